Background: an optimization exercise with open tools, aiming at small area. Do not read the settings as production practice. At most, simulation tests tie the RTL to the original design; equivalence was not proved. Runs are listed by start time; runs that overlapped did not see each other's results, and the first one shown may already differ from the original design. Not every run is shown, and edits may drop behaviour that the tests do not exercise. Function not checked in runs 3 and 15: the RTL went through the layout flow alone. In runs 6, 8, 9 and 11 to 16 the design's own scripts or RTL, not TritonCTS, make the clock network. The clock input has no modelled driver; a real chip could not lean on it and would need a root buffer or a full tree. No activity file was given, so power comes from the tool's default toggle rates.

### flow/constraint.sdc
create_clock -name core_clock -period 10.0 [get_ports {clk}]
set_input_delay 2.0000 -clock core_clock [delete_from_list [all_inputs] [get_ports {clk}]]
set_output_delay 2.0000 -clock core_clock [all_outputs]
set_load 0.01 [all_outputs]
### flow/design.v
`timescale 1ns / 1ps
module pro_v_2_0(a,clk,rst,colomn,r,l,u,d
 );
localparam integer DISP_DIV = 30;        
localparam integer TICK_DIV = 5000;      
integer i;
integer j;
input clk;
input rst;
input l,r,u,d;
output reg [6:0] a;
output reg [4:0] colomn;
reg [6:0] b;
reg [6:0]  m [4:0];
reg [6:0]  m_next [4:0];
reg [3:0] motion;
reg [6:0] sample_var;
integer i_block2;
integer light;
integer curr_coordinate;
reg [2:0] x_cor [2:0];
reg [2:0] y_cor [2:0];
reg [2:0] rand_x;
reg [2:0] rand_y;
integer i_block3;
integer k;
integer l1;
integer l2;
integer l3;
integer food_xcor;
integer food_ycor;
integer food_index;
integer ate_food;
always @(*) begin
	case (food_index)
	0:  begin rand_x = 3'b001; rand_y = 3'b010; end
	1:  begin rand_x = 3'b001; rand_y = 3'b001; end
	2:  begin rand_x = 3'b100; rand_y = 3'b000; end
	3:  begin rand_x = 3'b011; rand_y = 3'b100; end
	4:  begin rand_x = 3'b110; rand_y = 3'b000; end
	5:  begin rand_x = 3'b001; rand_y = 3'b011; end
	6:  begin rand_x = 3'b011; rand_y = 3'b001; end
	7:  begin rand_x = 3'b100; rand_y = 3'b000; end
	8:  begin rand_x = 3'b010; rand_y = 3'b011; end
	9:  begin rand_x = 3'b011; rand_y = 3'b000; end
	10: begin rand_x = 3'b001; rand_y = 3'b010; end
	11: begin rand_x = 3'b100; rand_y = 3'b011; end
	12: begin rand_x = 3'b001; rand_y = 3'b100; end
	13: begin rand_x = 3'b001; rand_y = 3'b011; end
	14: begin rand_x = 3'b010; rand_y = 3'b011; end
	15: begin rand_x = 3'b101; rand_y = 3'b010; end
	16: begin rand_x = 3'b110; rand_y = 3'b010; end
	17: begin rand_x = 3'b101; rand_y = 3'b100; end
	18: begin rand_x = 3'b110; rand_y = 3'b100; end
	19: begin rand_x = 3'b010; rand_y = 3'b010; end
	20: begin rand_x = 3'b000; rand_y = 3'b001; end
	21: begin rand_x = 3'b010; rand_y = 3'b000; end
	22: begin rand_x = 3'b000; rand_y = 3'b001; end
	23: begin rand_x = 3'b010; rand_y = 3'b010; end
	24: begin rand_x = 3'b100; rand_y = 3'b000; end
	25: begin rand_x = 3'b101; rand_y = 3'b001; end
	26: begin rand_x = 3'b011; rand_y = 3'b100; end
	27: begin rand_x = 3'b110; rand_y = 3'b001; end
	28: begin rand_x = 3'b011; rand_y = 3'b010; end
	29: begin rand_x = 3'b101; rand_y = 3'b001; end
	30: begin rand_x = 3'b100; rand_y = 3'b011; end
	31: begin rand_x = 3'b110; rand_y = 3'b010; end
	32: begin rand_x = 3'b000; rand_y = 3'b100; end
	33: begin rand_x = 3'b000; rand_y = 3'b000; end
	34: begin rand_x = 3'b000; rand_y = 3'b011; end
	default: begin rand_x = 3'b000; rand_y = 3'b000; end
	endcase
end
always @(posedge clk)
	begin
	if (rst)
		begin
			i = 0;
			k = 0;
			a = 7'b0000000;
			colomn = 5'b11111;
		end
	else
		begin
		i=i+1;
		if (i==DISP_DIV)
			begin
				a=7'b0000000;
				colomn = 5'b11111;
				i=0;
				colomn[k] = 0;
				b = m[k];
				a = b;
				k = k+1;
				if (k==5)
					begin
						k=0;
					end
			end
		end
end
always@(posedge clk) begin
	if (rst)
		motion <= 4'b1000;
	else if(l==1)
		motion <= 4'b1000;
	else if(r==1)
		motion <= 4'b0100;
	else if(u==1)
		motion <= 4'b0010;
	else if(d==1)
		motion <= 4'b0001;
end
always@(posedge clk)
		begin
		if (rst)
			begin
				i_block2 = 0;
				ate_food = 1;
				food_xcor = 0;
				food_ycor = 0;
				for (l1=0;l1<5;l1=l1+1)
					m[l1] <= 7'b0000000;
				x_cor[0] <= 3'b001;
				x_cor[1] <= 3'b010;
				x_cor[2] <= 3'b011;
				y_cor[0] <= 3'b100;
				y_cor[1] <= 3'b100;
				y_cor[2] <= 3'b100;
			end
		else
		begin
		i_block2=i_block2+1;
			if(i_block2==TICK_DIV)
				begin
					i_block2=0;
					if(ate_food==1)
					begin
					ate_food=0;
					food_xcor = rand_x;
					food_ycor = rand_y;
					end
								for(curr_coordinate = 0;curr_coordinate < 2;curr_coordinate = curr_coordinate+1)
									begin
										x_cor[curr_coordinate] <= x_cor[curr_coordinate+1] ;
										y_cor[curr_coordinate] <= y_cor[curr_coordinate+1] ;
									end
								if(motion==4'b0100)
									begin
									x_cor[curr_coordinate] <= x_cor[curr_coordinate] + 1;
									if (x_cor[curr_coordinate]==6)
									begin
										x_cor[curr_coordinate] <= 0 ;
									end
									end
								if(motion==4'b1000)
									begin
									x_cor[curr_coordinate] <= x_cor[curr_coordinate] - 1;
										if (x_cor[curr_coordinate]==0)
										begin
											x_cor[curr_coordinate] <= 6 ;
										end
									end
								if(motion==4'b0010)
									begin
									y_cor[curr_coordinate] <= y_cor[curr_coordinate]-1 ;
										if (y_cor[curr_coordinate]==0)
										begin
											y_cor[curr_coordinate] <= 4 ;
										end
									end
								if(motion==4'b0001)
									begin
									y_cor[curr_coordinate] <= y_cor[curr_coordinate]+1 ;
										if (y_cor[curr_coordinate]==4)
										begin
											y_cor[curr_coordinate] <= 0 ;
										end
									end
								if(x_cor[curr_coordinate]==food_xcor && y_cor[curr_coordinate]==food_ycor)
								begin
									food_xcor = rand_x;
									food_ycor = rand_y;
								end
								for(l1=0;l1<5;l1=l1+1)
									begin
										sample_var = 7'b0000000;
										for(l2=0;l2<3;l2 = l2+1)
											begin
												l3 = y_cor[l2];
												if(l3==l1)
													begin
														light = x_cor[l2];
														sample_var[light] = 1;
													end
											end
									m_next[l1] = sample_var;
									end
									sample_var = m_next[food_ycor];
									sample_var[food_xcor] = 1;
									m_next[food_ycor] = sample_var;
									for (l1=0;l1<5;l1=l1+1)
										m[l1] <= m_next[l1];
						end
					end
		end
always@(posedge clk) begin
	if (rst)
		begin
		i_block3 = 0;
		food_index <= 0;
		end
	else
	begin
	i_block3=i_block3+1;
	if(i_block3==TICK_DIV)
	begin
	i_block3=0;
	if(food_index+1==34)
		food_index <= 0;
	else
		food_index <= food_index+1;
	end
	end
	end
endmodule
### flow/run.sh
#!/bin/bash
# synth_recipe.tcl (not shown) runs the flow's synth.tcl, then flattens the netlist and writes it again
# the make line also repeats each setting of config.mk as NAME=value (left out here)
make -C /OpenROAD-flow-scripts/flow DESIGN_CONFIG=/design/flow/config.mk WORK_HOME=/design/flow/orfs CLKGATE_MAP_FILE= SYNTH_SCRIPT=/design/flow/synth_recipe.tcl finish
### flow/config.mk
export PLATFORM = sky130hd
export DESIGN_NAME = pro_v_2_0
export DESIGN_NICKNAME = pro_v_2_0
export VERILOG_FILES = /design/flow/design.v
export SDC_FILE = /design/flow/constraint.sdc
export NUM_CORES = 4
export LEC_CHECK = 0
export CAP_MARGIN = 20
export CORE_MARGIN = 2
export CORE_UTILIZATION = 40
export SLEW_MARGIN = 20
==> notes.md, run 1 <==
status - no timing/DRC/antenna violations
dpl cell area - 19300 um2
CTS max path bufs - 3
cell family with most CP delay - simple AND/OR/NAND/NOR gates
crit path DAT - 7.95 ns
post-synthesis async set-or-reset flop share - 0
diode count - 0
# DRC - 0
Worst-Margin Slew - 1.14 ns
DRT Pass-1 Iters - 8
WL final - 50.5 mm
number of port buffers - 17
placer congestion estimate - 0.948
fin crit share - 0.749
largest net degree at the start of global routing - 60
Pleak - 7.19 nW
worst hold path class - reg2reg
die area - 48600 um2
Crit Reg-Reg Endpoint - m[0][5]
Max-cap violations - 0
Iter 0 DRT Violations - 1694
post-CTS sizing - 0
GRT Total Usage - 0.207
Setup Fix Bufs, Post-CTS - 0
Final HPWL DP - 35.3 mm
CTS Buf Count - 36
Synth Area in Compound Gates - 0.188
Filler cells - 4654
R2R depth - 21
Die H - 221 um
critical path fanouts, max - 17
XOR/XNOR Fraction of Synth Area - 0.0738
Vias - 17700
area of the core - 46500 um2
row count - 79
Seq cells post-synth - 300
layout cells sized above 1 - 0.0565
GRT Residual Overflow - 0
largest family of logic cells by synthesized area - simple AND/OR/NAND/NOR gates
CTS Root Buffer Type - clkbuf_16
Largest stage delay, worst path - 0.80 ns
simple-gate share of the synthesized area - 0.318
synthesized area - 18800 um2
Area Growth Syn to Fin - 9.72%
Sequential cell area - 6190 um2
initial core utilization - 0.404
worst endpoint required time - 10.46 ns
RSZ-0062 raised after global routing - no
Buf/Inv on CP - 1
setup violators final - 0
worst path cell trace - nor4_4 -> nand4b_1 -> nor4b_2 -> a31oi_1 -> nor4_4 -> a21oi_2 -> nand2_1 -> o21ai_0 -> inv_1 -> ha_1 -> or3b_2 -> a32oi_1 -> o21ai_1 -> o21ai_1 -> mux2i_1 -> a221o_1 -> o32ai_1 -> or4b_1 -> nor4_4 -> a31oi_1 -> a211oi_1
final core occ - 0.443
startpoint types - register
fmax - 134 MHz
Final Non-Filler Cells - 3014
synth warn - 3
hold_ws - 0.447 ns
Top cell by count, worst path - nor4_4
Area contributors post-synth - dfxtp_1, nor2_1, nand2_1
flop2flop setup slack - 2.51 ns
Crit-path slowest cell - nor4_4
Final Instance Area - 20600 um2
Slew Limit Fails - 0
initial antenna violation count - 0
Setup WS post-layout - 2.51 ns
Setup Total Neg Slack - 0 ns
post-synth top area cell - dfxtp_1
number of global-route vias before repair - 16100
CP startpoint - food_xcor[9]
Avg Cell Area, Syn - 7.68 um2
Routed WL per cell - 16.8 um
total power per unit cell area - 131 nW/um2
Crit path depth - 21
Critical Path Sink - m[0][5]
# clock sinks - 300
Final min period - 7.49 ns
CTS H-tree lvls - 2
Place WS - 2.66 ns
cts hold-fix bufs - 0
remaining antenna violation count - 0
post-synthesis mux area share - 0.0219
Total Power - 2.70 mW
R2R Path Start - food_xcor[9]
Worst slew margin - 0.234
Synth Instances - 2442
top-area cell type share of the netlist area - 0.301
Final Hold Fails - 0
post-synth cell types - 88
Post-Synth Adder-Cell Area - 0.0253
CTS tree - built
first-pass GRT wire length - 83.3 mm
clk_skew - 0.0197 ns
Via density - 5.87
Inst Count DP - 2947
Primary FF master, synth - dfxtp_1
crit path kind - reg2reg
Reg clk slew, reported paths - 0.06 ns
Clk Latency, worst-skew pair - 0.56 ns
die width - 221 um
IO Count - 18
fin nets - 2423
post-synth net total - 2486
Multi-input gate area - 11800 um2
Worst setup EP type - register
Max IR drop VDD - 0.000120 V
EDFF count, synth - 18
register area share after synthesis - 0.330
## worst min-delay path by stage
stage	cells past startpoint	slack (ns)	from	endpoint
3_5_place_dp	1	0.44	food_ycor[14]	food_ycor[14]
5_1_grt	1	0.47	food_ycor[28]	food_ycor[28]
2_1_floorplan	1	0.42	food_ycor[18]	food_ycor[18]
6_report	2	0.45	m[2][1]	m[2][1]
4_1_cts	2	0.45	m[2][1]	m[2][1]
3_3_place_gp	1	0.43	food_ycor[18]	food_ycor[18]
## worst register-to-register path: stages, from the launching register on
cell      delay, ns
dfxtp_1        0.38
nor4_4         0.39
nand4b_1       0.34
nor4b_2        0.59
a31oi_1        0.24
nor4_4         0.44
a21oi_2        0.28
nand2_1        0.13
o21ai_0        0.16
inv_1          0.18
ha_1           0.31
or3b_2         0.47
a32oi_1        0.23
o21ai_1        0.11
o21ai_1        0.61
mux2i_1        0.27
a221o_1        0.16
o32ai_1        0.09
or4b_1         0.69
nor4_4         0.80
a31oi_1        0.21
a211oi_1       0.28
## where the power goes
group	total, mW	switching (mW)	internal, mW
registers	1.22	0.00776	1.21
clock network	1.42	0.533	0.891
logic	0.0578	0.0418	0.0160
## cell usage after synthesis (33+ instances only)
| library cell | number |
|---|---|
| xnor2_1 | 88 |
| o21ai_0 | 124 |
| nor2_1 | 278 |
| dfxtp_1 | 282 |
| nor3_1 | 103 |
| a31oi_1 | 48 |
| xor2_1 | 70 |
| inv_1 | 67 |
| nand3_1 | 98 |
| ha_1 | 38 |
| clkbuf_1 | 114 |
| and2_1 | 88 |
| a21oi_1 | 113 |
| or3_1 | 35 |
| and3_1 | 57 |
| nor4_1 | 68 |
| nand2_1 | 237 |
| o31ai_1 | 33 |
| nand4_1 | 54 |
## logic make-up after synthesis
group / count (synthesis)
and+or+nand+nor: 1160
AOI/OAI and AO/OA: 540
DFF: 300
buffers and inverters: 206
xor gates and xnor gates: 158
muxes: 40
adders and majority gates: 38
## final cells by class
| cell class | instances | area share |
|---|---|---|
| clock buffer | 48 | 0.0489 |
| clock inverter | 18 | 0.0134 |
| inverter | 69 | 0.0126 |
| multi-input combinational | 1936 | 0.572 |
| sequential | 300 | 0.301 |
| tap | 607 | 0.0369 |
| timing repair buffer | 36 | 0.0151 |
## state kept, by name (all words and copies together), names as in the netlist, named ones only
signal,cells
i_block3,32
food_index,32
x_cor,9
i_block2,32
k,32
colomn,5
i,32
a,7
food_ycor,32
m,35
food_xcor,32
ate_food,1
y_cor,9
motion,4
## layer usage
metal,wire (um),up-vias,global-route usage
li1,-,8771,-
met4,1140,0,0.0631
met3,2720,87,0.0318
met1,24100,8339,0.289
met5,0,-,0
met2,22600,491,0.329
## layout by cell type, fill, tap and decap left out, types with 23 or more instances in the layout
cell,n
a21oi_1,113
nand2_1,237
xnor2_1,88
a22oi_1,23
nor4_1,68
o21ai_0,124
and3_1,57
mux2i_1,32
clkbuf_16,37
ha_1,38
nor2_1,277
o31ai_1,32
nor2b_1,26
nand4_1,54
nor3_1,102
xor2_1,70
or3_1,35
nand3_1,98
inv_1,67
a31oi_1,48
and2_1,88
dfxtp_1,281
==> run 2: changes to the inputs <==
==> flow/design.v (replaced) <==
`timescale 1ns / 1ps
module pro_v_2_0(a,clk,rst,colomn,r,l,u,d);
input clk;
input rst;
input l,r,u,d;
output [6:0] a;
output [4:0] colomn;
localparam [1:0] DL = 2'b00, DR = 2'b01, DU = 2'b10, DD = 2'b11;
reg [4:0] i;
reg [2:0] lr;
reg [6:0] q;
reg [1:0] motion, sd;
reg [5:0] mp;           
reg [1:0] d0, d1, d2;
reg [5:0] food;         
reg [5:0] fi;
function [5:0] mv;
	input [5:0] p;
	input [1:0] dd;
	input neg;
	reg [2:0] x, y;
	reg plus;
	begin
		x = p[5:3]; y = p[2:0];
		plus = dd[0] ^ neg;
		if (!dd[1])
			x = plus ? ((x == 3'd6) ? 3'd0 : x + 3'd1) : ((x == 3'd0) ? 3'd6 : x - 3'd1);
		else
			y = plus ? ((y == 3'd4) ? 3'd0 : y + 3'd1) : ((y == 3'd0) ? 3'd4 : y - 3'd1);
		mv = {x, y};
	end
endfunction
reg [5:0] tab;
always @(*) begin
	case (fi)
	0:  tab = {3'd1, 3'd2};
	1:  tab = {3'd1, 3'd1};
	2:  tab = {3'd4, 3'd0};
	3:  tab = {3'd3, 3'd4};
	4:  tab = {3'd6, 3'd0};
	5:  tab = {3'd1, 3'd3};
	6:  tab = {3'd3, 3'd1};
	7:  tab = {3'd4, 3'd0};
	8:  tab = {3'd2, 3'd3};
	9:  tab = {3'd3, 3'd0};
	10: tab = {3'd1, 3'd2};
	11: tab = {3'd4, 3'd3};
	12: tab = {3'd1, 3'd4};
	13: tab = {3'd1, 3'd3};
	14: tab = {3'd2, 3'd3};
	15: tab = {3'd5, 3'd2};
	16: tab = {3'd6, 3'd2};
	17: tab = {3'd5, 3'd4};
	18: tab = {3'd6, 3'd4};
	19: tab = {3'd2, 3'd2};
	20: tab = {3'd0, 3'd1};
	21: tab = {3'd2, 3'd0};
	22: tab = {3'd0, 3'd1};
	23: tab = {3'd2, 3'd2};
	24: tab = {3'd4, 3'd0};
	25: tab = {3'd5, 3'd1};
	26: tab = {3'd3, 3'd4};
	27: tab = {3'd6, 3'd1};
	28: tab = {3'd3, 3'd2};
	29: tab = {3'd5, 3'd1};
	30: tab = {3'd4, 3'd3};
	31: tab = {3'd6, 3'd2};
	32: tab = {3'd0, 3'd4};
	33: tab = {3'd0, 3'd0};
	default: tab = 6'bxxxxxx;
	endcase
end
wire first = food[2] & food[1];
wire refresh = (i == 5'd29);
wire q33 = (q == 7'd33), q66 = (q == 7'd66), q0 = (q == 7'd0);
wire w1 = (lr == 3'd0) & q33;
wire w2 = (lr == 3'd2) & q66;
wire w3 = (lr == 3'd4) & q0;
wire apply = refresh & (w1 | w2 | w3);
wire hold = (w1 & (i >= 5'd20)) | (w2 & (i >= 5'd10)) | w3;
wire [5:0] head = mv(mp, d0, 1'b0);
wire [5:0] tail = mv(mp, d1, 1'b1);
wire [5:0] ptail = mv(tail, d2, 1'b1);
wire eat = first | (head == food);
always @(posedge clk) begin
	if (rst) begin
		i <= 5'd0;
		lr <= 3'd7;
		q <= 7'd0;
		motion <= DL;
		mp <= {3'd2, 3'd4};
		d0 <= DR;
		d1 <= DR;
		food[2:1] <= 2'b11;
		fi <= 6'd0;
	end else begin
		i <= refresh ? 5'd0 : i + 5'd1;
		if (refresh) begin
			lr <= (lr == 3'd4 || lr == 3'd7) ? 3'd0 : lr + 3'd1;
			if (lr == 3'd3)
				q <= (q == 7'd99) ? 7'd0 : q + 7'd1;
		end
		if (l) motion <= DL;
		else if (r) motion <= DR;
		else if (u) motion <= DU;
		else if (d) motion <= DD;
		if (apply) begin
			mp <= head;
			d0 <= sd;
			d1 <= d0;
			if (eat) food[2:1] <= tab[2:1];
			fi <= (fi == 6'd33) ? 6'd0 : fi + 6'd1;
		end
	end
end
always @(posedge clk) begin
	if (!hold)
		sd <= motion;
	if (apply) begin
		d2 <= d1;
		if (eat) begin
			food[5:3] <= tab[5:3];
			food[0] <= tab[0];
		end
	end
end
wire show = ~lr[2] | ~(lr[1] | lr[0]);    
wire on = show & ~first;
reg [6:0] row;
always @(*) begin
	row = 7'd0;
	if (ptail[2:0] == lr) row[ptail[5:3]] = 1'b1;
	if (tail[2:0] == lr) row[tail[5:3]] = 1'b1;
	if (mp[2:0] == lr) row[mp[5:3]] = 1'b1;
	if (food[2:0] == lr) row[food[5:3]] = 1'b1;
end
assign a = on ? row : 7'd0;
assign colomn = ~({4'd0, show} << lr);
endmodule
--- a/flow/config.mk
+++ b/flow/config.mk
@@ -5,7 +5,8 @@
 export SDC_FILE = /design/flow/constraint.sdc
 export NUM_CORES = 4
 export LEC_CHECK = 0
+export ABC_AREA = 1
 export CAP_MARGIN = 20
 export CORE_MARGIN = 2
-export CORE_UTILIZATION = 40
+export CORE_UTILIZATION = 60
 export SLEW_MARGIN = 20
==> run 2 against run 1 <==
Net effect: clock skew fell by 0.012 ns; first-iteration DRC count is 85% lower; register-to-register slack better by 4.0 ns; via count is 77% lower; cell area is 77% lower; global-route usage grew 4.7 points; sequential share of layout area is 7.5 points lower; synthesized area shrank 77%; die area fell by 84%; count of clock-buffer cells in the layout down 42; sequential cell count is 251 lower.
==> notes.md, run 2 <==
row count - 31
Avg Cell Area, Syn - 6.65 um2
number of global-route vias before repair - 3594
placer congestion estimate - 0.895
commonest non-fill, non-tap cell in the layout - nand2_1
Area Growth Syn to Fin - 7.17%
CTS Root Buffer Type - clkbuf_8
startpoint types - register
CTS Buf Count - 5
cell family with most CP delay - buffers and inverters
Via density - 5.32
worst hold path class - reg2reg
Place WS - 4.23 ns
Filler cells - 647
Buf/Inv on CP - 5
Final Hold Fails - 0
# DRC - 0
Setup Fix Bufs, Post-CTS - 0
EDFF count, synth - 8
GRT Residual Overflow - 0
post-synth cell types - 42
top-area cell type share of the netlist area - 0.187
Vias - 4093
post-synth net total - 711
max reg flops - 7
Setup WS post-layout - 3.86 ns
area of the core - 7180 um2
Biggest register - q
Area contributors post-synth - dfxtp_1, nand2_1, ha_1
diode count - 0
Iter 0 DRT Violations - 260
Setup Total Neg Slack - 0 ns
register area share after synthesis - 0.242
Reg clk slew, reported paths - 0.09 ns
Sequential cell area - 1060 um2
WL final - 9.86 mm
dpl cell area - 4580 um2
most frequent cells in the layout - nand2_1, inv_1, nand3_1, nor2_1, ha_1
Worst-Margin Slew - 0.658 ns
list of most frequent post-synthesis cells - nand2_1, inv_1, nand3_1
Final HPWL DP - 7.68 mm
post-synthesis async set-or-reset flop share - 0
layout cells sized above 1 - 0.106
status - no timing/DRC/antenna violations
critical path fanouts, max - 8
CTS tree - built
# clock sinks - 49
post-synth top area cell - dfxtp_1
Largest stage delay, worst path - 0.55 ns
DRT Pass-1 Iters - 5
first-pass GRT wire length - 16.1 mm
initial antenna violation count - 0
Final min period - 6.14 ns
die area - 8000 um2
hold_ws - 0.411 ns
worst endpoint required time - 8.00 ns
Worst setup EP type - output port
Seq cells post-synth - 49
Routed WL per cell - 12.8 um
initial core utilization - 0.610
die width - 89.4 um
most common cell in the netlist - nand2_1
Synth Instances - 659
Top cell by count, worst path - inv_1
Clk Latency, worst-skew pair - 0.31 ns
clk_skew - 0.00730 ns
remaining antenna violation count - 0
fin nets - 722
largest net degree at the start of global routing - 22
Final Instance Area - 4690 um2
Multi-input gate area - 2850 um2
IO Count - 18
GRT Total Usage - 0.254
synthesized area - 4380 um2
Max-cap violations - 0
Primary FF master, synth - dfxtp_1
setup violators final - 0
fin crit share - 0.614
crit path DAT - 4.14 ns
fmax - 163 MHz
worst path cell trace - inv_1 -> ha_1 -> nand3_1 -> o211ai_1 -> o21ai_1 -> inv_1 -> ha_1 -> inv_1 -> o21ai_0 -> a21oi_1 -> a21oi_2 -> ha_1 -> inv_1 -> nand2_1 -> nand2_1 -> nor2_1 -> nand2_1 -> a21oi_1 -> clkdlybuf4s50_1
Slew Limit Fails - 0
RSZ-0062 raised after global routing - no
Worst slew margin - 0.561
Die H - 89.4 um
cts hold-fix bufs - 0
number of port buffers - 17
post-CTS sizing - 0
Crit-path slowest cell - clkdlybuf4s50_1
crit path kind - reg2out
synth warn - 1
CTS max path bufs - 2
CTS H-tree lvls - 2
## run 2: cell count changes after synthesis, moves of 86 or more
| cell | before | now |
|---|---|---|
| and2_1 | 88 | 1 |
| dfxtp_1 | 282 | 41 |
| nor2_1 | 278 | 49 |
| o21ai_0 | 124 | 31 |
| nor3_1 | 103 | 13 |
| xnor2_1 | 88 | 2 |
| clkbuf_1 | 114 | 3 |
## run 2: per-stage QoR
step           instances   util
2_1_floorplan        659      -
3_3_place_gp         762  0.639
3_5_place_dp         762  0.639
4_1_cts              770  0.654
5_1_grt              770  0.654
6_report             770  0.654
## run 2: final timing paths
path                             start       to  slack [ns]  cells after the start
worst max-delay path             mp[3]     a[2]        3.86                     19
worst min-delay path            tab[4]  food[4]        0.41                      0
worst max register to register   lr[1]   tab[1]        6.56                     16
worst min register to register  tab[4]  food[4]        0.41                      0
## run 2: metal layers
metal,track usage,vias to the layer above,share of wire
li1,-,2161,-
met1,0.324,1857,0.47
met2,0.456,61,0.49
met3,0.0259,14,0.025
met4,0.0692,0,0.015
met5,0,-,0
## run 2: final cells by class
cell class | instances | area share
well taps | 99 | 0.0264
multi-input cells | 500 | 0.607
clock inverters | 2 | 0.00826
inverters | 97 | 0.0802
flip-flops and latches | 49 | 0.226
repair buffers | 17 | 0.0363
clock buffers | 6 | 0.0155
## run 2: kinds of logic (layout without fill, tap and decap cells)
group                    count (synthesis)  after routing  share of synthesized area
flip-flops                              49             49                      0.242
buffers and inverters                  110            122                      0.107
adder cells (fa/ha/maj)                 46             46                      0.131
XOR/XNOR                                15             15                     0.0300
AND/OR/NAND/NOR                        338            338                      0.355
AO/OA/AOI/OAI                          101            101                      0.134
Power of run 2 is not shown: the default activity estimate is doubtful for this run.
==> run 3: changes to the inputs <==
==> flow/design.v (replaced) <==
`timescale 1ns / 1ps
module pro_v_2_0(a,clk,rst,colomn,r,l,u,d);
input clk;
input rst;
input l,r,u,d;
output [6:0] a;
output [4:0] colomn;
reg [4:0] i;
reg [2:0] lr;
reg [6:0] q;
reg [1:0] motion, sd;
reg [2:0] mx, my;
reg [1:0] d0, d1, d2;
reg [2:0] fx, fy;
reg [5:0] fi;
function [2:0] mvx;
	input [2:0] x;
	input [1:0] dd;
	input neg;
	begin
		if (!dd[1]) mvx = x;
		else if (dd[0] ^ neg) mvx = {x[1], x[0], x[2] ^ x[1]};
		else mvx = {x[0] ^ x[2], x[2], x[1]};
	end
endfunction
function [2:0] mvy;
	input [2:0] y;
	input [1:0] dd;
	input neg;
	begin
		if (dd[1]) mvy = y;
		else if (dd[0] ^ neg) mvy = {y[1], y[0], ~(y[2] | y[1])};
		else mvy = {~(y[1] | y[0]), y[2], y[1]};
	end
endfunction
reg [5:0] tab;
always @(*) begin
	case (fi)
	6'd0: tab = {3'b010, 3'b000};
	6'd1: tab = {3'b010, 3'b100};
	6'd2: tab = {3'b111, 3'b110};
	6'd3: tab = {3'b011, 3'b011};
	6'd4: tab = {3'b100, 3'b110};
	6'd5: tab = {3'b010, 3'b001};
	6'd6: tab = {3'b011, 3'b100};
	6'd7: tab = {3'b111, 3'b110};
	6'd8: tab = {3'b101, 3'b001};
	6'd9: tab = {3'b011, 3'b110};
	6'd10: tab = {3'b010, 3'b000};
	6'd11: tab = {3'b111, 3'b001};
	6'd12: tab = {3'b010, 3'b011};
	6'd13: tab = {3'b010, 3'b001};
	6'd14: tab = {3'b101, 3'b001};
	6'd15: tab = {3'b110, 3'b000};
	6'd16: tab = {3'b100, 3'b000};
	6'd17: tab = {3'b110, 3'b011};
	6'd18: tab = {3'b100, 3'b011};
	6'd19: tab = {3'b101, 3'b000};
	6'd20: tab = {3'b001, 3'b100};
	6'd21: tab = {3'b101, 3'b110};
	6'd22: tab = {3'b001, 3'b100};
	6'd23: tab = {3'b101, 3'b000};
	6'd24: tab = {3'b111, 3'b110};
	6'd25: tab = {3'b110, 3'b100};
	6'd26: tab = {3'b011, 3'b011};
	6'd27: tab = {3'b100, 3'b100};
	6'd28: tab = {3'b011, 3'b000};
	6'd29: tab = {3'b110, 3'b100};
	6'd30: tab = {3'b111, 3'b001};
	6'd31: tab = {3'b100, 3'b000};
	6'd32: tab = {3'b001, 3'b011};
	6'd33: tab = {3'b001, 3'b110};
	default: tab = 6'bxxxxxx;
	endcase
end
wire first = fy[2] & fy[0];
wire refresh = (i == 5'd29);
wire w1 = (lr == 3'b110) & (q == 7'd33);
wire w2 = (lr == 3'b000) & (q == 7'd66);
wire w3 = (lr == 3'b011) & (q == 7'd0);
wire apply = refresh & (w1 | w2 | w3);
wire hold = (w1 & (i >= 5'd20)) | (w2 & (i >= 5'd10)) | w3;
wire [2:0] hx = mvx(mx, d0, 1'b0);
wire [2:0] hy = mvy(my, d0, 1'b0);
wire [2:0] tx = mvx(mx, d1, 1'b1);
wire [2:0] ty = mvy(my, d1, 1'b1);
wire [2:0] px = mvx(tx, d2, 1'b1);
wire [2:0] py = mvy(ty, d2, 1'b1);
wire eat = first | ({hx, hy} == {fx, fy});
always @(posedge clk) begin
	if (rst) begin
		i <= 5'd0;
		lr <= 3'b111;
		q <= 7'd0;
		motion <= 2'b10;
		mx <= 3'b101;
		my <= 3'b011;
		d0 <= 2'b11;
		d1 <= 2'b11;
		d2 <= 2'b11;
		fy <= 3'b101;
		fi <= 6'd0;
	end else begin
		i <= refresh ? 5'd0 : i + 5'd1;
		if (refresh) begin
			lr <= {lr[1], lr[0], ~(lr[2] | lr[1])};
			if (lr == 3'b001)
				q <= (q == 7'd99) ? 7'd0 : q + 7'd1;
		end
		if (l) motion <= 2'b10;
		else if (r) motion <= 2'b11;
		else if (u) motion <= 2'b00;
		else if (d) motion <= 2'b01;
		if (apply) begin
			mx <= hx;
			my <= hy;
			d0 <= sd;
			d1 <= d0;
			d2 <= d1;
			if (eat) fy <= tab[2:0];
			fi <= (fi == 6'd33) ? 6'd0 : fi + 6'd1;
		end
	end
end
always @(posedge clk) begin
	if (!hold)
		sd <= motion;
	if (apply & eat)
		fx <= tab[5:3];
end
wire [2:0] lre = lr | {3{first}};
wire mt = (ty == lre), mp_ = (py == lre), mm = (my == lre), mf = (fy == lre);
assign a = {
		(tx == 3'b100) & mt | (px == 3'b100) & mp_ | (mx == 3'b100) & mm | (fx == 3'b100) & mf,
		(tx == 3'b110) & mt | (px == 3'b110) & mp_ | (mx == 3'b110) & mm | (fx == 3'b110) & mf,
		(tx == 3'b111) & mt | (px == 3'b111) & mp_ | (mx == 3'b111) & mm | (fx == 3'b111) & mf,
		(tx == 3'b011) & mt | (px == 3'b011) & mp_ | (mx == 3'b011) & mm | (fx == 3'b011) & mf,
		(tx == 3'b101) & mt | (px == 3'b101) & mp_ | (mx == 3'b101) & mm | (fx == 3'b101) & mf,
		(tx == 3'b010) & mt | (px == 3'b010) & mp_ | (mx == 3'b010) & mm | (fx == 3'b010) & mf,
		(tx == 3'b001) & mt | (px == 3'b001) & mp_ | (mx == 3'b001) & mm | (fx == 3'b001) & mf
	};
assign colomn = {lr != 3'b011, lr != 3'b001, lr != 3'b000, lr != 3'b100, lr != 3'b110};
endmodule
==> flow/flow/run.sh (new file) <==
#!/bin/bash
# Own layout flow: ORFS through standard.sh, with
#  - synthesis mapped for area (synth.tcl: ABC script area.abc, no adder extraction);
#    registers come from the same passes as the standard synthesis;
#  - port buffers of the smallest buffer cell;
#  - a clock tree without dummy loads.
set -euo pipefail
W=$(pwd)
F=$W/flow
export MY_ABC_SCRIPT=$F/area.abc
bash standard.sh SYNTH_SCRIPT=$F/synth.tcl synth > $W/synth.log 2>&1
bash standard.sh SYNTH_SCRIPT=$F/synth.tcl \
  "BUFFER_PORTS_ARGS=-buffer_cell sky130_fd_sc_hd__buf_1" \
  "CTS_ARGS=-sink_clustering_enable -repair_clock_nets -dont_use_dummy_load -buf_list sky130_fd_sc_hd__clkbuf_8" \
  finish > $W/layout.log 2>&1
==> flow/flow/area.abc (new file) <==
strash
dch -f
map -a
strash
dch -f
amap
==> flow/flow/synth.tcl (new file) <==
proc synth {args} { yosys synth -nofsm -noshare {*}$args }
# Technology mapping for area: replace the ABC script ORFS passes.
proc abc {args} {
  set i [lsearch -exact $args -script]
  if { $i >= 0 } { set args [lreplace $args $i [expr {$i + 1}] -script $::env(MY_ABC_SCRIPT)] }
  set i [lsearch -exact $args -constr]
  if { $i >= 0 } { set args [lreplace $args $i [expr {$i + 1}]] }
  set i [lsearch -exact $args -D]
  if { $i >= 0 } { set args [lreplace $args $i [expr {$i + 1}]] }
  yosys abc {*}$args
}
# No full-adder extraction: ABC maps that logic smaller.
set ::env(ADDER_MAP_FILE) ""
source $::env(SCRIPTS_DIR)/synth.tcl
# left out here: clear keep_hierarchy, flatten, clean up, hide names made inside functions, write 1_2_yosys.v
==> flow/standard.sh (new file) <==
#!/bin/bash
# synth_recipe.tcl (not shown) runs the flow's synth.tcl, then flattens the netlist and writes it again
# the make line also repeats each setting of config.mk as NAME=value (left out here)
make -C /OpenROAD-flow-scripts/flow DESIGN_CONFIG=/design/flow/config.mk WORK_HOME=/design/flow/orfs CLKGATE_MAP_FILE= SYNTH_SCRIPT=/design/flow/synth_recipe.tcl "${@:-finish}"
--- a/flow/config.mk
+++ b/flow/config.mk
@@ -5,7 +5,6 @@
 export SDC_FILE = /design/flow/constraint.sdc
 export NUM_CORES = 4
 export LEC_CHECK = 0
-export ABC_AREA = 1
 export CAP_MARGIN = 20
 export CORE_MARGIN = 2
 export CORE_UTILIZATION = 60
removed: flow/run.sh
==> run 3 against run 2 <==
Net effect: still clean on timing, DRC and antenna; setup slack better by 0.65 ns; synthesized area down 37%; sequential share of layout area up 12 points; register-to-register slack worse by 1.1 ns; cell area down 36%; global-route usage up 0.45 points; non-clock buffer count up 1.
==> notes.md, run 3 <==
Largest stage delay, worst path - 0.55 ns
fin nets - 405
Seq cells post-synth - 49
worst endpoint required time - 8.00 ns
DRT Pass-1 Iters - 5
CTS H-tree lvls - 2
Max-cap violations - 0
R2R Path Start - q[0]
GRT Max-Usage Layer - met2
Crit path depth - 12
GRT Total Usage - 0.259
startpoint types - register
WL final - 6.51 mm
R2R depth - 13
Worst setup EP type - output port
number of global-route vias before repair - 2545
RSZ-0062 raised after global routing - no
Final Hold Fails - 0
top-area cell type share of the netlist area - 0.317
number of port buffers - 17
Final min period - 5.49 ns
CTS Buf Count - 5
# clock sinks - 49
initial core utilization - 0.629
area of the core - 4410 um2
register area share after synthesis - 0.372
list of most frequent post-synthesis cells - nor2_1, clkinv_1, dfxtp_1
layout cells sized above 1 - 0.0151
most frequent cells in the layout - nor2_1, clkinv_1, dfxtp_1, a21oi_1, o221ai_1
EDFF count, synth - 5
Final HPWL DP - 4.85 mm
CTS tree - built
initial antenna violation count - 0
diode count - 0
commonest non-fill, non-tap cell in the layout - nor2_1
post-synth cell types - 37
GRT Residual Overflow - 0
Routed WL per cell - 14.5 um
placer congestion estimate - 0.916
Biggest register - q
first-pass GRT wire length - 10.9 mm
Inst Count DP - 444
Iter 0 DRT Violations - 326
Synth Instances - 374
remaining antenna violation count - 0
Hold Path Origin - tab[3]
Reg clk slew, reported paths - 0.08 ns
Final Non-Filler Cells - 449
clk_skew - 0.0249 ns
Clk Latency, worst-skew pair - 0.30 ns
most common cell in the netlist - nor2_1
CTS max path bufs - 2
crit path DAT - 3.49 ns
row count - 24
Area Growth Syn to Fin - 7.39%
max reg flops - 7
Die H - 72.0 um
CP startpoint - mx[2]
critical path fanouts, max - 9
Crit-path slowest cell - o32ai_1
Buf/Inv on CP - 4
largest net degree at the start of global routing - 20
IO Count - 18
die area - 5190 um2
Setup Fix Bufs, Post-CTS - 0
# DRC - 0
post-CTS sizing - 0
status - no timing/DRC/antenna violations
Worst-Margin Slew - 0.784 ns
Cells on Worst Hold Path - 0
cts hold-fix bufs - 0
Setup Total Neg Slack - 0 ns
met3 Use GR - 0.0361
synth warn - 1
Worst slew margin - 0.472
worst path cell trace - clkinv_1 -> a22oi_1 -> nor2_1 -> o32ai_1 -> clkinv_1 -> o22ai_1 -> o221ai_1 -> o21ai_0 -> clkinv_1 -> o32a_1 -> o221ai_1 -> buf_1
Area contributors post-synth - dfxtp_1, nor2_1, clkinv_1
CTS Root Buffer Type - clkbuf_8
Avg Cell Area, Syn - 7.42 um2
Slew Limit Fails - 0
fin crit share - 0.549
die width - 72.0 um
post-synth top area cell - dfxtp_1
Via density - 6.45
crit path kind - reg2out
synthesized area - 2780 um2
Primary FF master, synth - dfxtp_1
met2 usage - 0.429
fmax - 182 MHz
Vias - 2897
post-synth net total - 380
cell family with most CP delay - compound AO/OA/AOI/OAI gates
grt met1 use - 0.345
worst hold path class - reg2reg
Top cell by count, worst path - clkinv_1
post-synthesis async set-or-reset flop share - 0
setup violators final - 0
run 3: cell count changes in the layout (fill, tap and decap cells not counted), sizes merged, moves of 23 or more:
| cell | previous run | this run |
|---|---|---|
| o21ai | 45 | 21 |
| inv | 96 | 0 |
| clkinv | 2 | 57 |
| ha | 46 | 0 |
| nand3 | 64 | 8 |
| o221ai | 0 | 23 |
| nand2 | 189 | 21 |
run 3: logic make-up after synthesis:
| family | Yosys count | synth area share |
|---|---|---|
| AND/OR/NAND/NOR | 136 | 0.220 |
| AO/OA/AOI/OAI | 132 | 0.331 |
| buffers and inverters | 57 | 0.0771 |
| flip-flops | 49 | 0.372 |
run 3: stage by stage:
stage          cell area, um2  hold slack (ns)  setup slack, ns   util
6_report                 2980            0.407             4.51  0.675
5_1_grt                  2980            0.430             4.23  0.675
4_1_cts                  2980            0.409             4.55  0.675
3_5_place_dp             2910            0.390             4.87  0.660
3_3_place_gp             2910            0.387             4.85  0.660
2_1_floorplan            2780            0.386             5.50      -
run 3: path summary, 6_finish.rpt:
check             endpoint  slack, ns
setup reg to reg    tab[1]       5.46
setup / recovery      a[0]       4.51
hold / removal       fx[0]       0.41
hold reg to reg      fx[0]       0.41
run 3: cell type report:
| type | count | area (um2) |
|---|---|---|
| multi-input combinational | 268 | 1530 |
| clock buffer | 5 | 68.8 |
| tap | 52 | 65.1 |
| inverter | 57 | 214 |
| fill | 389 | 1430 |
| sequential | 49 | 1030 |
| timing repair buffer | 18 | 71.3 |
run 3: routing by layer:
metal / part of all wire / wire length (um)
met5: 0 / 0
met4: 0.019 / 121
met3: 0.042 / 276
met2: 0.46 / 3010
met1: 0.48 / 3100
Power of run 3 is not shown: the default activity estimate is doubtful for this run.
==> run 4: changes to the inputs <==
--- a/flow/design.v
+++ b/flow/design.v
@@ -33,46 +33,8 @@
 		else mvy = {~(y[1] | y[0]), y[2], y[1]};
 	end
 endfunction
-reg [5:0] tab;
-always @(*) begin
-	case (fi)
-	6'd0: tab = {3'b010, 3'b000};
-	6'd1: tab = {3'b010, 3'b100};
-	6'd2: tab = {3'b111, 3'b110};
-	6'd3: tab = {3'b011, 3'b011};
-	6'd4: tab = {3'b100, 3'b110};
-	6'd5: tab = {3'b010, 3'b001};
-	6'd6: tab = {3'b011, 3'b100};
-	6'd7: tab = {3'b111, 3'b110};
-	6'd8: tab = {3'b101, 3'b001};
-	6'd9: tab = {3'b011, 3'b110};
-	6'd10: tab = {3'b010, 3'b000};
-	6'd11: tab = {3'b111, 3'b001};
-	6'd12: tab = {3'b010, 3'b011};
-	6'd13: tab = {3'b010, 3'b001};
-	6'd14: tab = {3'b101, 3'b001};
-	6'd15: tab = {3'b110, 3'b000};
-	6'd16: tab = {3'b100, 3'b000};
-	6'd17: tab = {3'b110, 3'b011};
-	6'd18: tab = {3'b100, 3'b011};
-	6'd19: tab = {3'b101, 3'b000};
-	6'd20: tab = {3'b001, 3'b100};
-	6'd21: tab = {3'b101, 3'b110};
-	6'd22: tab = {3'b001, 3'b100};
-	6'd23: tab = {3'b101, 3'b000};
-	6'd24: tab = {3'b111, 3'b110};
-	6'd25: tab = {3'b110, 3'b100};
-	6'd26: tab = {3'b011, 3'b011};
-	6'd27: tab = {3'b100, 3'b100};
-	6'd28: tab = {3'b011, 3'b000};
-	6'd29: tab = {3'b110, 3'b100};
-	6'd30: tab = {3'b111, 3'b001};
-	6'd31: tab = {3'b100, 3'b000};
-	6'd32: tab = {3'b001, 3'b011};
-	6'd33: tab = {3'b001, 3'b110};
-	default: tab = 6'bxxxxxx;
-	endcase
-end
+localparam [383:0] TABLE = 384'b000000000000000000000000000000000000000000000000000000000000000000000000000000000000000000000000000000000000000000000000000000000000000000000000000000000000000000000000000000000000001110001011100000111001110100011000100100011011110100111110101000001100101110001100101000100011110011100000110000101001010001010011111001010000011110101001111110011100010001100110011011111110010100010000;
+wire [5:0] tab = TABLE[fi * 6 +: 6];
 wire first = fy[2] & fy[0];
 wire refresh = (i == 5'd29);
 wire w1 = (lr == 3'b110) & (q == 7'd33);
==> run 4 against run 3 <==
Net effect: critical endpoint is now a[3]; wire length increased by 4.7%; die area down 4.0%; non-clock buffer count did not move; still clean; critical path type unchanged; synthesized cell count fell by 2.7%; largest cell class unchanged.
==> notes.md, run 4 <==
WL final - 6.81 mm
clk_skew - 0.0245 ns
Synth Instances - 364
RSZ-0062 raised after global routing - no
crit path DAT - 3.49 ns
IO Count - 18
synth warn - 1
post-synthesis async set-or-reset flop share - 0
most frequent cells in the layout - nor2_1, clkinv_1, dfxtp_1, a21oi_1, o221ai_1
Area contributors post-synth - dfxtp_1, nor2_1, clkinv_1
CTS max path bufs - 2
row count - 24
number of port buffers - 17
post-synth cell types - 32
Setup WS post-layout - 4.51 ns
largest net degree at the start of global routing - 18
Crit-path slowest cell - o32ai_1
first-pass GRT wire length - 11.6 mm
post-CTS sizing - 0
max reg flops - 7
initial antenna violation count - 0
Seq cells post-synth - 43
top-area cell type share of the netlist area - 0.286
layout cells sized above 1 - 0.0155
Buf/Inv on CP - 3
crit path kind - reg2out
GRT Residual Overflow - 0
list of most frequent post-synthesis cells - nor2_1, clkinv_1, dfxtp_1
fin crit share - 0.549
Final Hold Fails - 0
GRT Total Usage - 0.283
Primary FF master, synth - dfxtp_1
flop2flop setup slack - 7.08 ns
post-synth net total - 370
post-synth top area cell - dfxtp_1
worst path cell trace - clkinv_1 -> a22oi_1 -> nor2_1 -> o32ai_1 -> clkinv_1 -> a21oi_1 -> o32ai_1 -> or2_0 -> or2_0 -> o221ai_1 -> buf_1
cell family with most CP delay - compound AO/OA/AOI/OAI gates
Final min period - 5.49 ns
CTS Buf Count - 5
synthesized area - 2660 um2
hold_ws - 0.444 ns
Worst setup EP type - output port
Clk Latency, worst-skew pair - 0.29 ns
Worst-Margin Slew - 0.881 ns
Routed WL per cell - 15.5 um
CTS Root Buffer Type - clkbuf_8
most common cell in the netlist - nor2_1
die area - 4980 um2
Final HPWL DP - 5.08 mm
Setup Total Neg Slack - 0 ns
fmax - 182 MHz
DRT Pass-1 Iters - 5
register area share after synthesis - 0.343
cts hold-fix bufs - 0
Via density - 6.56
setup violators final - 0
Area Growth Syn to Fin - 7.72%
critical path fanouts, max - 10
Reg clk slew, reported paths - 0.08 ns
# DRC - 0
Largest stage delay, worst path - 0.60 ns
# clock sinks - 43
commonest non-fill, non-tap cell in the layout - nor2_1
worst hold path class - reg2reg
Setup Fix Bufs, Post-CTS - 0
Place WS - 4.89 ns
startpoint types - register
die width - 70.6 um
status - no timing/DRC/antenna violations
Worst slew margin - 0.411
CTS tree - built
placer congestion estimate - 0.942
Iter 0 DRT Violations - 262
initial core utilization - 0.615
diode count - 0
Avg Cell Area, Syn - 7.30 um2
CTS H-tree lvls - 2
fin nets - 395
EDFF count, synth - 5
area of the core - 4320 um2
number of global-route vias before repair - 2547
remaining antenna violation count - 0
Max-cap violations - 0
Vias - 2879
Slew Limit Fails - 0
Die H - 70.6 um
Biggest register - q
worst endpoint required time - 8.00 ns
==> run 4: path summary, 6_finish.rpt <==
check | startpoint | to | cells after the start
setup / recovery | mx[2] | a[3] | 11
hold / removal | motion[1] | sd[1] | 0
setup reg to reg | lr[2] | fy[1] | 11
hold reg to reg | motion[1] | sd[1] | 0
==> run 4: final cells by class <==
cell class / instances / area, um2
Inverter: 62 / 233
Timing Repair Buffer: 18 / 71.3
Tap cell: 52 / 65.1
Multi-Input combinational cell: 259 / 1510
Fill cell: 390 / 1460
Sequential cell: 43 / 911
Clock buffer: 5 / 68.8
==> run 4: stage by stage <==
stage | utilization | cell area (um2) | std cells
2_1_floorplan | - | 2660 | 364
3_3_place_gp | 0.646 | 2790 | 434
3_5_place_dp | 0.646 | 2790 | 434
4_1_cts | 0.662 | 2860 | 439
5_1_grt | 0.662 | 2860 | 439
6_report | 0.662 | 2860 | 439
==> run 4: layer usage <==
metal  share of wire  global-route usage
met3           0.044              0.0442
met4           0.024              0.0943
met1            0.45               0.394
met5               0                   0
met2            0.48               0.454
==> run 4: kinds of logic after synthesis <==
logic type      synth area share
simple gates               0.214
flops                      0.343
buf+inv                   0.0876
compound gates             0.355
Power of run 4 is not shown: the default activity estimate is doubtful for this run.
==> run 5: changes to the inputs <==
==> flow/design.v (replaced) <==
`timescale 1ns / 1ps
module pro_v_2_0(a,clk,rst,colomn,r,l,u,d);
input clk;
input rst;
input l,r,u,d;
output [6:0] a;
output [4:0] colomn;
reg [4:0] i;
reg [2:0] lr;
reg [6:0] q;
reg [1:0] motion, sd;
reg [2:0] mx, my;
reg [1:0] d0, d1, d2;
reg [2:0] fx, fy;
reg [5:0] fi;
function [2:0] mvx;
	input [2:0] x;
	input [1:0] dd;
	input neg;
	begin
		if (!dd[1]) mvx = x;
		else if (dd[0] ^ neg) mvx = {x[1], x[0], x[2] ^ x[1]};
		else mvx = {x[0] ^ x[2], x[2], x[1]};
	end
endfunction
function [2:0] mvy;
	input [2:0] y;
	input [1:0] dd;
	input neg;
	begin
		if (dd[1]) mvy = y;
		else if (dd[0] ^ neg) mvy = {y[1], y[0], ~(y[2] | y[1])};
		else mvy = {~(y[1] | y[0]), y[2], y[1]};
	end
endfunction
localparam [203:0] TABLE = 204'b101110101011010000100001001100110000010100110011001100100110111000101100111110101100111000010011001011010000001000111001011001011011100001011000110110111001100110110100011001010110110011100110011100011000;
wire [5:0] tab = (fi < 6'd34) ? TABLE[fi * 6 +: 6] : 6'd0;
wire first = fy[2] & fy[0];
wire refresh = (i[4] & i[3] & ~i[2] & ~i[1] & i[0]);
wire apply = refresh & (
	(lr == 3'b110) & (~q[5] & ~q[4] & ~q[3] & ~q[2] & ~q[0]) |
	(lr == 3'b000) & (~q[5] & ~q[4] & ~q[3] & ~q[2] & ~q[1]) |
	(lr == 3'b011) & (~q[6] & ~q[4] & q[3] & ~q[2] & q[1] & ~q[0]));
wire hold = lr[0] ? lr[1] : (lr[1] ? (~i[0] | ~i[2]) : (i[0] | ~i[1] | ~i[4]));
wire [2:0] hx = mvx(mx, d0, 1'b0);
wire [2:0] hy = mvy(my, d0, 1'b0);
wire [2:0] tx = mvx(mx, d1, 1'b1);
wire [2:0] ty = mvy(my, d1, 1'b1);
wire [2:0] px = mvx(tx, d2, 1'b1);
wire [2:0] py = mvy(ty, d2, 1'b1);
wire eat = first | ({hx, hy} == {fx, fy});
always @(posedge clk) begin
	if (rst | refresh)
		i <= 5'b00101;
	else
		i <= {i[3:0], ~^{i[4], i[1]}};
	if (rst) begin
		lr <= 3'b111;
		q <= 7'b0101010;
		motion <= 2'b10;
		mx <= 3'b111;
		my <= 3'b011;
		d0 <= 2'b11;
		d1 <= 2'b11;
		d2 <= 2'b11;
		fy <= 3'b101;
		fi <= 6'd0;
	end else begin
		if (refresh) begin
			lr <= {lr[1], lr[0], ~(lr[2] | lr[1])};
			if (lr == 3'b001)
				q <= (q[6] & q[4] & q[2] & q[1] & q[0]) ? 7'b0101010 : {q[5:0], ~^{q[6], q[0]}};
		end
		if (l) motion <= 2'b10;
		else if (r) motion <= 2'b11;
		else if (u) motion <= 2'b00;
		else if (d) motion <= 2'b01;
		if (apply) begin
			mx <= hx;
			my <= hy;
			d0 <= sd;
			d1 <= d0;
			d2 <= d1;
			if (eat) fy <= tab[2:0];
			fi <= (fi == 6'd33) ? 6'd0 : fi + 6'd1;
		end
	end
end
always @(posedge clk) begin
	if (!hold)
		sd <= motion;
	if (apply & eat)
		fx <= tab[5:3];
end
wire [2:0] lre = lr | {3{first}};
wire mt = (ty == lre), mp = (py == lre), mm = (my == lre), mf = (fy == lre);
assign a = {
		(tx == 3'b010) & mt | (px == 3'b010) & mp | (mx == 3'b010) & mm | (fx == 3'b010) & mf,
		(tx == 3'b001) & mt | (px == 3'b001) & mp | (mx == 3'b001) & mm | (fx == 3'b001) & mf,
		(tx == 3'b100) & mt | (px == 3'b100) & mp | (mx == 3'b100) & mm | (fx == 3'b100) & mf,
		(tx == 3'b110) & mt | (px == 3'b110) & mp | (mx == 3'b110) & mm | (fx == 3'b110) & mf,
		(tx == 3'b111) & mt | (px == 3'b111) & mp | (mx == 3'b111) & mm | (fx == 3'b111) & mf,
		(tx == 3'b011) & mt | (px == 3'b011) & mp | (mx == 3'b011) & mm | (fx == 3'b011) & mf,
		(tx == 3'b101) & mt | (px == 3'b101) & mp | (mx == 3'b101) & mm | (fx == 3'b101) & mf
	};
assign colomn = {lr != 3'b011, lr != 3'b001, lr != 3'b000, lr != 3'b100, lr != 3'b110};
endmodule
--- a/flow/flow/run.sh
+++ b/flow/flow/run.sh
@@ -11,5 +11,5 @@
 bash standard.sh SYNTH_SCRIPT=$F/synth.tcl synth > $W/synth.log 2>&1
 bash standard.sh SYNTH_SCRIPT=$F/synth.tcl \
   "BUFFER_PORTS_ARGS=-buffer_cell sky130_fd_sc_hd__buf_1" \
-  "CTS_ARGS=-sink_clustering_enable -repair_clock_nets -dont_use_dummy_load -buf_list sky130_fd_sc_hd__clkbuf_8" \
+  "CTS_ARGS=-sink_clustering_enable -sink_clustering_size 64 -sink_clustering_max_diameter 1000 -repair_clock_nets -dont_use_dummy_load -buf_list sky130_fd_sc_hd__clkbuf_8 -root_buf sky130_fd_sc_hd__clkbuf_8" \
   finish > $W/layout.log 2>&1
==> run 5 against run 4 <==
Net effect: global-route usage shrank 1.5 points; synthesized area down 2.6%; synthesized cell count fell by 3.8%; utilization up 2.3 points; critical path type unchanged; critical endpoint unchanged; largest cell class unchanged.
==> notes.md, run 5 <==
list of most frequent post-synthesis cells - nor2_1, clkinv_1, dfxtp_1
DRT Pass-1 Iters - 8
CTS H-tree lvls - 2
first-pass GRT wire length - 10.9 mm
Area Growth Syn to Fin - 8.07%
row count - 23
max reg flops - 7
die width - 69.7 um
Biggest register - q
Final Hold Fails - 0
fin nets - 381
die area - 4860 um2
Clk Latency, worst-skew pair - 0.30 ns
total power per unit cell area - 101 nW/um2
initial core utilization - 0.633
Primary FF master, synth - dfxtp_1
post-synth top area cell - dfxtp_1
Crit Reg-Reg Endpoint - fy[1]
post-synthesis async set-or-reset flop share - 0
# clock sinks - 43
status - no timing/DRC/antenna violations
Worst setup EP type - output port
Pleak - 0.843 nW
Final min period - 5.55 ns
final core occ - 0.685
Final HPWL DP - 4.83 mm
area of the core - 4090 um2
Reg clk slew, reported paths - 0.09 ns
register area share after synthesis - 0.352
synthesized area - 2590 um2
most common cell in the netlist - nor2_1
# DRC - 0
flop2flop setup slack - 6.49 ns
fin crit share - 0.555
Cells on Worst Hold Path - 2
setup violators final - 0
CTS Buf Count - 5
Setup Total Neg Slack - 0 ns
crit path DAT - 3.55 ns
placer congestion estimate - 0.965
worst hold path class - reg2reg
Die H - 69.7 um
startpoint types - register
commonest non-fill, non-tap cell in the layout - nor2_1
fmax - 180 MHz
CTS Root Buffer Type - clkbuf_8
top-area cell type share of the netlist area - 0.294
Seq cells post-synth - 43
hold_ws - 0.444 ns
R2R Path Start - i[4]
Via density - 6.56
Hold Path Origin - i[2]
Area contributors post-synth - dfxtp_1, nor2_1, o221ai_1
critical path fanouts, max - 11
number of global-route vias before repair - 2450
Hold Crit Endpoint - i[3]
EDFF count, synth - 5
Max-cap violations - 0
CTS tree - built
Setup Fix Bufs, Post-CTS - 0
CTS max path bufs - 2
crit path kind - reg2out
RSZ-0062 raised after global routing - no
Iter 0 DRT Violations - 323
initial antenna violation count - 0
most frequent cells in the layout - nor2_1, clkinv_1, dfxtp_1, o221ai_1, a21oi_1
layout cells sized above 1 - 0.0188
Filler cells - 359
IO Count - 18
GRT Total Usage - 0.268
R2R depth - 10
WL final - 6.43 mm
Avg Cell Area, Syn - 7.40 um2
post-CTS sizing - 0
Synth Instances - 350
post-synth cell types - 33
largest net degree at the start of global routing - 21
GRT Residual Overflow - 0
diode count - 0
Worst-Margin Slew - 0.791 ns
worst endpoint required time - 8.00 ns
Routed WL per cell - 15.2 um
synth warn - 1
clk_skew - 0.0217 ns
cts hold-fix bufs - 0
remaining antenna violation count - 0
Max IR drop VDD - 0.000107 V
post-synth net total - 356
Worst slew margin - 0.473
number of port buffers - 17
Vias - 2774
Slew Limit Fails - 0
## run 5: changes by cell type after synthesis, moves of 3 or more
cell       delta
a221oi_1      -8
o221ai_1      +8
clkinv_1      -6
nand3_1       -6
or2_0         -4
or3_1         +4
a2111oi_0     +3
nand2_1       -3
## run 5: worst max path at each step
stage	startpoint	end	slack [ns]	cells past startpoint
6_report	mx[1]	a[3]	4.45	10
2_1_floorplan	mx[1]	a[4]	5.33	9
3_3_place_gp	mx[1]	a[4]	4.92	10
4_1_cts	mx[1]	a[6]	4.51	10
5_1_grt	mx[1]	a[4]	4.08	10
3_5_place_dp	mx[1]	a[6]	4.83	10
## run 5: where the power goes
part           switching [mW]  internal [mW]
registers             0.00132          0.176
logic                 0.00515        0.00228
clock network          0.0526         0.0450
## run 5: logic make-up (layout without fill, tap and decap cells)
group | Yosys count | in the layout | share of synthesized area
AOI/OAI and AO/OA | 128 | 128 | 0.360
buffers and inverters | 56 | 79 | 0.0812
DFF | 43 | 43 | 0.352
and+or+nand+nor | 123 | 123 | 0.207
## run 5: worst max-delay path, cell delays in order, from the launching register on
cell,delay [ns]
dfxtp_1,0.41
clkinv_1,0.28
a22oi_1,0.30
nor2_1,0.07
o32ai_1,0.64
clkinv_1,0.37
o22ai_1,0.31
clkinv_1,0.15
or3_1,0.39
o221ai_1,0.17
buf_1,0.17
## run 5: metrics by stage
stage	power (mW)	instance area (um2)	instances	setup WS, ns
after floorplan	0.185	2590	350	5.33
after global placement	0.188	2730	418	4.92
after detailed placement	0.189	2730	418	4.83
after CTS	0.285	2800	423	4.51
after global routing	0.293	2800	423	4.08
final	0.283	2800	423	4.45
## run 5: cell type report
cell class                      count  area (um2)  share of cell area
Sequential cell                    43         911               0.326
Multi-Input combinational cell    251        1470               0.527
Inverter                           56         210              0.0751
Clock buffer                        5        68.8              0.0246
Tap cell                           50        62.6              0.0224
Timing Repair Buffer               18        71.3              0.0255
## run 5: per-layer routing
layer / global-route usage / share of wire / vias to the layer above
li1: - / - / 1390
met1: 0.348 / 0.45 / 1284
met2: 0.436 / 0.47 / 89
met3: 0.0712 / 0.060 / 11
met4: 0.0855 / 0.017 / 0
met5: 0 / 0 / -
==> run 6: changes to the inputs <==
==> flow/flow/run.sh (replaced) <==
#!/bin/bash
# Own layout flow: ORFS through standard.sh, with
#  - synthesis mapped for area (synth.tcl: ABC script area.abc, no adder extraction);
#    registers come from the same passes as the standard synthesis;
#  - port buffers of the smallest buffer cell;
#  - a one-buffer clock tree (cts.tcl) in place of ORFS's CTS.
set -euo pipefail
W=$(pwd)
F=$W/flow
export MY_ABC_SCRIPT=$F/area.abc
export MY_CLK_PORT=clk
export MY_CLK_BUF=${MY_CLK_BUF:-sky130_fd_sc_hd__clkbuf_8}
export MY_CLK_NBUF=${MY_CLK_NBUF:-3}
bash standard.sh SYNTH_SCRIPT=$F/synth.tcl synth > $W/synth.log 2>&1
bash standard.sh SYNTH_SCRIPT=$F/synth.tcl \
  "BUFFER_PORTS_ARGS=-buffer_cell sky130_fd_sc_hd__buf_1" \
  PRE_CTS_TCL=$F/cts.tcl \
  finish > $W/layout.log 2>&1
==> flow/flow/cts.tcl (new file) <==
# PRE_CTS hook: a flat clock tree. The clock port drives MY_CLK_NBUF clock
# buffers (MY_CLK_BUF); the registers, sorted by x, are split evenly between
# them, and each buffer sits at the centre of its registers. CTS itself is then
# skipped; the rest of ORFS's CTS step (placement legalisation, timing repair)
# runs as usual.
set block [ord::get_db_block]
set clk_net [$block findNet $::env(MY_CLK_PORT)]
set master [[ord::get_db] findMaster $::env(MY_CLK_BUF)]
set nbuf $::env(MY_CLK_NBUF)
set sinks {}
foreach it [$clk_net getITerms] {
  set loc [[$it getInst] getLocation]
  lappend sinks [list [lindex $loc 0] [lindex $loc 1] $it]
}
set sinks [lsort -integer -index 0 $sinks]
set n [llength $sinks]
for {set k 0} {$k < $nbuf} {incr k} {
  set buf [odb::dbInst_create $block $master clkbuf_flat_$k]
  set leaf [odb::dbNet_create $block clknet_flat_$k]
  $leaf setSigType CLOCK
  set lo [expr {$k * $n / $nbuf}]
  set hi [expr {($k + 1) * $n / $nbuf}]
  set sx 0; set sy 0
  foreach s [lrange $sinks $lo [expr {$hi - 1}]] {
    lassign $s x y it
    set sx [expr {$sx + $x}]; set sy [expr {$sy + $y}]
    $it disconnect
    $it connect $leaf
  }
  [$buf findITerm A] connect $clk_net
  [$buf findITerm X] connect $leaf
  $buf setLocation [expr {$sx / ($hi - $lo)}] [expr {$sy / ($hi - $lo)}]
  $buf setPlacementStatus PLACED
  puts "flat clock tree: buffer $k drives [expr {$hi - $lo}] sinks"
}
rename clock_tree_synthesis ""
proc clock_tree_synthesis {args} { puts "clock_tree_synthesis skipped" }
set_propagated_clock [all_clocks]
==> run 6 against run 5 <==
Net effect: wire length fell by 0.31%; maximum frequency rose by 2.3%; critical path depth did not move; setup slack improved by 0.12 ns; sequential cell count did not move; register-to-register slack improved by 0.05 ns; die area did not move; sequential share of layout area rose by 0.32 points; global-route usage fell by 1.3 points; cell area fell by 0.98%; synthesized area did not move.
==> notes.md, run 6 <==
critical path fanouts, max - 11
Vias - 2778
Comb power frac - 0.029
Crit-path slowest cell - o32ai_1
Top cell by count, worst path - clkinv_1
DRT Pass-1 Iters - 7
setup violators final - 0
initial antenna violation count - 0
most common cell in the netlist - nor2_1
Filler cells - 361
Worst setup EP type - output port
Final HPWL DP - 4.83 mm
total power per unit cell area - 92.7 nW/um2
Final Instance Area - 2770 um2
post-synth top area cell - dfxtp_1
row count - 23
synth warn - 1
worst path cell trace - clkinv_1 -> a22oi_1 -> nor2_1 -> o32ai_1 -> clkinv_1 -> o22ai_1 -> clkinv_1 -> or3_1 -> o221ai_1 -> buf_1
Primary FF master, synth - dfxtp_1
Reg power frac - 0.691
post-synthesis async set-or-reset flop share - 0
diode count - 0
fmax - 184 MHz
EDFF count, synth - 5
crit path kind - reg2out
fin nets - 379
worst endpoint required time - 8.00 ns
Clk Latency, worst-skew pair - 0.16 ns
die width - 69.7 um
initial core utilization - 0.633
WL final - 6.41 mm
Area Growth Syn to Fin - 7.01%
Final min period - 5.42 ns
Switching Share - 0.197
most frequent cells in the layout - nor2_1, clkinv_1, dfxtp_1, o221ai_1, a21oi_1
R2R Path Start - i[4]
synthesized area - 2590 um2
Pleak - 0.829 nW
Die H - 69.7 um
Setup Fix Bufs, Post-CTS - 0
number of port buffers - 17
list of most frequent post-synthesis cells - nor2_1, clkinv_1, dfxtp_1
clock share of power - 0.280
cts hold-fix bufs - 0
layout cells sized above 1 - 0.0135
status - no timing/DRC/antenna violations
Synth Instances - 350
GRT Residual Overflow - 0
Setup WS post-layout - 4.58 ns
Iter 0 DRT Violations - 270
area of the core - 4090 um2
post-CTS sizing - 0
# DRC - 0
number of global-route vias before repair - 2435
Avg Cell Area, Syn - 7.40 um2
Max-cap violations - 0
dpl cell area - 2730 um2
Seq cells post-synth - 43
Reg clk slew, reported paths - 0.10 ns
Max IR drop VDD - 0.000175 V
post-synth net total - 356
Routed WL per cell - 15.2 um
Worst slew margin - 0.491
worst hold path class - reg2reg
Cells on Worst Hold Path - 0
Slew Limit Fails - 0
commonest non-fill, non-tap cell in the layout - nor2_1
top-area cell type share of the netlist area - 0.294
Total Power - 257 uW
R2R depth - 10
crit path DAT - 3.42 ns
Area contributors post-synth - dfxtp_1, nor2_1, o221ai_1
first-pass GRT wire length - 10.8 mm
Setup Total Neg Slack - 0 ns
largest net degree at the start of global routing - 21
Hold Path Origin - motion[0]
Sw Pwr - 50.7 uW
Place WS - 4.83 ns
fin crit share - 0.542
clk_skew - 0.0170 ns
register area share after synthesis - 0.352
startpoint types - register
RSZ-0062 raised after global routing - no
Worst-Margin Slew - 0.763 ns
max reg flops - 7
internal power - 206 uW
GRT Total Usage - 0.255
Biggest register - q
CP startpoint - mx[1]
Via density - 6.60
remaining antenna violation count - 0
Largest stage delay, worst path - 0.63 ns
placer congestion estimate - 0.965
Final Hold Fails - 0
die area - 4860 um2
post-synth cell types - 33
IO Count - 18
run 6: changes by cell type in the layout (fill, tap and decap cells not counted), sizes merged:
cell / delta
clkbuf: -2
run 6: stage by stage:
| stage | util | std cells | hold slack [ns] |
|---|---|---|---|
| after floorplan | - | 350 | 0.409 |
| after global placement | 0.668 | 418 | 0.419 |
| after detailed placement | 0.668 | 418 | 0.426 |
| after CTS | 0.678 | 421 | 0.447 |
| after global routing | 0.678 | 421 | 0.454 |
| final | 0.678 | 421 | 0.443 |
run 6: worst max-delay path: cells and delay by family (launching register included):
family,cells,cell delay (ns)
buffers and inverters,4,0.97
DFF,1,0.43
and+or+nand+nor,2,0.46
AOI/OAI and AO/OA,4,1.41
run 6: area by class of cell:
| class | instances | area, um2 | share of cell area |
|---|---|---|---|
| Multi-Input combinational cell | 251 | 1470 | 0.532 |
| Sequential cell | 43 | 911 | 0.329 |
| Inverter | 56 | 210 | 0.0759 |
| Timing Repair Buffer | 18 | 71.3 | 0.0257 |
| Tap cell | 50 | 62.6 | 0.0226 |
| Buffer | 3 | 41.3 | 0.0149 |
run 6: logic make-up after synthesis:
family | after synthesis | synth area share
simple gates | 123 | 0.207
buf+inv | 56 | 0.0812
compound gates | 128 | 0.360
flops | 43 | 0.352
run 6: path summary, 6_finish.rpt:
path / to / slack [ns]
max: a[3] / 4.58
min: sd[0] / 0.44
max reg2reg: fy[1] / 6.54
min reg2reg: sd[0] / 0.44
run 6: routing by layer:
layer / up-vias / share of wire / track usage
li1: 1389 / - / -
met5: - / 0 / 0
met2: 95 / 0.49 / 0.451
met3: 6 / 0.050 / 0.0218
met4: 0 / 0.0094 / 0.0385
met1: 1288 / 0.45 / 0.347
run 6: power by group through the flow:
stage          Combinational (mW)  Sequential (mW)  Clock (mW)
2_1_floorplan             0.00413            0.181           0
3_3_place_gp              0.00706            0.181           0
3_5_place_dp              0.00733            0.181           0
4_1_cts                   0.00737            0.177      0.0733
5_1_grt                   0.00830            0.178      0.0777
6_report                  0.00741            0.177      0.0720
==> run 7: changes to the inputs <==
--- a/flow/flow/run.sh
+++ b/flow/flow/run.sh
@@ -9,8 +9,8 @@
 F=$W/flow
 export MY_ABC_SCRIPT=$F/area.abc
 export MY_CLK_PORT=clk
-export MY_CLK_BUF=${MY_CLK_BUF:-sky130_fd_sc_hd__clkbuf_8}
-export MY_CLK_NBUF=${MY_CLK_NBUF:-3}
+export MY_CLK_BUF=${MY_CLK_BUF:-sky130_fd_sc_hd__buf_12}
+export MY_CLK_NBUF=${MY_CLK_NBUF:-2}
 bash standard.sh SYNTH_SCRIPT=$F/synth.tcl synth > $W/synth.log 2>&1
 bash standard.sh SYNTH_SCRIPT=$F/synth.tcl \
   "BUFFER_PORTS_ARGS=-buffer_cell sky130_fd_sc_hd__buf_1" \
--- a/flow/config.mk
+++ b/flow/config.mk
@@ -7,5 +7,5 @@
 export LEC_CHECK = 0
 export CAP_MARGIN = 20
 export CORE_MARGIN = 2
-export CORE_UTILIZATION = 60
+export CORE_UTILIZATION = 80
 export SLEW_MARGIN = 20
==> run 7 against run 6 <==
Net effect: the flow now stops in global placement without I/O (3_1_place_gp_skip_io); synthesized area unchanged; synthesized cell count unchanged.
==> notes.md, run 7 <==
Seq cells post-synth - 43
list of most frequent post-synthesis cells - nor2_1, clkinv_1, dfxtp_1
Area contributors post-synth - dfxtp_1, nor2_1, o221ai_1
most common cell in the netlist - nor2_1
register area share after synthesis - 0.352
post-synth net total - 356
Stop Error - [ERROR GPL-0301] Utilization 100.439 % exceeds 100%.
synthesized area - 2590 um2
initial core utilization - 0.841
Primary FF master, synth - dfxtp_1
Die H - 60.9 um
post-synth top area cell - dfxtp_1
last flow stage reached - global placement without I/O (3_1_place_gp_skip_io)
Synth Instances - 350
post-synth cell types - 33
die width - 60.9 um
row count - 20
Avg Cell Area, Syn - 7.40 um2
synth warn - 1
top-area cell type share of the netlist area - 0.294
post-synthesis async set-or-reset flop share - 0
EDFF count, synth - 5
status - aborted with a tool error
[run 7: cell counts after synthesis]
Identical to the previous run, type by type.
[run 7: cells by family after synthesis]
kind of cell | count (synthesis) | share of synthesized area
flip-flops | 43 | 0.352
buffers and inverters | 56 | 0.0812
AO/OA/AOI/OAI | 128 | 0.360
AND/OR/NAND/NOR | 123 | 0.207
==> run 8: changes to the inputs <==
--- a/flow/config.mk
+++ b/flow/config.mk
@@ -6,6 +6,8 @@
 export NUM_CORES = 4
 export LEC_CHECK = 0
 export CAP_MARGIN = 20
+export CELL_PAD_IN_SITES_DETAIL_PLACEMENT = 0
+export CELL_PAD_IN_SITES_GLOBAL_PLACEMENT = 0
 export CORE_MARGIN = 2
-export CORE_UTILIZATION = 80
+export CORE_UTILIZATION = 75
 export SLEW_MARGIN = 20
==> run 8 against run 7 <==
Net effect: now clean on timing, DRC and antenna; synthesized area stayed put; synthesized cell count stayed put.
==> notes.md, run 8 <==
status - no timing/DRC/antenna violations
Pleak - 0.826 nW
Reg clk slew, reported paths - 0.09 ns
cts hold-fix bufs - 0
post-synth top area cell - dfxtp_1
startpoint types - register
most frequent cells in the layout - nor2_1, clkinv_1, dfxtp_1, o221ai_1, a21oi_1
post-synth cell types - 33
Synth Instances - 350
Routed WL per cell - 16.4 um
fmax - 185 MHz
number of global-route vias before repair - 2594
critical path fanouts, max - 11
most common cell in the netlist - nor2_1
layout cells sized above 1 - 0.0108
post-CTS sizing - 0
largest net degree at the start of global routing - 23
DRT Pass-1 Iters - 5
Area contributors post-synth - dfxtp_1, nor2_1, o221ai_1
number of port buffers - 17
commonest non-fill, non-tap cell in the layout - nor2_1
post-synth net total - 356
initial antenna violation count - 0
Worst-Margin Slew - 0.760 ns
row count - 21
worst endpoint required time - 8.00 ns
GRT Total Usage - 0.339
# DRC - 0
RSZ-0062 raised after global routing - no
fin crit share - 0.541
Seq cells post-synth - 43
IO Count - 18
crit path DAT - 3.41 ns
Max IR drop VDD - 0.000171 V
Worst slew margin - 0.493
max reg flops - 7
Iter 0 DRT Violations - 221
Setup Fix Bufs, Post-CTS - 0
Biggest register - q
synth warn - 1
Area Growth Syn to Fin - 6.77%
synthesized area - 2590 um2
area of the core - 3340 um2
total power per unit cell area - 95.0 nW/um2
Via density - 6.94
Final HPWL DP - 4.95 mm
Die H - 62.8 um
crit path kind - reg2out
Worst setup EP type - output port
hold_ws - 0.445 ns
post-synthesis async set-or-reset flop share - 0
clk_skew - 0.00821 ns
worst hold path class - reg2reg
register area share after synthesis - 0.352
placer congestion estimate - 0.864
die area - 3940 um2
Clk Latency, worst-skew pair - 0.13 ns
Avg Cell Area, Syn - 7.40 um2
setup violators final - 0
EDFF count, synth - 5
Vias - 2888
Setup Total Neg Slack - 0 ns
Slew Limit Fails - 0
top-area cell type share of the netlist area - 0.294
initial core utilization - 0.776
diode count - 0
die width - 62.8 um
Max-cap violations - 0
Primary FF master, synth - dfxtp_1
first-pass GRT wire length - 11.3 mm
fin nets - 378
Final min period - 5.41 ns
WL final - 6.81 mm
list of most frequent post-synthesis cells - nor2_1, clkinv_1, dfxtp_1
GRT Residual Overflow - 0
remaining antenna violation count - 0
Final Hold Fails - 0
==> run 8: path summary, 6_finish.rpt <==
| path | start | end | slack (ns) | cells past startpoint |
|---|---|---|---|---|
| max | mx[1] | a[6] | 4.59 | 10 |
| min | motion[0] | sd[0] | 0.44 | 0 |
| max reg2reg | i[2] | fy[1] | 6.34 | 11 |
| min reg2reg | motion[0] | sd[0] | 0.44 | 0 |
==> run 8: logic make-up (layout without fill, tap and decap cells) <==
kind of cell | Yosys count | in the layout | synth area share
DFF | 43 | 43 | 0.352
buffers and inverters | 56 | 76 | 0.0812
AOI/OAI and AO/OA | 128 | 128 | 0.360
and+or+nand+nor | 123 | 123 | 0.207
==> run 8: area by class of cell <==
class / instances / area, um2
Multi-Input combinational cell: 251 / 1470
Buffer: 2 / 40.0
Inverter: 56 / 210
Timing Repair Buffer: 18 / 71.3
Tap cell: 46 / 57.6
Fill cell: 234 / 573
Sequential cell: 43 / 911
==> run 8: routing by layer <==
layer / vias to the layer above / track usage / share of wire
li1: 1387 / - / -
met1: 1295 / 0.429 / 0.40
met2: 173 / 0.625 / 0.50
met3: 33 / 0.0234 / 0.076
met4: 0 / 0.0833 / 0.025
met5: - / 0 / 0
==> run 8: stage by stage <==
stage	total power [mW]	utilization	instance area (um2)	setup slack [ns]	instances
6_report	0.262	0.828	2760	4.59	416
5_1_grt	0.267	0.828	2760	4.41	416
4_1_cts	0.262	0.828	2760	4.73	416
3_5_place_dp	0.189	0.816	2720	4.90	414
3_3_place_gp	0.188	0.816	2720	5.04	414
2_1_floorplan	0.185	-	2590	5.33	350
==> run 8: worst max-delay path: stages (launching register included) <==
cell      delay [ns]
dfxtp_1         0.43
clkinv_1        0.29
a22oi_1         0.31
nor2_1          0.07
o32ai_1         0.63
clkinv_1        0.35
o22ai_1         0.30
clkinv_1        0.16
or3_1           0.39
o221ai_1        0.18
buf_1           0.17
==> run 8: power breakdown <==
group          leakage [nW]  switching (mW)  internal (mW)  total [mW]
clock network        0.0188          0.0448         0.0326      0.0774
logic                 0.447         0.00525        0.00228     0.00753
registers             0.360         0.00131          0.176       0.178
==> run 9: changes to the inputs <==
==> flow/flow/run.sh (replaced) <==
#!/bin/bash
# Own layout flow: ORFS through standard.sh, with
#  - synthesis mapped for area (synth.tcl: the smallest of several ABC scripts,
#    *.abc, and no adder extraction); registers come from the same passes as the
#    standard synthesis;
#  - port buffers of the smallest buffer cell;
#  - a flat clock tree (cts.tcl: MY_CLK_NBUF buffers driven by the clock port)
#    in place of ORFS's CTS.
set -euo pipefail
W=$(pwd)
F=$W/flow
export MY_ABC_SCRIPTS="$(ls $F/*.abc | tr '\n' ' ')"
export MY_CLK_PORT=clk
export MY_CLK_BUF=${MY_CLK_BUF:-sky130_fd_sc_hd__buf_12}
export MY_CLK_NBUF=${MY_CLK_NBUF:-2}
bash standard.sh SYNTH_SCRIPT=$F/synth.tcl synth > $W/synth.log 2>&1
bash standard.sh SYNTH_SCRIPT=$F/synth.tcl \
  "BUFFER_PORTS_ARGS=-buffer_cell sky130_fd_sc_hd__buf_1" \
  PRE_CTS_TCL=$F/cts.tcl \
  finish > $W/layout.log 2>&1
==> flow/flow/d1.abc (new file) <==
strash
&get -n
&deepsyn -T 10 -S 17
&put
dch -f
amap
==> flow/flow/d2.abc (new file) <==
strash
&get -n
&deepsyn -T 10 -S 34
&put
dch -f
amap
==> flow/flow/d3.abc (new file) <==
strash
&get -n
&deepsyn -T 10 -S 51
&put
dch -f
amap
==> flow/flow/d4.abc (new file) <==
strash
&get -n
&deepsyn -T 10 -S 68
&put
dch -f
amap
==> flow/flow/s1.abc (new file) <==
strash
dch -f
map -a
strash
dch -f
amap
==> flow/flow/s4.abc (new file) <==
strash
&get -n
&deepsyn -T 3
&put
dch -f
amap
==> flow/flow/synth.tcl (replaced) <==
proc synth {args} { yosys synth -nofsm -noshare {*}$args }
# Technology mapping for area: ORFS's single ABC call is replaced by several
# ABC scripts for area, and the smallest mapping is kept.
proc abc {args} {
  set lib ""
  set i [lsearch -exact $args -liberty]
  if { $i >= 0 } { set lib [lindex $args [expr {$i + 1}]] }
  foreach opt {-script -constr -D} {
    set i [lsearch -exact $args $opt]
    if { $i >= 0 } { set args [lreplace $args $i [expr {$i + 1}]] }
  }
  yosys design -save my_pre_abc
  set best ""
  set best_area 1e18
  foreach script $::env(MY_ABC_SCRIPTS) {
    yosys design -load my_pre_abc
    yosys abc -script $script {*}$args
    set report [tee -q -s result.string stat -liberty $lib]
    if { [regexp {Chip area for module [^:]*: ([0-9.]+)} $report -> area] } {
      puts "ABC script $script: area $area"
      if { $area < $best_area } {
        set best_area $area
        set best $script
        yosys design -save my_best_abc
      }
    }
  }
  puts "ABC script kept: $best (area $best_area)"
  yosys design -load my_best_abc
}
# No full-adder extraction: ABC maps that logic smaller.
set ::env(ADDER_MAP_FILE) ""
source $::env(SCRIPTS_DIR)/synth.tcl
# left out here: clear keep_hierarchy, flatten, clean up, hide names made inside functions, write 1_2_yosys.v
--- a/flow/config.mk
+++ b/flow/config.mk
@@ -5,9 +5,9 @@
 export SDC_FILE = /design/flow/constraint.sdc
 export NUM_CORES = 4
 export LEC_CHECK = 0
-export CAP_MARGIN = 20
+export CAP_MARGIN = 0
 export CELL_PAD_IN_SITES_DETAIL_PLACEMENT = 0
 export CELL_PAD_IN_SITES_GLOBAL_PLACEMENT = 0
 export CORE_MARGIN = 2
 export CORE_UTILIZATION = 75
-export SLEW_MARGIN = 20
+export SLEW_MARGIN = 0
removed: flow/flow/area.abc
==> run 9 against run 8 <==
Net effect: sequential share of layout area increased by 1.1 points; register-to-register slack improved by 0.61 ns; combinational power decreased by 3.2%; clock skew decreased by 0.0023 ns; cell area decreased by 3.2%; power decreased by 1.6%; die area decreased by 2.7%; synthesized area decreased by 2.9%; largest cell class unchanged; setup slack improved by 0.18 ns; synthesized cell count decreased by 0.57%; sequential power about the same.
==> notes.md, run 9 <==
crit path DAT - 3.24 ns
initial core utilization - 0.766
remaining antenna violation count - 0
max reg flops - 7
Avg Cell Area, Syn - 7.23 um2
Reg clk slew, reported paths - 0.08 ns
most common cell in the netlist - nor2_1
clk_skew - 0.00589 ns
Clk Latency, worst-skew pair - 0.12 ns
Reg power frac - 0.688
Worst-Margin Slew - 0.785 ns
worst endpoint required time - 8.00 ns
commonest non-fill, non-tap cell in the layout - nor2_1
Iter 0 DRT Violations - 259
largest net degree at the start of global routing - 23
Final HPWL DP - 4.53 mm
# DRC - 0
status - no timing/DRC/antenna violations
Sequential cell area - 911 um2
post-synthesis async set-or-reset flop share - 0
post-synth net total - 354
Inst Count DP - 411
Worst slew margin - 0.471
Max IR drop VDD - 0.000205 V
RSZ-0062 raised after global routing - no
met1 wire length - 2.53 mm
WL final - 5.91 mm
Routed WL per cell - 14.3 um
Vias - 2654
total power per unit cell area - 96.5 nW/um2
first-pass GRT wire length - 9.31 mm
Synth Instances - 348
register area share after synthesis - 0.362
metal3 WL - 291 um
setup violators final - 0
initial antenna violation count - 0
GRT Total Usage - 0.310
Area Growth Syn to Fin - 6.42%
cts hold-fix bufs - 0
post-synth top area cell - dfxtp_1
Sw Pwr - 47.2 uW
hold_ws - 0.433 ns
top sig layer - met4
diode count - 0
Final Non-Filler Cells - 413
DRT Pass-1 Iters - 5
EDFF count, synth - 5
worst hold path class - reg2reg
WL met2 - 2.97 mm
final core occ - 0.815
Primary FF master, synth - dfxtp_1
IO Count - 18
GRT Residual Overflow - 0
Seq cells post-synth - 43
Setup Fix Bufs, Post-CTS - 0
Switching Share - 0.183
Pleak - 0.858 nW
fin nets - 375
die area - 3830 um2
Area contributors post-synth - dfxtp_1, nor2_1, clkinv_1
Setup Total Neg Slack - 0 ns
Filler cells - 238
number of port buffers - 17
fin crit share - 0.524
Multi-input gate area - 1390 um2
die width - 61.9 um
top-area cell type share of the netlist area - 0.302
Slew Limit Fails - 0
Total Power - 258 uW
number of global-route vias before repair - 2235
layout cells sized above 1 - 0.00545
Final Hold Fails - 0
Via density - 6.43
Final min period - 5.24 ns
Biggest register - q
crit path kind - reg2out
placer congestion estimate - 0.929
internal power - 211 uW
Worst setup EP type - output port
Max-cap violations - 0
clock share of power - 0.284
most frequent cells in the layout - nor2_1, clkinv_1, dfxtp_1, o22ai_1, nand2_1
synth warn - 1
row count - 21
list of most frequent post-synthesis cells - nor2_1, clkinv_1, dfxtp_1
Comb power frac - 0.028
startpoint types - register
critical path fanouts, max - 8
Die H - 61.9 um
fmax - 191 MHz
post-synth cell types - 37
area of the core - 3280 um2
post-CTS sizing - 0
synthesized area - 2510 um2
run 9: cell count changes after synthesis, moves of 3 or more:
cell      delta
o221ai_1    -24
o22ai_1     +16
o22a_1      +14
nor3_1       -8
or3_1        -8
nand2_1      +7
o21ai_0      +5
a22oi_1      -4
o32a_1       -4
a222oi_1     +3
o32ai_1      -3
or2_0        +3
run 9: through the flow:
step | setup slack, ns | cell area, um2
global route | 4.44 | 2680
floorplan | 5.32 | 2510
global placement | 5.11 | 2640
detailed placement | 4.99 | 2640
CTS | 4.82 | 2680
finish | 4.76 | 2680
run 9: power by group through the flow:
| stage | Sequential (mW) | Clock [mW] | Combinational, mW |
|---|---|---|---|
| global route | 0.178 | 0.0783 | 0.00834 |
| finish | 0.178 | 0.0734 | 0.00729 |
| global placement | 0.181 | 0 | 0.00680 |
| floorplan | 0.181 | 0 | 0.00448 |
| CTS | 0.177 | 0.0741 | 0.00724 |
| detailed placement | 0.181 | 0 | 0.00712 |
run 9: final timing paths:
check | depth (start not counted) | end | from | slack [ns]
worst max-delay path | 13 | a[6] | mx[2] | 4.76
worst min-delay path | 0 | sd[1] | motion[1] | 0.43
worst max register to register | 9 | fy[0] | d0[1] | 6.95
worst min register to register | 0 | sd[1] | motion[1] | 0.43
run 9: worst max-delay path: stages (launching register included):
cell      delay, ns
dfxtp_1        0.42
clkinv_1       0.22
o22ai_1        0.26
nor2_1         0.06
o32ai_1        0.44
clkinv_1       0.24
nor2_1         0.23
nor2_1         0.06
a221o_1        0.31
o21ai_0        0.14
clkinv_1       0.13
or2_0          0.26
o221ai_1       0.15
buf_1          0.17
run 9: layout make-up:
type                            count  area share
Sequential cell                    43       0.340
Inverter                           57      0.0799
Multi-Input combinational cell    248       0.519
Buffer                              2      0.0150
Timing Repair Buffer               17      0.0238
Tap cell                           46      0.0215
run 9: routing by layer:
metal  up-vias  GRT usage
met1      1186      0.381
li1       1343          -
met3        14     0.0186
met2       111      0.582
met5         -          0
met4         0     0.0912
run 9: logic make-up (layout without fill, tap and decap cells):
logic type,Yosys count,count (layout),share of synthesized area
AO/OA/AOI/OAI,126,126,0.345
AND/OR/NAND/NOR,122,122,0.207
buffers and inverters,57,76,0.0851
flip-flops,43,43,0.362
==> run 10: changes to the inputs <==
--- a/flow/flow/run.sh
+++ b/flow/flow/run.sh
@@ -11,8 +11,9 @@
 F=$W/flow
 export MY_ABC_SCRIPTS="$(ls $F/*.abc | tr '\n' ' ')"
 export MY_CLK_PORT=clk
-export MY_CLK_BUF=${MY_CLK_BUF:-sky130_fd_sc_hd__buf_12}
-export MY_CLK_NBUF=${MY_CLK_NBUF:-2}
+export MY_CLK_PRE=${MY_CLK_PRE-sky130_fd_sc_hd__clkinv_2}
+export MY_CLK_BUF=${MY_CLK_BUF:-sky130_fd_sc_hd__clkinv_16}
+export MY_CLK_NBUF=${MY_CLK_NBUF:-1}
 bash standard.sh SYNTH_SCRIPT=$F/synth.tcl synth > $W/synth.log 2>&1
 bash standard.sh SYNTH_SCRIPT=$F/synth.tcl \
   "BUFFER_PORTS_ARGS=-buffer_cell sky130_fd_sc_hd__buf_1" \
--- a/flow/flow/cts.tcl
+++ b/flow/flow/cts.tcl
@@ -1,8 +1,16 @@
 # PRE_CTS hook: a flat clock tree. The clock port drives MY_CLK_NBUF clock
 # buffers (MY_CLK_BUF); the registers, sorted by x, are split evenly between
-# them, and each buffer sits at the centre of its registers. CTS itself is then
+# them, and each buffer sits at the centre of its registers. With MY_CLK_PRE
+# set, the clock port drives one cell of that type, which drives the buffers
+# (an inverter pair when both are inverters). CTS itself is then
 # skipped; the rest of ORFS's CTS step (placement legalisation, timing repair)
 # runs as usual.
+proc out_iterm {inst} {
+  foreach it [$inst getITerms] {
+    if { [$it isOutputSignal] } { return $it }
+  }
+  error "no output on [$inst getName]"
+}
 set block [ord::get_db_block]
 set clk_net [$block findNet $::env(MY_CLK_PORT)]
 set master [[ord::get_db] findMaster $::env(MY_CLK_BUF)]
@@ -13,6 +21,12 @@
   lappend sinks [list [lindex $loc 0] [lindex $loc 1] $it]
 }
 set sinks [lsort -integer -index 0 $sinks]
+set root_net $clk_net
+if { [info exists ::env(MY_CLK_PRE)] && $::env(MY_CLK_PRE) ne "" } {
+  set pre [odb::dbInst_create $block [[ord::get_db] findMaster $::env(MY_CLK_PRE)] clkbuf_flat_pre]
+  set root_net [odb::dbNet_create $block clknet_flat_pre]
+  $root_net setSigType CLOCK
+}
 set n [llength $sinks]
 for {set k 0} {$k < $nbuf} {incr k} {
   set buf [odb::dbInst_create $block $master clkbuf_flat_$k]
@@ -27,12 +41,20 @@
     $it disconnect
     $it connect $leaf
   }
-  [$buf findITerm A] connect $clk_net
-  [$buf findITerm X] connect $leaf
+  [$buf findITerm A] connect $root_net
+  [out_iterm $buf] connect $leaf
   $buf setLocation [expr {$sx / ($hi - $lo)}] [expr {$sy / ($hi - $lo)}]
   $buf setPlacementStatus PLACED
   puts "flat clock tree: buffer $k drives [expr {$hi - $lo}] sinks"
 }
+if { $root_net ne $clk_net } {
+  [$pre findITerm A] connect $clk_net
+  [out_iterm $pre] connect $root_net
+  set b0 [$block findInst clkbuf_flat_0]
+  set loc [$b0 getLocation]
+  $pre setLocation [lindex $loc 0] [lindex $loc 1]
+  $pre setPlacementStatus PLACED
+}
 rename clock_tree_synthesis ""
 proc clock_tree_synthesis {args} { puts "clock_tree_synthesis skipped" }
 set_propagated_clock [all_clocks]
==> run 10 against run 9 <==
Net effect: the run now fails in clock tree synthesis (4_1_cts); synthesized area did not move; synthesized cell count unchanged.
==> notes.md, run 10 <==
status - aborted with a tool error
last flow stage reached - clock tree synthesis (4_1_cts)
Stop Error - [ERROR DPL-0038] Utilization greater than 100%, impossible to legalize
most common cell in the netlist - nor2_1
Area contributors post-synth - dfxtp_1, nor2_1, clkinv_1
post-synth top area cell - dfxtp_1
Die H - 61.9 um
EDFF count, synth - 5
row count - 21
Final HPWL DP - 4.53 mm
number of port buffers - 17
post-synth net total - 354
die width - 61.9 um
post-synth cell types - 37
synthesized area - 2510 um2
Avg Cell Area, Syn - 7.23 um2
post-synthesis async set-or-reset flop share - 0
register area share after synthesis - 0.362
placer congestion estimate - 0.929
list of most frequent post-synthesis cells - nor2_1, clkinv_1, dfxtp_1
synth warn - 1
Seq cells post-synth - 43
dpl cell area - 2640 um2
IO Count - 18
initial core utilization - 0.766
Primary FF master, synth - dfxtp_1
Synth Instances - 348
top-area cell type share of the netlist area - 0.302
run 10: cell counts after synthesis:
Identical to the previous run, type by type.
run 10: metrics by stage:
stage	instances	power (mW)	worst slack (ns)
3_5_place_dp	411	0.188	4.99
3_3_place_gp	411	0.188	5.11
2_1_floorplan	348	0.185	5.32
run 10: cells by family after synthesis:
logic type / synth area share
AND/OR/NAND/NOR: 0.207
AO/OA/AOI/OAI: 0.345
flip-flops: 0.362
buffers and inverters: 0.0851
run 10: worst max-delay path by stage:
stage           from    to  cells after the start
2_1_floorplan  mx[2]  a[1]                     12
3_3_place_gp   mx[2]  a[6]                     13
3_5_place_dp   mx[2]  a[1]                     13
run 10: power by group through the flow:
stage               sequential (mW)  clock, mW  combinational, mW
floorplan                     0.181          0            0.00448
global placement              0.181          0            0.00680
detailed placement            0.181          0            0.00712
==> run 11: changes to the inputs <==
--- a/flow/flow/cts.tcl
+++ b/flow/flow/cts.tcl
@@ -55,6 +55,9 @@
   $pre setLocation [lindex $loc 0] [lindex $loc 1]
   $pre setPlacementStatus PLACED
 }
+# ORFS would clone clock inverters next to each register.
+rename repair_clock_inverters ""
+proc repair_clock_inverters {args} { puts "repair_clock_inverters skipped" }
 rename clock_tree_synthesis ""
 proc clock_tree_synthesis {args} { puts "clock_tree_synthesis skipped" }
 set_propagated_clock [all_clocks]
==> run 11 against run 10 <==
Net effect: now clean on timing, DRC and antenna; synthesized area stayed put; synthesized cell count did not move.
==> notes.md, run 11 <==
status - no timing/DRC/antenna violations
Setup WS post-layout - 4.61 ns
hold_ws - 0.440 ns
worst hold path class - reg2reg
startpoint types - register
Final Hold Fails - 0
Via density - 6.41
Reg clk slew, reported paths - 0.10 ns
fin nets - 375
Max IR drop VDD - 0.000136 V
remaining antenna violation count - 0
post-synth top area cell - dfxtp_1
largest net degree at the start of global routing - 44
placer congestion estimate - 0.929
setup violators final - 0
most common cell in the netlist - nor2_1
crit path DAT - 3.39 ns
clock share of power - 0.252
Synth Instances - 348
Multi-input gate area - 1390 um2
commonest non-fill, non-tap cell in the layout - nor2_1
GRT Total Usage - 0.308
Worst-Margin Slew - 0.784 ns
number of port buffers - 17
Setup Fix Bufs, Post-CTS - 0
clk_skew - 0.00318 ns
Avg Cell Area, Syn - 7.23 um2
fin crit share - 0.539
WL final - 5.86 mm
# DRC - 0
total power per unit cell area - 92.3 nW/um2
worst endpoint required time - 8.00 ns
Primary FF master, synth - dfxtp_1
Final Instance Area - 2670 um2
Vias - 2649
die width - 61.9 um
post-synth net total - 354
Sw Pwr - 59.5 uW
most frequent cells in the layout - nor2_1, clkinv_1, dfxtp_1, o22ai_1, nand2_1
Comb power frac - 0.029
fmax - 186 MHz
post-synth cell types - 37
RSZ-0062 raised after global routing - no
dpl cell area - 2640 um2
list of most frequent post-synthesis cells - nor2_1, clkinv_1, dfxtp_1
GRT Residual Overflow - 0
Iter 0 DRT Violations - 237
EDFF count, synth - 5
diode count - 0
Final HPWL DP - 4.53 mm
max reg flops - 7
Pleak - 0.855 nW
first-pass GRT wire length - 9.25 mm
Filler cells - 238
final core occ - 0.813
Biggest register - q
Place WS - 4.99 ns
Max-cap violations - 0
Area Growth Syn to Fin - 6.22%
synthesized area - 2510 um2
DRT Pass-1 Iters - 5
crit path kind - reg2out
Slew Limit Fails - 0
internal power - 187 uW
number of global-route vias before repair - 2224
Sequential cell area - 911 um2
Setup Total Neg Slack - 0 ns
Seq cells post-synth - 43
Die H - 61.9 um
critical path fanouts, max - 8
initial core utilization - 0.766
Worst slew margin - 0.472
Clk Latency, worst-skew pair - 0.26 ns
die area - 3830 um2
Worst setup EP type - output port
Reg power frac - 0.719
row count - 21
register area share after synthesis - 0.362
Final min period - 5.39 ns
Largest stage delay, worst path - 0.44 ns
layout cells sized above 1 - 0.00545
Area contributors post-synth - dfxtp_1, nor2_1, clkinv_1
IO Count - 18
initial antenna violation count - 0
post-synthesis async set-or-reset flop share - 0
Routed WL per cell - 14.2 um
synth warn - 1
Switching Share - 0.241
Crit-path slowest cell - o32ai_1
worst path cell trace - clkinv_1 -> o22ai_1 -> nor2_1 -> o32ai_1 -> clkinv_1 -> nor2_1 -> nor2_1 -> a221o_1 -> o21ai_0 -> clkinv_1 -> or2_0 -> o21ai_0 -> buf_1
post-CTS sizing - 0
area of the core - 3280 um2
cts hold-fix bufs - 0
top-area cell type share of the netlist area - 0.302
-- run 11: per-stage QoR --
step                      instances  total power [mW]
after floorplan                 348             0.185
after CTS                       413             0.248
after detailed placement        411             0.188
after global placement          411             0.188
after global routing            413             0.255
final                           413             0.247
-- run 11: worst paths after layout --
kind                                 from    end  slack [ns]  depth (start not counted)
worst min register to register  motion[1]  sd[1]        0.44                          0
worst max-delay path                mx[2]   a[1]        4.61                         13
worst max register to register      d0[1]  fy[0]        6.98                          9
worst min-delay path            motion[1]  sd[1]        0.44                          0
-- run 11: power by group through the flow --
| stage | Combinational [mW] | Clock (mW) | Sequential [mW] |
|---|---|---|---|
| after floorplan | 0.00448 | 0 | 0.181 |
| after global placement | 0.00680 | 0 | 0.181 |
| after detailed placement | 0.00712 | 0 | 0.181 |
| after CTS | 0.00720 | 0.0635 | 0.177 |
| after global routing | 0.00831 | 0.0693 | 0.178 |
| final | 0.00724 | 0.0621 | 0.177 |
-- run 11: metal layers --
| layer | wire (um) | vias to the layer above | global-route usage | part of all wire |
|---|---|---|---|---|
| li1 | - | 1344 | - | - |
| met1 | 2570 | 1190 | 0.382 | 0.44 |
| met2 | 2970 | 100 | 0.586 | 0.51 |
| met3 | 247 | 15 | 0.0145 | 0.042 |
| met4 | 72 | 0 | 0.0669 | 0.012 |
| met5 | 0 | - | 0 | 0 |
-- run 11: final cells by class --
| type | instances | share of cell area |
|---|---|---|
| multi-input combinational | 248 | 0.520 |
| sequential | 43 | 0.341 |
| inverter | 59 | 0.0932 |
| timing repair buffer | 17 | 0.0239 |
| tap | 46 | 0.0215 |
-- run 11: worst max-delay path: cells and delay by family, from the launching register on --
kind,cells,cell delay [ns]
compound gates,5,1.32
buf+inv,4,0.77
simple gates,4,0.63
flops,1,0.43
-- run 11: cells by family (layout without fill, tap and decap cells) --
| logic type | count (synthesis) | in the layout | synth area share |
|---|---|---|---|
| and+or+nand+nor | 122 | 122 | 0.207 |
| buffers and inverters | 57 | 76 | 0.0851 |
| DFF | 43 | 43 | 0.362 |
| AOI/OAI and AO/OA | 126 | 126 | 0.345 |
==> run 12: changes to the inputs <==
--- a/flow/flow/run.sh
+++ b/flow/flow/run.sh
@@ -12,7 +12,7 @@
 export MY_ABC_SCRIPTS="$(ls $F/*.abc | tr '\n' ' ')"
 export MY_CLK_PORT=clk
 export MY_CLK_PRE=${MY_CLK_PRE-sky130_fd_sc_hd__clkinv_2}
-export MY_CLK_BUF=${MY_CLK_BUF:-sky130_fd_sc_hd__clkinv_16}
+export MY_CLK_BUF=${MY_CLK_BUF:-sky130_fd_sc_hd__inv_16}
 export MY_CLK_NBUF=${MY_CLK_NBUF:-1}
 bash standard.sh SYNTH_SCRIPT=$F/synth.tcl synth > $W/synth.log 2>&1
 bash standard.sh SYNTH_SCRIPT=$F/synth.tcl \
==> run 12 against run 11 <==
Net effect: critical endpoint unchanged; sequential cell count unchanged; cell count is the same; sequential power about the same.
==> notes.md, run 12 <==
status - no timing/DRC/antenna violations
remaining antenna violation count - 0
synth warn - 1
# DRC - 0
commonest non-fill, non-tap cell in the layout - nor2_1
Avg Cell Area, Syn - 7.23 um2
die width - 61.9 um
Clk Latency, worst-skew pair - 0.26 ns
diode count - 0
first-pass GRT wire length - 9.27 mm
top-area cell type share of the netlist area - 0.302
dpl cell area - 2640 um2
max reg flops - 7
Filler cells - 243
Final Instance Area - 2660 um2
GRT Residual Overflow - 0
crit path DAT - 3.39 ns
Via density - 6.39
Primary FF master, synth - dfxtp_1
Setup Total Neg Slack - 0 ns
placer congestion estimate - 0.929
cts hold-fix bufs - 0
post-synthesis async set-or-reset flop share - 0
layout cells sized above 1 - 0.00545
startpoint types - register
Iter 0 DRT Violations - 219
Final Hold Fails - 0
number of port buffers - 17
worst endpoint required time - 8.00 ns
post-CTS sizing - 0
Sequential cell area - 911 um2
Synth Instances - 348
Vias - 2640
Max IR drop VDD - 0.000159 V
fmax - 186 MHz
post-synth net total - 354
total power per unit cell area - 91.8 nW/um2
register area share after synthesis - 0.362
Area Growth Syn to Fin - 5.82%
Final HPWL DP - 4.53 mm
Seq cells post-synth - 43
most frequent cells in the layout - nor2_1, clkinv_1, dfxtp_1, o22ai_1, nand2_1
synthesized area - 2510 um2
RSZ-0062 raised after global routing - no
Worst slew margin - 0.468
critical path fanouts, max - 8
number of global-route vias before repair - 2215
DRT Pass-1 Iters - 6
fin nets - 375
list of most frequent post-synthesis cells - nor2_1, clkinv_1, dfxtp_1
Final min period - 5.39 ns
largest net degree at the start of global routing - 44
Max-cap violations - 0
post-synth top area cell - dfxtp_1
most common cell in the netlist - nor2_1
Inst Count DP - 411
EDFF count, synth - 5
initial antenna violation count - 0
hold_ws - 0.448 ns
row count - 21
Routed WL per cell - 14.3 um
Worst-Margin Slew - 0.789 ns
Final Non-Filler Cells - 413
crit path kind - reg2out
WL final - 5.89 mm
post-synth cell types - 37
Reg clk slew, reported paths - 0.12 ns
area of the core - 3280 um2
clk_skew - 0.00886 ns
Multi-input gate area - 1390 um2
Pleak - 0.853 nW
initial core utilization - 0.766
Area contributors post-synth - dfxtp_1, nor2_1, clkinv_1
Setup Fix Bufs, Post-CTS - 0
Worst setup EP type - output port
GRT Total Usage - 0.308
IO Count - 18
fin crit share - 0.539
Die H - 61.9 um
Slew Limit Fails - 0
die area - 3830 um2
Biggest register - q
setup violators final - 0
worst hold path class - reg2reg
run 12: cell types whose count changed in the layout (fill, tap and decap cells not counted), sizes merged:
cell and change:
inv +1, clkinv -1
run 12: stage by stage:
stage,setup slack [ns],power [mW],util
2_1_floorplan,5.32,0.185,-
3_3_place_gp,5.11,0.188,0.803
6_report,4.61,0.244,0.810
3_5_place_dp,4.99,0.188,0.803
5_1_grt,4.27,0.252,0.810
4_1_cts,4.66,0.245,0.810
run 12: per-layer routing:
metal	GRT usage	wire (um)
met5	0	0
met4	0.0851	103
met3	0.0186	184
met2	0.573	2970
met1	0.383	2640
run 12: cells by family (layout without fill, tap and decap cells):
group / after synthesis / count (layout) / share of synthesized area
buffers and inverters: 57 / 76 / 0.0851
AOI/OAI and AO/OA: 126 / 126 / 0.345
and+or+nand+nor: 122 / 122 / 0.207
DFF: 43 / 43 / 0.362
run 12: worst max-delay path, cell delays in order, from the launching register on:
cell and delay [ns]:
dfxtp_1 0.44, clkinv_1 0.22, o22ai_1 0.26, nor2_1 0.06, o32ai_1 0.44, clkinv_1 0.24
nor2_1 0.23, nor2_1 0.06, a221o_1 0.31, o21ai_0 0.14, clkinv_1 0.13, or2_0 0.26
o21ai_0 0.16, buf_1 0.17
run 12: layout make-up:
cell class | instances | share of cell area
tap | 46 | 0.0216
multi-input combinational | 248 | 0.522
timing repair buffer | 17 | 0.0240
inverter | 59 | 0.0898
sequential | 43 | 0.342
run 12: final timing paths:
kind | start | endpoint | slack [ns] | cells after the start
worst max-delay path | mx[2] | a[1] | 4.61 | 13
worst min-delay path | motion[1] | sd[1] | 0.45 | 0
worst max register to register | d0[1] | fy[0] | 7.00 | 9
worst min register to register | motion[1] | sd[1] | 0.45 | 0
run 12: where the power goes:
part / switching [mW] / total (mW) / leakage (nW) / internal, mW
clock: 0.0518 / 0.0598 / 0.0137 / 0.00801
sequential: 0.00117 / 0.177 / 0.356 / 0.176
combinational: 0.00507 / 0.00733 / 0.483 / 0.00226
total: 0.0580 / 0.244 / 0.853 / 0.186
==> run 13: changes to the inputs <==
--- a/flow/flow/run.sh
+++ b/flow/flow/run.sh
@@ -12,7 +12,7 @@
 export MY_ABC_SCRIPTS="$(ls $F/*.abc | tr '\n' ' ')"
 export MY_CLK_PORT=clk
 export MY_CLK_PRE=${MY_CLK_PRE-sky130_fd_sc_hd__clkinv_2}
-export MY_CLK_BUF=${MY_CLK_BUF:-sky130_fd_sc_hd__inv_16}
+export MY_CLK_BUF=${MY_CLK_BUF:-sky130_fd_sc_hd__clkinv_16}
 export MY_CLK_NBUF=${MY_CLK_NBUF:-1}
 bash standard.sh SYNTH_SCRIPT=$F/synth.tcl synth > $W/synth.log 2>&1
 bash standard.sh SYNTH_SCRIPT=$F/synth.tcl \
==> flow/flow/e1.abc (new file) <==
strash
&get -n
&deepsyn -T 15 -S 11
&put
dch -f
amap
==> flow/flow/e2.abc (new file) <==
strash
&get -n
&deepsyn -T 15 -S 22
&put
dch -f
amap
==> flow/flow/e3.abc (new file) <==
strash
&get -n
&deepsyn -T 15 -S 33
&put
dch -f
amap
==> flow/flow/e4.abc (new file) <==
strash
&get -n
&deepsyn -T 15 -S 44
&put
dch -f
amap
==> flow/flow/e5.abc (new file) <==
strash
&get -n
&deepsyn -T 15 -S 55
&put
dch -f
amap
==> flow/flow/e6.abc (new file) <==
strash
&get -n
&deepsyn -T 15 -S 66
&put
dch -f
amap
==> flow/flow/e7.abc (new file) <==
strash
&get -n
&deepsyn -T 15 -S 77
&put
dch -f
amap
==> flow/flow/e8.abc (new file) <==
strash
&get -n
&deepsyn -T 15 -S 88
&put
dch -f
amap
==> run 13 against run 12 <==
Net effect: cell area grew 0.38%; largest cell class unchanged; clock skew decreased by 0.0057 ns; utilization rose by 0.30 points; sequential cell count unchanged; critical path depth stayed put; sequential power barely moved; sequential share of layout area fell by 0.13 points; die area unchanged; maximum frequency barely moved; critical endpoint unchanged; combinational power fell by 1%; first-iteration DRC count grew 8.2%; cell count did not move; still clean.
==> notes.md, run 13 <==
Final HPWL DP - 4.53 mm
Inst Count DP - 411
IO Count - 18
DRT Pass-1 Iters - 5
Pleak - 0.855 nW
critical path fanouts, max - 8
post-synth top area cell - dfxtp_1
Worst setup EP type - output port
Seq cells post-synth - 43
Final Instance Area - 2670 um2
Max IR drop VDD - 0.000136 V
Vias - 2649
area of the core - 3280 um2
Routed WL per cell - 14.2 um
crit path kind - reg2out
Area contributors post-synth - dfxtp_1, nor2_1, clkinv_1
register area share after synthesis - 0.362
GRT Residual Overflow - 0
commonest non-fill, non-tap cell in the layout - nor2_1
die width - 61.9 um
cts hold-fix bufs - 0
Max-cap violations - 0
max reg flops - 7
post-synth net total - 354
Setup Fix Bufs, Post-CTS - 0
Setup Total Neg Slack - 0 ns
row count - 21
fin crit share - 0.539
Place WS - 4.99 ns
largest net degree at the start of global routing - 44
GRT Total Usage - 0.308
Biggest register - q
synthesized area - 2510 um2
layout cells sized above 1 - 0.00545
clk_skew - 0.00318 ns
dpl cell area - 2640 um2
WL final - 5.86 mm
Setup WS post-layout - 4.61 ns
# DRC - 0
Primary FF master, synth - dfxtp_1
Synth Instances - 348
most frequent cells in the layout - nor2_1, clkinv_1, dfxtp_1, o22ai_1, nand2_1
Via density - 6.41
Worst-Margin Slew - 0.784 ns
Final min period - 5.39 ns
total power per unit cell area - 92.3 nW/um2
synth warn - 1
initial core utilization - 0.766
Area Growth Syn to Fin - 6.22%
fin nets - 375
remaining antenna violation count - 0
number of global-route vias before repair - 2224
Final Non-Filler Cells - 413
die area - 3830 um2
EDFF count, synth - 5
post-CTS sizing - 0
Avg Cell Area, Syn - 7.23 um2
top-area cell type share of the netlist area - 0.302
Slew Limit Fails - 0
post-synth cell types - 37
Iter 0 DRT Violations - 237
hold_ws - 0.440 ns
Final Hold Fails - 0
RSZ-0062 raised after global routing - no
diode count - 0
Clk Latency, worst-skew pair - 0.26 ns
Reg clk slew, reported paths - 0.10 ns
Die H - 61.9 um
worst hold path class - reg2reg
placer congestion estimate - 0.929
fmax - 186 MHz
crit path DAT - 3.39 ns
list of most frequent post-synthesis cells - nor2_1, clkinv_1, dfxtp_1
initial antenna violation count - 0
first-pass GRT wire length - 9.25 mm
Worst slew margin - 0.472
startpoint types - register
status - no timing/DRC/antenna violations
post-synthesis async set-or-reset flop share - 0
setup violators final - 0
worst endpoint required time - 8.00 ns
most common cell in the netlist - nor2_1
number of port buffers - 17
-- run 13: cell counts after synthesis --
Identical to the previous run, type by type.
-- run 13: path summary, 6_finish.rpt --
path	startpoint	endpoint	slack [ns]	depth (start not counted)
worst max-delay path	mx[2]	a[1]	4.61	13
worst min-delay path	motion[1]	sd[1]	0.44	0
worst max register to register	d0[1]	fy[0]	6.98	9
worst min register to register	motion[1]	sd[1]	0.44	0
-- run 13: area by class of cell --
type,count,area [um2]
multi-input combinational,248,1390
sequential,43,911
fill,238,613
inverter,59,249
timing repair buffer,17,63.8
tap,46,57.6
-- run 13: report_power, final --
| group | total [mW] | switching [mW] | internal, mW |
|---|---|---|---|
| sequential | 0.177 | 0.00120 | 0.176 |
| combinational | 0.00724 | 0.00498 | 0.00226 |
| clock | 0.0621 | 0.0533 | 0.00875 |
-- run 13: critical path, stage by stage (launching register included) --
cell and delay (ns):
dfxtp_1 0.43, clkinv_1 0.23, o22ai_1 0.27, nor2_1 0.06
o32ai_1 0.44, clkinv_1 0.24, nor2_1 0.24, nor2_1 0.07
a221o_1 0.31, o21ai_0 0.14, clkinv_1 0.13, or2_0 0.26
o21ai_0 0.16, buf_1 0.17
-- run 13: routing by layer --
metal / track usage / wire [um]
met2: 0.586 / 2970
met4: 0.0669 / 72
met3: 0.0145 / 247
met5: 0 / 0
met1: 0.382 / 2570
-- run 13: cells by family after synthesis --
kind of cell | Yosys count | share of synthesized area
AOI/OAI and AO/OA | 126 | 0.345
buffers and inverters | 57 | 0.0851
DFF | 43 | 0.362
and+or+nand+nor | 122 | 0.207
-- run 13: through the flow --
stage	util	total power, mW
after floorplan	-	0.185
after detailed placement	0.803	0.188
after global placement	0.803	0.188
after global routing	0.813	0.255
after CTS	0.813	0.248
final	0.813	0.247
==> run 14: changes to the inputs <==
==> flow/design.v (replaced) <==
`timescale 1ns / 1ps
module pro_v_2_0(a,clk,rst,colomn,r,l,u,d);
input clk;
input rst;
input l,r,u,d;
output [6:0] a;
output [4:0] colomn;
reg [4:0] i;
reg [2:0] lr;
reg [6:0] q;
reg [1:0] motion, sd;
reg [2:0] mx, my;
reg [1:0] d0, d1, d2;
reg [2:0] fx, fy;
reg [5:0] fi;
function [2:0] mvx;
	input [2:0] x;
	input [1:0] dd;
	input neg;
	begin
		if (!dd[1]) mvx = x;
		else if (dd[0] ^ neg) mvx = {x[1], x[0], x[2] ^ x[1]};
		else mvx = {x[0] ^ x[2], x[2], x[1]};
	end
endfunction
function [2:0] mvy;
	input [2:0] y;
	input [1:0] dd;
	input neg;
	begin
		if (dd[1]) mvy = y;
		else if (dd[0] ^ neg) mvy = {y[1], y[0], ~(y[2] | y[1])};
		else mvy = {~(y[1] | y[0]), y[2], y[1]};
	end
endfunction
localparam [383:0] TABLE = 384'b101110101011101110101011101110101011101110101011101110101011101110101011101110101011101110101011101110101011101110101011101110101011101110101011101110101011101110101011101110101011101110101011010000100001001100110000010100110011001100100110111000101100111110101100111000010011001011010000001000111001011001011011100001011000110110111001100110110100011001010110110011100110011100011000;
wire [5:0] tab = TABLE[fi * 6 +: 6];
wire first = fy[2] & fy[0];
wire refresh = (i[4] & i[3] & ~i[2] & ~i[1] & i[0]);
wire apply = refresh & (
	(lr[1] & ~lr[0]) & (~q[5] & ~q[4] & ~q[3] & ~q[2] & ~q[0]) |
	(~lr[2] & ~lr[0]) & (~q[5] & ~q[4] & ~q[3] & ~q[2] & ~q[1]) |
	(~lr[2] & lr[1]) & (~q[6] & ~q[4] & q[3] & ~q[2] & q[1] & ~q[0]));
wire hold = lr[0] ? lr[1] : (lr[1] ? (~i[0] | ~i[2]) : (i[0] | ~i[1] | ~i[4]));
wire [2:0] hx = mvx(mx, d0, 1'b0);
wire [2:0] hy = mvy(my, d0, 1'b0);
wire [2:0] tx = mvx(mx, d1, 1'b1);
wire [2:0] ty = mvy(my, d1, 1'b1);
wire [2:0] px = mvx(tx, d2, 1'b1);
wire [2:0] py = mvy(ty, d2, 1'b1);
wire eat = first | ({hx, hy} == {fx, fy});
always @(posedge clk) begin
	if (rst | refresh)
		i <= 5'b00101;
	else
		i <= {i[3:0], ~^{i[4], i[1]}};
	if (rst) begin
		lr <= 3'b111;
		q <= 7'b0101010;
		motion <= 2'b10;
		mx <= 3'b111;
		my <= 3'b011;
		d0 <= 2'b11;
		d1 <= 2'b11;
		d2 <= 2'b11;
		fy <= 3'b101;
		fi <= 6'd0;
	end else begin
		if (refresh) begin
			lr <= {lr[1], lr[0], ~(lr[2] | lr[1])};
			if ((~lr[1] & lr[0]))
				q <= (q[6] & q[4] & q[2] & q[1] & q[0]) ? 7'b0101010 : {q[5:0], ~^{q[6], q[0]}};
		end
		if (l) motion <= 2'b10;
		else if (r) motion <= 2'b11;
		else if (u) motion <= 2'b00;
		else if (d) motion <= 2'b01;
		if (apply) begin
			mx <= hx;
			my <= hy;
			d0 <= sd;
			d1 <= d0;
			d2 <= d1;
			if (eat) fy <= tab[2:0];
			fi <= (fi[5] & fi[0]) ? 6'd0 : fi + 6'd1;    
		end
	end
end
always @(posedge clk) begin
	if (!hold)
		sd <= motion;
	if (apply & eat)
		fx <= tab[5:3];
end
wire [2:0] lre = lr | {3{first}};
wire mt = (ty == lre), mp = (py == lre), mm = (my == lre), mf = (fy == lre);
assign a = {
		(~tx[2] & ~tx[0]) & mt | (~px[2] & ~px[0]) & mp | (~mx[2] & ~mx[0]) & mm | (~fx[2] & ~fx[0]) & mf,
		(~tx[2] & ~tx[1]) & mt | (~px[2] & ~px[1]) & mp | (~mx[2] & ~mx[1]) & mm | (~fx[2] & ~fx[1]) & mf,
		(~tx[1] & ~tx[0]) & mt | (~px[1] & ~px[0]) & mp | (~mx[1] & ~mx[0]) & mm | (~fx[1] & ~fx[0]) & mf,
		(tx[2] & tx[1] & ~tx[0]) & mt | (px[2] & px[1] & ~px[0]) & mp | (mx[2] & mx[1] & ~mx[0]) & mm | (fx[2] & fx[1] & ~fx[0]) & mf,
		(tx[2] & tx[1] & tx[0]) & mt | (px[2] & px[1] & px[0]) & mp | (mx[2] & mx[1] & mx[0]) & mm | (fx[2] & fx[1] & fx[0]) & mf,
		(~tx[2] & tx[1] & tx[0]) & mt | (~px[2] & px[1] & px[0]) & mp | (~mx[2] & mx[1] & mx[0]) & mm | (~fx[2] & fx[1] & fx[0]) & mf,
		(tx[2] & ~tx[1] & tx[0]) & mt | (px[2] & ~px[1] & px[0]) & mp | (mx[2] & ~mx[1] & mx[0]) & mm | (fx[2] & ~fx[1] & fx[0]) & mf
	};
assign colomn = {~(~lr[2] & lr[1]), ~(~lr[1] & lr[0]), ~(~lr[2] & ~lr[0]), ~(lr[2] & ~lr[1]), ~(lr[1] & ~lr[0])};
endmodule
==> run 14 against run 13 <==
Net effect: setup slack gained 0.0017 ns; die area down 2.3%; first-iteration DRC count is 12% higher; hold slack improved by 0.014 ns; maximum frequency is essentially flat; highest routed layer unchanged; critical path depth down 1; synthesized cell count is 3.2% lower; sequential cell count unchanged.
==> notes.md, run 14 <==
Largest stage delay, worst path - 0.74 ns
hold_ws - 0.454 ns
Inst Count DP - 398
Post-Synth Adder-Cell Area - 0
DRT Pass-1 Iters - 5
initial core utilization - 0.797
largest family of logic cells by synthesized area - compound AO/OA/AOI/OAI gates
Via density - 6.73
# DRC - 0
top-area cell type share of the netlist area - 0.310
Area Growth Syn to Fin - 6.28%
Filler cells - 208
Worst slew margin - 0.440
die width - 61.2 um
Reg clk slew, reported paths - 0.10 ns
synthesized area - 2450 um2
Biggest register - q
number of global-route vias before repair - 2435
cts hold-fix bufs - 0
EDFF count, synth - 5
simple-gate share of the synthesized area - 0.201
Crit-path slowest cell - a2111oi_0
Setup Fix Bufs, Post-CTS - 0
Final HPWL DP - 4.73 mm
register area share after synthesis - 0.371
die area - 3740 um2
Buf/Inv on CP - 3
Final Non-Filler Cells - 400
fin nets - 364
GRT Total Usage - 0.344
most common cell in the netlist - clkinv_1
worst endpoint required time - 8.00 ns
worst path cell trace - clkinv_1 -> nor2_1 -> nor2_1 -> clkinv_1 -> nor2_1 -> a2111oi_0 -> a31oi_1 -> or2_0 -> nor3_1 -> a21oi_1 -> o31ai_1 -> buf_1
diode count - 0
Iter 0 DRT Violations - 265
post-synth net total - 343
list of most frequent post-synthesis cells - clkinv_1, nor2_1, dfxtp_1
Seq cells post-synth - 43
Pleak - 0.824 nW
setup violators final - 0
first-pass GRT wire length - 10.1 mm
Crit path depth - 12
post-synth cell types - 33
Multi-input gate area - 1340 um2
status - no timing/DRC/antenna violations
crit path kind - reg2out
Routed WL per cell - 15.7 um
Synth Instances - 337
IO Count - 18
number of port buffers - 17
Final Hold Fails - 0
Worst-Margin Slew - 0.819 ns
post-synth top area cell - dfxtp_1
post-synthesis async set-or-reset flop share - 0
row count - 20
Avg Cell Area, Syn - 7.28 um2
Final min period - 5.38 ns
Top cell by count, worst path - nor2_1
Worst setup EP type - output port
area of the core - 3080 um2
critical path fanouts, max - 5
Synth Area in Compound Gates - 0.343
Max IR drop VDD - 0.000135 V
initial antenna violation count - 0
Primary FF master, synth - dfxtp_1
placer congestion estimate - 0.920
largest net degree at the start of global routing - 44
XOR/XNOR Fraction of Synth Area - 0
R2R depth - 13
Total Power - 251 uW
crit path DAT - 3.38 ns
Vias - 2690
Slew Limit Fails - 0
Setup Total Neg Slack - 0 ns
most frequent cells in the layout - clkinv_1, nor2_1, dfxtp_1, a21oi_1
dpl cell area - 2570 um2
RSZ-0062 raised after global routing - no
clk_skew - 0.00312 ns
layout cells sized above 1 - 0.00562
post-synthesis mux area share - 0
Cells on Worst Hold Path - 0
commonest non-fill, non-tap cell in the layout - clkinv_1
Final Instance Area - 2610 um2
max reg flops - 7
startpoint types - register
WL final - 6.26 mm
fin crit share - 0.538
Sequential cell area - 911 um2
GRT Residual Overflow - 0
Max-cap violations - 0
remaining antenna violation count - 0
Clk Latency, worst-skew pair - 0.27 ns
Die H - 61.2 um
worst hold path class - reg2reg
Area contributors post-synth - dfxtp_1, clkinv_1, nor2_1
total power per unit cell area - 96.3 nW/um2
synth warn - 1
fmax - 186 MHz
cell family with most CP delay - compound AO/OA/AOI/OAI gates
post-CTS sizing - 0
==> run 14: changes by cell type after synthesis, moves of 3 or more <==
cell	delta
o31ai_1	+3
nor3_1	+11
a31oi_1	+4
o21ai_0	-4
a21oi_1	+8
a211oi_1	+4
o22a_1	-4
a222oi_1	-4
nor2_1	-19
o22ai_1	-5
==> run 14: worst reg2reg max path, cell delays in order, from the launching register on <==
cell	delay (ns)
dfxtp_1	0.32
clkinv_1	0.08
nand3_1	0.09
nor3_1	0.49
clkinv_1	0.30
nor4_1	0.53
clkinv_1	0.31
nor2_1	0.22
clkinv_1	0.14
nor2_1	0.27
nand2_1	0.16
nor3_1	0.31
nor2_1	0.08
nor2_1	0.10
==> run 14: worst paths after layout <==
path | from | to | slack [ns]
max reg2reg | i[2] | fi[5] | 6.55
max | fy[2] | a[6] | 4.62
min reg2reg | motion[0] | sd[0] | 0.45
min | motion[0] | sd[0] | 0.45
==> run 14: stage by stage <==
| step | worst slack (ns) | utilization |
|---|---|---|
| final | 4.62 | 0.847 |
| after floorplan | 5.56 | - |
| after detailed placement | 5.04 | 0.835 |
| after CTS | 4.73 | 0.847 |
| after global placement | 5.16 | 0.835 |
| after global routing | 4.11 | 0.847 |
==> run 14: cell type report <==
type	instances	share of cell area
Multi-Input combinational cell	239	0.512
Sequential cell	43	0.349
Inverter	57	0.0927
Timing Repair Buffer	17	0.0245
Tap cell	44	0.0211
==> run 14: routing by layer <==
layer / part of all wire / track usage / wire, um / up-vias
li1: - / - / - / 1297
met1: 0.42 / 0.423 / 2650 / 1244
met2: 0.49 / 0.611 / 3090 / 135
met3: 0.060 / 0.0399 / 378 / 14
met4: 0.022 / 0.137 / 138 / 0
met5: 0 / 0 / 0 / -
==> run 14: power breakdown <==
group,switching [mW],internal (mW)
Sequential,0.00115,0.176
Combinational,0.00533,0.00209
Clock,0.0572,0.00883
Total,0.0637,0.187
==> run 14: kinds of logic after synthesis <==
logic type	count (synthesis)
AO/OA/AOI/OAI	126
buffers and inverters	55
flip-flops	43
AND/OR/NAND/NOR	113
==> run 15: changes to the inputs <==
--- a/flow/design.v
+++ b/flow/design.v
@@ -38,9 +38,9 @@
 wire first = fy[2] & fy[0];
 wire refresh = (i[4] & i[3] & ~i[2] & ~i[1] & i[0]);
 wire apply = refresh & (
-	(lr[1] & ~lr[0]) & (~q[5] & ~q[4] & ~q[3] & ~q[2] & ~q[0]) |
-	(~lr[2] & ~lr[0]) & (~q[5] & ~q[4] & ~q[3] & ~q[2] & ~q[1]) |
-	(~lr[2] & lr[1]) & (~q[6] & ~q[4] & q[3] & ~q[2] & q[1] & ~q[0]));
+	(lr == 3'b110) & (~q[5] & ~q[4] & ~q[3] & ~q[2] & ~q[0]) |
+	(lr == 3'b000) & (~q[5] & ~q[4] & ~q[3] & ~q[2] & ~q[1]) |
+	(lr == 3'b011) & (~q[6] & ~q[4] & q[3] & ~q[2] & q[1] & ~q[0]));
 wire hold = lr[0] ? lr[1] : (lr[1] ? (~i[0] | ~i[2]) : (i[0] | ~i[1] | ~i[4]));
 wire [2:0] hx = mvx(mx, d0, 1'b0);
 wire [2:0] hy = mvy(my, d0, 1'b0);
@@ -68,7 +68,7 @@
 	end else begin
 		if (refresh) begin
 			lr <= {lr[1], lr[0], ~(lr[2] | lr[1])};
-			if ((~lr[1] & lr[0]))
+			if ((lr == 3'b001))
 				q <= (q[6] & q[4] & q[2] & q[1] & q[0]) ? 7'b0101010 : {q[5:0], ~^{q[6], q[0]}};
 		end
 		if (l) motion <= 2'b10;
@@ -95,13 +95,13 @@
 wire [2:0] lre = lr | {3{first}};
 wire mt = (ty == lre), mp = (py == lre), mm = (my == lre), mf = (fy == lre);
 assign a = {
-		(~tx[2] & ~tx[0]) & mt | (~px[2] & ~px[0]) & mp | (~mx[2] & ~mx[0]) & mm | (~fx[2] & ~fx[0]) & mf,
-		(~tx[2] & ~tx[1]) & mt | (~px[2] & ~px[1]) & mp | (~mx[2] & ~mx[1]) & mm | (~fx[2] & ~fx[1]) & mf,
-		(~tx[1] & ~tx[0]) & mt | (~px[1] & ~px[0]) & mp | (~mx[1] & ~mx[0]) & mm | (~fx[1] & ~fx[0]) & mf,
-		(tx[2] & tx[1] & ~tx[0]) & mt | (px[2] & px[1] & ~px[0]) & mp | (mx[2] & mx[1] & ~mx[0]) & mm | (fx[2] & fx[1] & ~fx[0]) & mf,
-		(tx[2] & tx[1] & tx[0]) & mt | (px[2] & px[1] & px[0]) & mp | (mx[2] & mx[1] & mx[0]) & mm | (fx[2] & fx[1] & fx[0]) & mf,
-		(~tx[2] & tx[1] & tx[0]) & mt | (~px[2] & px[1] & px[0]) & mp | (~mx[2] & mx[1] & mx[0]) & mm | (~fx[2] & fx[1] & fx[0]) & mf,
-		(tx[2] & ~tx[1] & tx[0]) & mt | (px[2] & ~px[1] & px[0]) & mp | (mx[2] & ~mx[1] & mx[0]) & mm | (fx[2] & ~fx[1] & fx[0]) & mf
+		(tx == 3'b010) & mt | (px == 3'b010) & mp | (mx == 3'b010) & mm | (fx == 3'b010) & mf,
+		(tx == 3'b001) & mt | (px == 3'b001) & mp | (mx == 3'b001) & mm | (fx == 3'b001) & mf,
+		(tx == 3'b100) & mt | (px == 3'b100) & mp | (mx == 3'b100) & mm | (fx == 3'b100) & mf,
+		(tx == 3'b110) & mt | (px == 3'b110) & mp | (mx == 3'b110) & mm | (fx == 3'b110) & mf,
+		(tx == 3'b111) & mt | (px == 3'b111) & mp | (mx == 3'b111) & mm | (fx == 3'b111) & mf,
+		(tx == 3'b011) & mt | (px == 3'b011) & mp | (mx == 3'b011) & mm | (fx == 3'b011) & mf,
+		(tx == 3'b101) & mt | (px == 3'b101) & mp | (mx == 3'b101) & mm | (fx == 3'b101) & mf
 	};
-assign colomn = {~(~lr[2] & lr[1]), ~(~lr[1] & lr[0]), ~(~lr[2] & ~lr[0]), ~(lr[2] & ~lr[1]), ~(lr[1] & ~lr[0])};
+assign colomn = {~(lr == 3'b011), ~(lr == 3'b001), ~(lr == 3'b000), ~(lr == 3'b100), ~(lr == 3'b110)};
 endmodule
==> run 15 against run 14 <==
Net effect: still clean; synthesized cell count rose by 2.1%; maximum frequency rose by 1.4%; clock power fell by 5.5%; wire length rose by 0.78%; global-route usage fell by 2.1 points; clock skew rose by 0.0023 ns; setup slack improved by 0.072 ns; cell area rose by 1.3%; largest cell class unchanged; highest routed layer unchanged.
==> notes.md, run 15 <==
Final Hold Fails - 0
Clk Latency, worst-skew pair - 0.26 ns
first-pass GRT wire length - 9.51 mm
WL final - 6.31 mm
fin crit share - 0.531
fmax - 188 MHz
number of global-route vias before repair - 2275
Biggest register - q
internal power - 187 uW
post-synth net total - 350
Crit Reg-Reg Endpoint - fi[5]
Iter 0 DRT Violations - 353
Vias - 2774
layout cells sized above 1 - 0.00824
Seq cells post-synth - 43
remaining antenna violation count - 0
Primary FF master, synth - dfxtp_1
Worst slew margin - 0.434
critical path fanouts, max - 7
final core occ - 0.851
worst hold path class - reg2reg
synthesized area - 2480 um2
setup violators final - 0
number of port buffers - 17
CP startpoint - d1[1]
Max IR drop VDD - 0.000123 V
# DRC - 0
Hold Crit Endpoint - sd[1]
clk_skew - 0.00539 ns
flop2flop setup slack - 7.14 ns
Hold Path Origin - motion[1]
Area Growth Syn to Fin - 6.51%
Worst-Margin Slew - 0.827 ns
initial core utilization - 0.799
Comb power frac - 0.028
Final min period - 5.31 ns
RSZ-0062 raised after global routing - no
diode count - 0
Reg clk slew, reported paths - 0.10 ns
GRT Total Usage - 0.323
Switching Share - 0.241
Multi-input gate area - 1370 um2
status - no timing/DRC/antenna violations
post-synth cell types - 36
synth warn - 1
register area share after synthesis - 0.367
Setup Total Neg Slack - 0 ns
Synth Instances - 344
Largest stage delay, worst path - 0.72 ns
Max-cap violations - 0
placer congestion estimate - 1.04
Sw Pwr - 59.6 uW
Cells on Worst Hold Path - 0
max reg flops - 7
Area contributors post-synth - dfxtp_1, nor2_1, clkinv_1
Setup Fix Bufs, Post-CTS - 0
cts hold-fix bufs - 0
area of the core - 3100 um2
commonest non-fill, non-tap cell in the layout - nor2_1
R2R depth - 12
Final HPWL DP - 4.78 mm
fin nets - 372
worst endpoint required time - 8.00 ns
largest net degree at the start of global routing - 44
Slew Limit Fails - 0
Reg power frac - 0.719
Sequential cell area - 911 um2
Filler cells - 187
Total Power - 247 uW
post-synth top area cell - dfxtp_1
crit path kind - reg2out
Pleak - 0.828 nW
Avg Cell Area, Syn - 7.21 um2
post-synthesis async set-or-reset flop share - 0
worst path cell trace - clkinv_1 -> o22ai_1 -> clkinv_1 -> nor2_1 -> a21oi_1 -> a2111oi_0 -> o21ai_0 -> o21ai_0 -> a22oi_1 -> o32ai_1 -> buf_1
crit path DAT - 3.31 ns
startpoint types - register
Crit-path slowest cell - a2111oi_0
most frequent cells in the layout - nor2_1, clkinv_1, dfxtp_1, nand2_1, o22ai_1
row count - 20
Die H - 61.5 um
top-area cell type share of the netlist area - 0.307
die area - 3780 um2
initial antenna violation count - 0
Via density - 6.80
Routed WL per cell - 15.5 um
post-CTS sizing - 0
R2R Path Start - i[0]
Worst setup EP type - output port
hold_ws - 0.439 ns
most common cell in the netlist - nor2_1
total power per unit cell area - 93.4 nW/um2
GRT Residual Overflow - 0
clock share of power - 0.253
IO Count - 18
DRT Pass-1 Iters - 6
EDFF count, synth - 5
die width - 61.5 um
list of most frequent post-synthesis cells - nor2_1, clkinv_1, dfxtp_1
==> run 15: cell count changes after synthesis, sizes merged, moves of 4 or more <==
cell,previous run,this run
nor2,50,64
nor3,20,12
a21oi,25,19
o21ai,17,23
a31oi,8,4
==> run 15: stage by stage <==
step           cells  area (um2)  setup slack [ns]
2_1_floorplan    344        2480              5.59
3_3_place_gp     406        2610              5.28
3_5_place_dp     406        2610              5.15
4_1_cts          408        2640              4.85
5_1_grt          408        2640              4.45
6_report         408        2640              4.69
==> run 15: power groups by stage <==
stage	sequential, mW	combinational [mW]	clock, mW
final	0.177	0.00695	0.0624
after global routing	0.177	0.00767	0.0716
after CTS	0.177	0.00689	0.0647
after detailed placement	0.181	0.00680	0
after global placement	0.181	0.00650	0
after floorplan	0.181	0.00433	0
==> run 15: cells by family (layout without fill, tap and decap cells) <==
family,count (synthesis),after routing,synth area share
flip-flops,43,43,0.367
buffers and inverters,53,73,0.0803
AND/OR/NAND/NOR,124,124,0.212
AO/OA/AOI/OAI,124,124,0.340
==> run 15: worst max-delay path: cells and delay by family, from the launching register on <==
kind                   cells  cell delay [ns]
AND/OR/NAND/NOR            1             0.12
buffers and inverters      3             0.59
flip-flops                 1             0.46
AO/OA/AOI/OAI              7             1.89
==> run 15: layout make-up <==
type                    count  area share
repair buffers             18      0.0270
inverters                  55      0.0886
flip-flops and latches     43       0.345
well taps                  44      0.0209
multi-input cells         248       0.518
==> run 15: metal layers <==
layer | wire length, um | global-route usage
met1 | 2640 | 0.405
met2 | 3050 | 0.588
met3 | 423 | 0.0252
met4 | 201 | 0.0973
met5 | 0 | 0
==> run 15: worst max path at each step <==
stage	endpoint	cells after the start
floorplan	a[3]	10
global placement	a[6]	11
detailed placement	a[6]	11
CTS	a[6]	11
global route	a[3]	11
finish	a[6]	11
==> run 16: changes to the inputs <==
==> flow/design.v: back to that of run 14 <==
==> flow/flow/run.sh (replaced) <==
#!/bin/bash
# Own layout flow: ORFS through standard.sh, with
#  - synthesis mapped for area (synth.tcl: the smallest of several ABC scripts
#    written below, and no adder extraction); registers come from the same
#    passes as the standard synthesis;
#  - port buffers of the smallest buffer cell;
#  - a flat clock tree (cts.tcl: MY_CLK_NBUF buffers driven by the clock port)
#    in place of ORFS's CTS.
set -euo pipefail
W=$(pwd)
F=$W/flow
mkdir -p $W/abc
printf 'strash\ndch -f\nmap -a\nstrash\ndch -f\namap\n' > $W/abc/map.abc
for s in $(seq 1 32); do
  printf 'strash\n&get -n\n&deepsyn -T 10 -S %d\n&put\ndch -f\namap\n' $((s * 3)) > $W/abc/deep$s.abc
done
export MY_ABC_SCRIPTS="$(ls $W/abc/*.abc | tr '\n' ' ')"
export MY_CLK_PORT=clk
export MY_CLK_PRE=${MY_CLK_PRE-sky130_fd_sc_hd__clkinv_2}
export MY_CLK_BUF=${MY_CLK_BUF:-sky130_fd_sc_hd__clkinv_16}
export MY_CLK_NBUF=${MY_CLK_NBUF:-1}
bash standard.sh SYNTH_SCRIPT=$F/synth.tcl synth > $W/synth.log 2>&1
bash standard.sh SYNTH_SCRIPT=$F/synth.tcl \
  "BUFFER_PORTS_ARGS=-buffer_cell sky130_fd_sc_hd__buf_1" \
  PRE_CTS_TCL=$F/cts.tcl \
  finish > $W/layout.log 2>&1
removed: flow/flow/d1.abc
removed: flow/flow/d2.abc
removed: flow/flow/d3.abc
removed: flow/flow/d4.abc
removed: flow/flow/e1.abc
removed: flow/flow/e2.abc
removed: flow/flow/e3.abc
removed: flow/flow/e4.abc
removed: flow/flow/e5.abc
removed: flow/flow/e6.abc
removed: flow/flow/e7.abc
removed: flow/flow/e8.abc
removed: flow/flow/s1.abc
removed: flow/flow/s4.abc
==> run 16 against run 15 <==
Net effect: still clean; maximum frequency shrank 1.3%; register-to-register slack worse by 0.59 ns; first-iteration DRC count fell by 25%; setup slack worse by 0.072 ns; cell area is 1.3% lower; synthesized area decreased by 1.1%; via count is 3.0% lower; die area down 0.99%.
==> notes.md, run 16 <==
first-pass GRT wire length - 10.1 mm
Area contributors post-synth - dfxtp_1, clkinv_1, nor2_1
R2R depth - 13
diode count - 0
Setup Fix Bufs, Post-CTS - 0
area of the core - 3080 um2
row count - 20
synthesized area - 2450 um2
R2R Path Start - i[2]
die area - 3740 um2
critical path fanouts, max - 5
startpoint types - register
GRT Residual Overflow - 0
most common cell in the netlist - clkinv_1
layout cells sized above 1 - 0.00562
Clk Latency, worst-skew pair - 0.27 ns
Hold Crit Endpoint - sd[0]
Pleak - 0.824 nW
WL final - 6.26 mm
Switching Share - 0.254
placer congestion estimate - 0.920
fin nets - 364
Max IR drop VDD - 0.000135 V
number of global-route vias before repair - 2435
die width - 61.2 um
top-area cell type share of the netlist area - 0.310
Synth Instances - 337
setup violators final - 0
Seq cells post-synth - 43
# DRC - 0
Post-Synth Adder-Cell Area - 0
Routed WL per cell - 15.7 um
Hold Path Origin - motion[0]
Cells on Worst Hold Path - 0
DRT Pass-1 Iters - 5
crit path DAT - 3.38 ns
post-synth net total - 343
Place WS - 5.04 ns
Vias - 2690
IO Count - 18
clock share of power - 0.263
clk_skew - 0.00312 ns
post-CTS sizing - 0
Comb power frac - 0.030
Total Power - 251 uW
flop2flop setup slack - 6.55 ns
post-synthesis async set-or-reset flop share - 0
Sequential cell area - 911 um2
internal power - 187 uW
Biggest register - q
Via density - 6.73
met1 wire length - 2.65 mm
Crit Reg-Reg Endpoint - fi[5]
most frequent cells in the layout - clkinv_1, nor2_1, dfxtp_1, a21oi_1
Die H - 61.2 um
WL met2 - 3.09 mm
post-synth top area cell - dfxtp_1
top sig layer - met4
XOR/XNOR Fraction of Synth Area - 0
Reg power frac - 0.707
Worst slew margin - 0.440
worst endpoint required time - 8.00 ns
Worst-Margin Slew - 0.819 ns
Filler cells - 208
fin crit share - 0.538
Synth Area in Compound Gates - 0.343
Iter 0 DRT Violations - 265
crit path kind - reg2out
Primary FF master, synth - dfxtp_1
worst hold path class - reg2reg
Reg clk slew, reported paths - 0.10 ns
Setup WS post-layout - 4.62 ns
Worst setup EP type - output port
Multi-input gate area - 1340 um2
total power per unit cell area - 96.3 nW/um2
Final Non-Filler Cells - 400
cts hold-fix bufs - 0
Setup Total Neg Slack - 0 ns
largest family of logic cells by synthesized area - compound AO/OA/AOI/OAI gates
metal3 WL - 378 um
simple-gate share of the synthesized area - 0.201
EDFF count, synth - 5
Max-cap violations - 0
Inst Count DP - 398
Slew Limit Fails - 0
RSZ-0062 raised after global routing - no
commonest non-fill, non-tap cell in the layout - clkinv_1
max reg flops - 7
fmax - 186 MHz
synth warn - 1
Final Hold Fails - 0
remaining antenna violation count - 0
Avg Cell Area, Syn - 7.28 um2
register area share after synthesis - 0.371
list of most frequent post-synthesis cells - clkinv_1, nor2_1, dfxtp_1
Sw Pwr - 63.7 uW
largest net degree at the start of global routing - 44
post-synthesis mux area share - 0
Area Growth Syn to Fin - 6.28%
Final min period - 5.38 ns
initial antenna violation count - 0
post-synth cell types - 33
initial core utilization - 0.797
Final HPWL DP - 4.73 mm
GRT Total Usage - 0.344
status - no timing/DRC/antenna violations
number of port buffers - 17
## run 16: cell count changes in the layout (fill, tap and decap cells not counted), moves of 4 or more
cell     delta
a21oi_1     +6
a31oi_1     +4
nor2_1     -14
nor3_1      +8
o21ai_0     -6
## run 16: how the worst max path moves through the flow
| stage | startpoint | endpoint | slack (ns) | depth (start not counted) |
|---|---|---|---|---|
| 6_report | fy[2] | a[6] | 4.62 | 12 |
| 5_1_grt | my[1] | a[2] | 4.11 | 11 |
| 4_1_cts | my[1] | a[6] | 4.73 | 12 |
| 3_5_place_dp | my[1] | a[6] | 5.04 | 12 |
| 3_3_place_gp | d1[0] | a[0] | 5.16 | 12 |
| 2_1_floorplan | my[1] | a[1] | 5.56 | 10 |
## run 16: metrics by stage
| stage | hold slack [ns] | cell area (um2) | util |
|---|---|---|---|
| after floorplan | 0.400 | 2450 | - |
| after global placement | 0.413 | 2570 | 0.835 |
| after detailed placement | 0.423 | 2570 | 0.835 |
| after CTS | 0.447 | 2610 | 0.847 |
| after global routing | 0.466 | 2610 | 0.847 |
| final | 0.454 | 2610 | 0.847 |
## run 16: critical path, stage by stage (launching register included)
cell	delay, ns
dfxtp_1	0.46
clkinv_1	0.13
nor2_1	0.26
nor2_1	0.15
clkinv_1	0.10
nor2_1	0.05
a2111oi_0	0.74
a31oi_1	0.21
or2_0	0.32
nor3_1	0.32
a21oi_1	0.13
o31ai_1	0.08
buf_1	0.17
## run 16: cell families (layout without fill, tap and decap cells)
family	count (synthesis)	in the layout
AO/OA/AOI/OAI	126	126
buffers and inverters	55	74
AND/OR/NAND/NOR	113	113
flip-flops	43	43
## run 16: layer usage
layer  up-vias  track usage
li1       1297            -
met2       135        0.611
met5         -            0
met3        14       0.0399
met1      1244        0.423
met4         0        0.137
## run 16: power groups by stage
stage	logic [mW]	clock network, mW	registers, mW
final	0.00743	0.0660	0.177
after global routing	0.00815	0.0713	0.178
after CTS	0.00737	0.0653	0.177
after detailed placement	0.00731	0	0.181
after global placement	0.00675	0	0.181
after floorplan	0.00451	0	0.181
## run 16: area by class of cell
class                      instances  area share
inverter                          57      0.0927
multi-input combinational        239       0.512
sequential                        43       0.349
tap                               44      0.0211
timing repair buffer              17      0.0245

-- what the ideal ports hide --
No port has a modelled driver above. Below, the same layouts with a new extraction and two added sets of constraints. Step 1 assumes that a clkbuf_16 drives the clock port and a buf_2 every other input. Step 2, shift: input delay + t, output delay - t, t = (earliest + latest rising clock arrival at the registers) / 2. This alone moves slack from input paths to output paths. Slacks: ideal ports / drivers / drivers and shift; pairs: ideal ports / drivers.
| run | t (ns) | slack for setup (ns) | slew at the worst register clock pin (ns) |
|---|---|---|---|
| run 1 | 0.604 | 2.512 / 2.512 / 2.512 | 0.06 / 0.06 |
| run 2 | 0.334 | 3.859 / 3.827 / 4.161 | 0.09 / 0.09 |
| run 3 | 0.316 | 4.508 / 4.480 / 4.795 | 0.09 / 0.09 |
| run 4 | 0.309 | 4.509 / 4.479 / 4.789 | 0.08 / 0.08 |
| run 5 | 0.315 | 4.454 / 4.425 / 4.740 | 0.09 / 0.09 |
| run 6 | 0.190 | 4.578 / 4.538 / 4.728 | 0.10 / 0.10 |
| run 8 | 0.173 | 4.586 / 4.537 / 4.710 | 0.09 / 0.09 |
| run 9 | 0.165 | 4.765 / 4.719 / 4.884 | 0.09 / 0.09 |
| run 11 | 0.280 | 4.615 / 4.590 / 4.870 | 0.10 / 0.10 |
| run 12 | 0.284 | 4.614 / 4.589 / 4.874 | 0.12 / 0.12 |
| run 13 | 0.280 | 4.615 / 4.590 / 4.870 | 0.10 / 0.10 |
| run 14 | 0.293 | 4.616 / 4.588 / 4.881 | 0.10 / 0.10 |
| run 15 | 0.281 | 4.689 / 4.664 / 4.945 | 0.10 / 0.10 |
| run 16 | 0.293 | 4.616 / 4.588 / 4.881 | 0.10 / 0.10 |
After both steps setup and hold are still met in every run listed.
